This is an optimization exercise on Yosys and OpenROAD, whose aim is small area, not a production implementation.
At most, simulation tests tie the RTL to the original design; equivalence was not proved.
Order is by start time. A run may have started before the one above it ended, and the first run may already hold edits.
Not every run is shown, and edits may drop behaviour that the tests do not exercise.
For runs 3, 4 and 12, only the layout was checked, not whether the RTL still works.
The clock port is modelled as an ideal driver; clocking choices that lean on that would not hold on a real chip.

===== design.v =====
module simpletimer (
    input         clk,
    input         reset_n,
    output reg [7:0] data_out,
    input   [7:0] data_in,
    input         cs_n,
    input         rd_n,
    input         wr_n,
    input   [3:0] addr
);
    localparam TIMER_DEL0   = 0;
    localparam TIMER_DEL1   = 1;
    localparam TIMER_DEL2   = 2;
    localparam TIMER_DEL3   = 3;
    localparam TIMER_CFG    = 4;
    localparam TIMER_BUSY   = 5;
    localparam TIMER_NOW0   = 6;
    localparam TIMER_NOW1   = 7;
    localparam TIMER_NOW2   = 8;
    localparam TIMER_NOW3   = 9;
    reg         timer_busy;
    reg   [7:0] timer_cfg;
    reg  [31:0] timer_cnt;
    reg  [31:0] timer_now;
    reg  [31:0] timer_del;
    reg  [31:0] done_time;
    reg         start_pulse;
    reg         now_pulse;
    reg         load_pulse;
    wire read_sel  = !cs_n & !rd_n &  wr_n;
    wire write_sel = !cs_n &  rd_n & !wr_n;
    always @(posedge clk or negedge reset_n) begin
        if (~reset_n) begin
            timer_cfg <= 8'h0;
            timer_del <= 32'h0;
            start_pulse <= 1'b0;
            now_pulse <= 1'b0;
            load_pulse <= 1'b0;
        end else begin
            if (write_sel) begin
                case (addr)
                   TIMER_DEL0 : timer_del[0*8 +: 8] <= data_in;
                   TIMER_DEL1 : timer_del[1*8 +: 8] <= data_in;
                   TIMER_DEL2 : timer_del[2*8 +: 8] <= data_in;
                   TIMER_DEL3 : timer_del[3*8 +: 8] <= data_in;
                   TIMER_CFG  : timer_cfg <= data_in;
                endcase
            end
            start_pulse <= write_sel && addr==TIMER_CFG && data_in[1];
            now_pulse   <= write_sel && addr==TIMER_CFG && data_in[2];
            load_pulse  <= write_sel && addr==TIMER_CFG && data_in[3];
        end
    end
    wire timer_on = timer_cfg[0];
    always@(*) begin
        if (~read_sel)
            data_out <= 8'b0;
        else begin
            case (addr)
                TIMER_DEL0 : data_out <= timer_del[0*8 +: 8];
                TIMER_DEL1 : data_out <= timer_del[1*8 +: 8];
                TIMER_DEL2 : data_out <= timer_del[2*8 +: 8];
                TIMER_DEL3 : data_out <= timer_del[3*8 +: 8];
                TIMER_CFG  : data_out <= timer_cfg;
                TIMER_BUSY : data_out <= {7'b0, timer_busy};
                TIMER_NOW0 : data_out <= timer_now[0*8 +: 8];
                TIMER_NOW1 : data_out <= timer_now[1*8 +: 8];
                TIMER_NOW2 : data_out <= timer_now[2*8 +: 8];
                TIMER_NOW3 : data_out <= timer_now[3*8 +: 8];
                default : data_out <= 8'b0;
            endcase
        end
    end
    always @(posedge clk or negedge reset_n) begin
        if (~reset_n) begin
            timer_cnt  <= 32'h0;
            timer_now  <= 32'h0;
            done_time   <= 32'h0;
            timer_busy <= 1'b0;
        end else begin
            if (~timer_on)
                timer_cnt <= 32'h0;
            else if (load_pulse)
                timer_cnt <= timer_now;
            else
                timer_cnt <= timer_cnt + 1;
            if (now_pulse) timer_now <= timer_cnt;
            else if (write_sel) begin
                case (addr)
                   TIMER_NOW0 : timer_now[0*8 +: 8] <= data_in;
                   TIMER_NOW1 : timer_now[1*8 +: 8] <= data_in;
                   TIMER_NOW2 : timer_now[2*8 +: 8] <= data_in;
                   TIMER_NOW3 : timer_now[3*8 +: 8] <= data_in;
                endcase
            end
            if (~timer_on) begin
                timer_busy <= 1'b0;
                done_time <= 'h0;
            end else if (start_pulse) begin
                timer_busy <= 1'b1;
                done_time <= done_time + timer_del;
            end else if (timer_busy && (timer_cnt == done_time) ) begin
                timer_busy <= 1'b0;
            end
        end  
    end  
endmodule

===== run.sh =====
#!/bin/bash
# synth_recipe.tcl (not shown) runs the flow's synth.tcl, then flattens the netlist and writes it again
# the make line also repeats each setting of config.mk as NAME=value (left out here)
make -C /OpenROAD-flow-scripts/flow DESIGN_CONFIG=/design/flow/config.mk WORK_HOME=/design/flow/orfs CLKGATE_MAP_FILE= SYNTH_SCRIPT=/design/flow/synth_recipe.tcl finish

===== config.mk =====
export PLATFORM = sky130hd
export DESIGN_NAME = simpletimer
export DESIGN_NICKNAME = simpletimer
export VERILOG_FILES = /design/flow/design.v
export SDC_FILE = /design/flow/constraint.sdc
export NUM_CORES = 4
export LEC_CHECK = 0
export CAP_MARGIN = 20
export CORE_MARGIN = 2
export CORE_UTILIZATION = 40
export SLEW_MARGIN = 20

===== constraint.sdc =====
create_clock -name core_clock -period 4.0 [get_ports {clk}]
set_input_delay 0.8000 -clock core_clock [delete_from_list [all_inputs] [get_ports {clk}]]
set_output_delay 0.8000 -clock core_clock [all_outputs]
set_load 0.01 [all_outputs]

==> results.py, run 1 <==
metrics = {
    "global_routing": {
        "track_usage": 0.233,
        "antenna_found_initial": 0,
        "grt_pass1_wl_um": 41900,
        "grt_overflow_total": 0,
        "grt_start_max_net_pins": 92,
        "grt_pass1_vias": 7024,
    },
    "synth": {
        "ys_ff_latch": 140,
        "synth_seq_area_share": 0.395,
        "synth.avg_cell_area_um2": 9.39,
        "yosysMostFrequentCell": "dfrtp_1",
        "syn_inst": 946,
        "yosys.area.top_type": "dfrtp_1",
        "yosys-top-cells-count": "140 x dfrtp_1, 115 x nor2_1, 81 x nand2_1",
        "yosys.area.top_type_share": 0.395,
        "ys_warn_count": 1,
        "ys_async_sr_fraction": 1.00,
        "synth_edf_count": 0,
        "ys_types": 74,
        "syn_nets": 996,
        "ys.flop_type": "dfrtp_1",
        "synth_area_leaders": "dfrtp_1 39%, mux2i_1 5.9%, xor2_1 5.5%, nor2_1 4.9%, mux2_2 4.8%",
        "syn-cell-area_mm2": 0.00888,
    },
    "status": {
        "status": "finished clean",
    },
    "timing": {
        "clock.fmax_mhz": 264,
        "finalCritPeriodShare": 0.946,
        "fin_skew_ns": 0.00740,
        "slew_viol_final": 0,
        "hold_viol_final": 0,
        "max_slew_margin": 0.324,
        "worst_slew_pin_slew_ns": 1.01,
        "fin_tns_setup_ns": 0,
        "min_period_ns": 3.78,
        "grt_setup_unrepaired": "false",
        "final-setup-viol-count": 0,
    },
    "detailed_routing": {
        "via_count": 7222,
        "via_per_inst": 5.78,
        "ant_nets": 0,
        "wl_per_cell_um": 21.6,
        "drt-total-wl_um": 26900,
        "drt_iter0_markers": 656,
        "first_pass_iters": 5,
        "drc": 0,
    },
    "floorplan": {
        "dieHeight_um": 153,
        "die_x_um": 153,
        "die_area_mm2": 0.0234,
        "pin_count": 25,
        "core_area_mm2": 0.0218,
        "initial_core_util": 0.407,
        "num_rows": 54,
    },
    "cts": {
        "numClockSinks": 140,
        "clock_latency_ns": 0.42,
        "cts_buffers": 17,
        "cts_tree": "yes",
        "htreeDepth": 4,
        "clockRootBuffer": "clkbuf_16",
        "clk_pin_slew_ns": 0.06,
        "cts.repair.resized": 0,
        "post_cts_buffers": 0,
        "hold_buffers": 0,
        "cts_buffer_depth": 2,
    },
    "critical_path": {
        "crit_fanout": 35,
        "path_class": "input port to output pin",
        "required_ns": 3.20,
        "arrival_ns": 2.98,
        "worstSetupStartpointType": "input port",
        "critPathCaptureType": "output pin",
    },
    "min_path": {
        "hp-class": "input port to async pin",
    },
    "layout": {
        "nets": 1006,
        "diodes": 0,
        "regArea_mm2": 0.00351,
        "drive_gt1_frac": 0.112,
        "area_growth_pct": 13.6,
        "multi_input_area_mm2": 0.00512,
        "n_fill_cell": 2075,
    },
    "flow_run": {
        "max-cap-violations": 0,
    },
    "placement": {
        "gp_congestion": 0.939,
        "numPortBuffers": 24,
        "hpwl_um": 19700,
    },
}
==> layout by cell type (no fill, tap or decap), drive strengths merged, types with 15 or more instances in the layout <==
| master | netlist | routed |
|---|---|---|
| clkdlybuf4s50 | 0 | 23 |
| nor2 | 115 | 115 |
| dfrtp | 140 | 140 |
| nor3 | 18 | 18 |
| xor2 | 56 | 56 |
| inv | 13 | 15 |
| a21oi | 66 | 66 |
| clkbuf | 34 | 20 |
| o21ai | 57 | 57 |
| and3 | 15 | 15 |
| mux2 | 38 | 38 |
| nor2b | 15 | 15 |
| buf | 14 | 16 |
| mux2i | 52 | 52 |
| xnor2 | 22 | 22 |
| ha | 32 | 32 |
| nand3 | 23 | 23 |
| a21o | 23 | 23 |
| nand2 | 83 | 83 |
==> layout make-up <==
type,instances,area share
clock buffers,20,0.0443
clock inverters,12,0.0208
inverters,13,0.00484
multi-input cells,745,0.508
flip-flops and latches,140,0.348
well taps,280,0.0347
repair buffers,39,0.0401
==> path summary, 6_finish.rpt <==
check | end | slack [ns] | cells after the start | start
worst max-delay path | data_out[6] | 0.22 | 8 | addr[0]
worst min-delay path | timer_del[9]$_DFFE_PN0P_ | 0.47 | 1 | reset_n
worst max register to register | done_time[30]$_DFFE_PN0P_ | 0.99 | 11 | timer_del[0]$_DFFE_PN0P_
worst min register to register | timer_cfg[2]$_DFFE_PN0P_ | 0.47 | 1 | timer_cfg[2]$_DFFE_PN0P_
max in group asynchronous | done_time[21]$_DFFE_PN0P_ | 2.77 | 2 | reset_n
min in group core_clock | timer_cfg[2]$_DFFE_PN0P_ | 0.47 | 1 | timer_cfg[2]$_DFFE_PN0P_
==> flip-flops by register name (all words and copies together), names as in the netlist <==
name / cells
start_pulse: 1
load_pulse: 1
now_pulse: 1
timer_busy: 1
done_time: 32
timer_now: 32
timer_del: 32
timer_cfg: 8
timer_cnt: 32
==> stage by stage <==
step                      instances  worst slack, ns  instance area [um2]  utilization  hold slack (ns)
after floorplan                 946             1.04                 8880            -            0.449
after global placement         1217            0.223                 9430        0.432            0.460
after detailed placement       1217            0.234                 9430        0.432            0.465
after CTS                      1249            0.216                10100        0.462            0.478
after global routing           1249            0.101                10100        0.462            0.494
final                          1249            0.218                10100        0.462            0.466
==> metal layers <==
| metal | global-route usage | part of all wire | vias to the layer above |
|---|---|---|---|
| met2 | 0.381 | 0.47 | 197 |
| met5 | 0 | 0 | - |
| met3 | 0.0388 | 0.041 | 42 |
| met4 | 0.0683 | 0.025 | 0 |
| met1 | 0.319 | 0.46 | 3556 |
| li1 | - | - | 3427 |
==> worst max-delay path, cell delays in order <==
cell	delay [ns]
clkdlybuf4s50_1	0.52
buf_12	0.21
mux4_2	0.51
a32oi_1	0.16
nor2_1	0.05
a21oi_1	0.12
nor2_1	0.08
clkdlybuf4s50_1	0.52
==> logic make-up after synthesis <==
family | after synthesis | synth area share
flops | 140 | 0.395
xor+xnor | 78 | 0.0769
fa+ha+maj | 33 | 0.0473
simple gates | 320 | 0.171
buf+inv | 61 | 0.0289
mux | 97 | 0.125
compound gates | 217 | 0.156
Power of run 1 is not shown: the default activity estimate is doubtful for this run.
==> run 2: changes to the inputs <==
==> design.v (replaced) <==
module simpletimer (
    input         clk,
    input         reset_n,
    output  [7:0] data_out,
    input   [7:0] data_in,
    input         cs_n,
    input         rd_n,
    input         wr_n,
    input   [3:0] addr
);
    reg         timer_busy;
    reg   [7:0] timer_cfg;
    reg  [31:0] timer_cnt;
    reg  [31:0] timer_now;
    reg  [31:0] timer_del;
    reg  [31:0] done_time;
    reg         done_c;
    reg         cfg_wr;
    reg         st2_q;
    genvar i, k;
    wire [7:0] din_n;
    wire [3:0] a_n;
    wire cs_i, rd_i, wr_i, wsel_n, rsel_n, wsel, rsel;
    generate for (i = 0; i < 8; i = i + 1) begin : g_dinn
        p_inv u (.a(data_in[i]), .y(din_n[i]));
    end endgenerate
    generate for (i = 0; i < 4; i = i + 1) begin : g_an
        p_inv u (.a(addr[i]), .y(a_n[i]));
    end endgenerate
    p_inv   u_csi (.a(cs_n), .y(cs_i));
    p_inv   u_rdi (.a(rd_n), .y(rd_i));
    p_inv   u_wri (.a(wr_n), .y(wr_i));
    p_nand3 u_wsn (.a(cs_i), .b(rd_n), .c(wr_i), .y(wsel_n));
    p_nand3 u_rsn (.a(cs_i), .b(rd_i), .c(wr_n), .y(rsel_n));
    p_inv   u_ws  (.a(wsel_n), .y(wsel));
    p_inv   u_rs  (.a(rsel_n), .y(rsel));
    wire [3:0] lo_n;
    p_nand2 u_lo0 (.a(a_n[1]),  .b(a_n[0]),  .y(lo_n[0]));
    p_nand2 u_lo1 (.a(a_n[1]),  .b(addr[0]), .y(lo_n[1]));
    p_nand2 u_lo2 (.a(addr[1]), .b(a_n[0]),  .y(lo_n[2]));
    p_nand2 u_lo3 (.a(addr[1]), .b(addr[0]), .y(lo_n[3]));
    wire [2:0] wh_n, rh_n;
    p_nand3 u_wh0 (.a(wsel), .b(a_n[3]),  .c(a_n[2]),  .y(wh_n[0]));
    p_nand3 u_wh1 (.a(wsel), .b(a_n[3]),  .c(addr[2]), .y(wh_n[1]));
    p_nand3 u_wh2 (.a(wsel), .b(addr[3]), .c(a_n[2]),  .y(wh_n[2]));
    p_nand3 u_rh0 (.a(rsel), .b(a_n[3]),  .c(a_n[2]),  .y(rh_n[0]));
    p_nand3 u_rh1 (.a(rsel), .b(a_n[3]),  .c(addr[2]), .y(rh_n[1]));
    p_nand3 u_rh2 (.a(rsel), .b(addr[3]), .c(a_n[2]),  .y(rh_n[2]));
    wire [9:0] we, rs;
    generate for (k = 0; k < 10; k = k + 1) begin : g_sel
        p_nor2 uw (.a(lo_n[k % 4]), .b(wh_n[k / 4]), .y(we[k]));
        p_nor2 ur (.a(lo_n[k % 4]), .b(rh_n[k / 4]), .y(rs[k]));
    end endgenerate
    wire [9:0] we_n;
    generate for (k = 0; k < 10; k = k + 1) begin : g_wen
        if (k != 5) begin : g
            p_inv u (.a(we[k]), .y(we_n[k]));
        end else begin : g5
            assign we_n[k] = 1'b1;
        end
    end endgenerate
    wire on = timer_cfg[0];
    wire on_n, start, cap, ld_n, ld_on, inc_on, cin_hi;
    p_inv   u_onn  (.a(on), .y(on_n));
    p_and2  u_st   (.a(cfg_wr), .b(timer_cfg[1]), .y(start));
    p_and2  u_cap  (.a(cfg_wr), .b(timer_cfg[2]), .y(cap));
    p_nand2 u_ldn  (.a(cfg_wr), .b(timer_cfg[3]), .y(ld_n));
    p_nor2  u_ldon (.a(ld_n), .b(on_n), .y(ld_on));
    p_and2  u_inon (.a(ld_n), .b(on), .y(inc_on));
    p_and2  u_cih  (.a(done_c), .b(st2_q), .y(cin_hi));
    wire clr, clr_n, lo_add, lo_hold, strq;
    p_nor2  u_clr  (.a(we_n[4]), .b(data_in[0]), .y(clr));
    p_inv   u_clrn (.a(clr), .y(clr_n));
    p_and3  u_ladd (.a(we[4]), .b(data_in[1]), .c(data_in[0]), .y(lo_add));
    p_or2   u_strq (.a(data_in[1]), .b(din_n[0]), .y(strq));
    p_nand2 u_lhld (.a(we[4]), .b(strq), .y(lo_hold));
    wire [7:0]  cfg_d;
    wire [31:0] del_d;
    generate for (i = 0; i < 8; i = i + 1) begin : g_cfg
        p_a22o ud (.a1(we[4]), .a2(data_in[i]), .b1(we_n[4]), .b2(timer_cfg[i]), .y(cfg_d[i]));
    end endgenerate
    generate for (i = 0; i < 32; i = i + 1) begin : g_del
        p_a22o ud (.a1(we[i / 8]), .a2(data_in[i % 8]), .b1(we_n[i / 8]), .b2(timer_del[i]), .y(del_d[i]));
    end endgenerate
    wire [3:0] nw, nh;
    generate for (k = 0; k < 4; k = k + 1) begin : g_nsel
        p_nor2 uw (.a(we_n[6 + k]), .b(cap), .y(nw[k]));
        p_nor2 uh (.a(we[6 + k]),   .b(cap), .y(nh[k]));
    end endgenerate
    wire [31:0] now_dn, now_d;
    generate for (i = 0; i < 32; i = i + 1) begin : g_now
        p_a222oi ua (.a1(cap), .a2(timer_cnt[i]), .b1(nw[i / 8]), .b2(data_in[i % 8]),
                     .c1(nh[i / 8]), .c2(timer_now[i]), .y(now_dn[i]));
        p_inv    ui (.a(now_dn[i]), .y(now_d[i]));
    end endgenerate
    wire [31:0] inc;
    wire [32:0] t;
    wire [5:0]  nib_n;
    generate for (k = 0; k < 6; k = k + 1) begin : g_nib
        p_nand4 u (.a(timer_cnt[4*k]), .b(timer_cnt[4*k+1]), .c(timer_cnt[4*k+2]),
                   .d(timer_cnt[4*k+3]), .y(nib_n[k]));
    end endgenerate
    wire z23, z45;
    p_nor2 u_t8  (.a(nib_n[0]), .b(nib_n[1]), .y(t[8]));
    p_nor2 u_z23 (.a(nib_n[2]), .b(nib_n[3]), .y(z23));
    p_and2 u_t16 (.a(t[8]), .b(z23), .y(t[16]));
    p_nor2 u_z45 (.a(nib_n[4]), .b(nib_n[5]), .y(z45));
    p_and2 u_t24 (.a(t[16]), .b(z45), .y(t[24]));
    p_inv  u_i0  (.a(timer_cnt[0]), .y(inc[0]));
    assign t[1] = timer_cnt[0];
    generate for (i = 1; i < 32; i = i + 1) begin : g_inc
        if ((i % 8) == 7) begin : gx
            p_xor2 u (.a(timer_cnt[i]), .b(t[i]), .y(inc[i]));
        end else begin : gh
            p_ha u (.a(timer_cnt[i]), .b(t[i]), .s(inc[i]), .co(t[i+1]));
        end
    end endgenerate
    assign t[0] = 1'b1;
    assign t[32] = 1'b0;
    wire [31:0] cnt_d;
    generate for (i = 0; i < 32; i = i + 1) begin : g_cnt
        p_a22o ud (.a1(ld_on), .a2(timer_now[i]), .b1(inc_on), .b2(inc[i]), .y(cnt_d[i]));
    end endgenerate
    wire [15:0] s_lo;
    wire        c16;
    add16_lo u_addlo (.a(done_time[15:0]), .b(timer_del[15:0]), .s(s_lo), .co(c16));
    wire [15:0] lo_d;
    generate for (i = 0; i < 16; i = i + 1) begin : g_lo
        p_a22o ud (.a1(lo_add), .a2(s_lo[i]), .b1(lo_hold), .b2(done_time[i]), .y(lo_d[i]));
    end endgenerate
    wire [15:0] gdel;
    generate for (i = 0; i < 16; i = i + 1) begin : g_gd
        p_and2 u (.a(timer_del[16 + i]), .b(st2_q), .y(gdel[i]));
    end endgenerate
    wire [3:0]  s_hi_a;
    wire [11:0] s_hi_bn;
    add16_hi u_addhi (.a(done_time[31:16]), .b(gdel), .ci(cin_hi), .s_a(s_hi_a), .s_bn(s_hi_bn));
    wire [15:0] hi_d;
    generate for (i = 0; i < 4; i = i + 1) begin : g_hia
        p_and2 u (.a(s_hi_a[i]), .b(clr_n), .y(hi_d[i]));
    end endgenerate
    generate for (i = 0; i < 12; i = i + 1) begin : g_hib
        p_nor2 u (.a(s_hi_bn[i]), .b(clr), .y(hi_d[4 + i]));
    end endgenerate
    wire [31:0] e;
    wire [7:0]  ne4;
    wire [3:0]  eq8;
    wire [1:0]  ne16;
    wire        neq, bz_n, busy_d;
    generate for (i = 0; i < 32; i = i + 1) begin : g_eq
        p_xnor2 u (.a(timer_cnt[i]), .b(done_time[i]), .y(e[i]));
    end endgenerate
    generate for (k = 0; k < 8; k = k + 1) begin : g_eq4
        p_nand4 u (.a(e[4*k]), .b(e[4*k+1]), .c(e[4*k+2]), .d(e[4*k+3]), .y(ne4[k]));
    end endgenerate
    generate for (k = 0; k < 4; k = k + 1) begin : g_eq8
        p_nor2 u (.a(ne4[2*k]), .b(ne4[2*k+1]), .y(eq8[k]));
    end endgenerate
    p_nand2 u_ne16a (.a(eq8[0]), .b(eq8[1]), .y(ne16[0]));
    p_nand2 u_ne16b (.a(eq8[2]), .b(eq8[3]), .y(ne16[1]));
    p_or2   u_neq   (.a(ne16[0]), .b(ne16[1]), .y(neq));
    p_a21oi u_bz    (.a1(timer_busy), .a2(neq), .b1(start), .y(bz_n));
    p_nor2  u_bd    (.a(bz_n), .b(on_n), .y(busy_d));
    wire [7:0] ra, rb, rc;
    wire       rbusy_n;
    generate for (i = 0; i < 8; i = i + 1) begin : g_rd
        p_a222oi ua (.a1(rs[0]), .a2(timer_del[i]),      .b1(rs[1]), .b2(timer_del[8 + i]),
                     .c1(rs[2]), .c2(timer_del[16 + i]), .y(ra[i]));
        p_a222oi ub (.a1(rs[3]), .a2(timer_del[24 + i]), .b1(rs[4]), .b2(timer_cfg[i]),
                     .c1(rs[6]), .c2(timer_now[i]),      .y(rb[i]));
        p_a222oi uc (.a1(rs[7]), .a2(timer_now[8 + i]),  .b1(rs[8]), .b2(timer_now[16 + i]),
                     .c1(rs[9]), .c2(timer_now[24 + i]), .y(rc[i]));
        if (i == 0) begin : g0
            p_nand2 ubz (.a(rs[5]), .b(timer_busy), .y(rbusy_n));
            p_nand4 uo  (.a(ra[i]), .b(rb[i]), .c(rc[i]), .d(rbusy_n), .y(data_out[i]));
        end else begin : gn
            p_nand3 uo  (.a(ra[i]), .b(rb[i]), .c(rc[i]), .y(data_out[i]));
        end
    end endgenerate
    always @(posedge clk or negedge reset_n) begin
        if (~reset_n) begin
            timer_cfg  <= 8'h0;
            timer_del  <= 32'h0;
            timer_now  <= 32'h0;
            done_time  <= 32'h0;
            timer_busy <= 1'b0;
            cfg_wr     <= 1'b0;
            st2_q      <= 1'b0;
        end else begin
            timer_cfg  <= cfg_d;
            timer_del  <= del_d;
            timer_now  <= now_d;
            done_time  <= {hi_d, lo_d};
            timer_busy <= busy_d;
            cfg_wr     <= we[4];
            st2_q      <= lo_add;
        end
    end
    always @(posedge clk) begin
        timer_cnt <= cnt_d;
        done_c    <= c16;
    end
endmodule
module add16_lo (
    input  [15:0] a,
    input  [15:0] b,
    output [15:0] s,
    output        co
);
    wire [3:0] c;
    wire [11:0] x;
    wire [2:0]  xc;
    rca4 u_a (.a(a[3:0]), .b(b[3:0]), .s(s[3:0]), .co(c[0]));
    genvar j;
    generate for (j = 1; j < 4; j = j + 1) begin : g
        rca4 u_r (.a(a[4*j +: 4]), .b(b[4*j +: 4]), .s(x[4*j-4 +: 4]), .co(xc[j-1]));
        fix4 u_f (.x(x[4*j-4 +: 4]), .c(c[j-1]), .xc(xc[j-1]), .s(s[4*j +: 4]), .co(c[j]));
    end endgenerate
    assign co = c[3];
endmodule
module add16_hi (
    input  [15:0] a,
    input  [15:0] b,
    input         ci,
    output  [3:0] s_a,
    output [11:0] s_bn
);
    wire [3:0] c;
    wire [11:0] x;
    wire [2:0]  xc;
    rca4c u_a (.a(a[3:0]), .b(b[3:0]), .ci(ci), .s(s_a), .co(c[0]));
    genvar j;
    generate for (j = 1; j < 4; j = j + 1) begin : g
        rca4 u_r (.a(a[4*j +: 4]), .b(b[4*j +: 4]), .s(x[4*j-4 +: 4]), .co(xc[j-1]));
        fix4n u_f (.x(x[4*j-4 +: 4]), .c(c[j-1]), .xc(xc[j-1]), .sn(s_bn[4*j-4 +: 4]), .co(c[j]));
    end endgenerate
endmodule
module rca4 (
    input  [3:0] a,
    input  [3:0] b,
    output [3:0] s,
    output       co
);
    wire [4:1] c;
    p_ha u0 (.a(a[0]), .b(b[0]), .s(s[0]), .co(c[1]));
    p_fa u1 (.a(a[1]), .b(b[1]), .ci(c[1]), .s(s[1]), .co(c[2]));
    p_fa u2 (.a(a[2]), .b(b[2]), .ci(c[2]), .s(s[2]), .co(c[3]));
    p_fa u3 (.a(a[3]), .b(b[3]), .ci(c[3]), .s(s[3]), .co(c[4]));
    assign co = c[4];
endmodule
module rca4c (
    input  [3:0] a,
    input  [3:0] b,
    input        ci,
    output [3:0] s,
    output       co
);
    wire [4:1] c;
    p_fa u0 (.a(a[0]), .b(b[0]), .ci(ci),   .s(s[0]), .co(c[1]));
    p_fa u1 (.a(a[1]), .b(b[1]), .ci(c[1]), .s(s[1]), .co(c[2]));
    p_fa u2 (.a(a[2]), .b(b[2]), .ci(c[2]), .s(s[2]), .co(c[3]));
    p_fa u3 (.a(a[3]), .b(b[3]), .ci(c[3]), .s(s[3]), .co(c[4]));
    assign co = c[4];
endmodule
module fix4 (
    input  [3:0] x,
    input        c,
    input        xc,
    output [3:0] s,
    output       co
);
    wire q1, q2, q3, p;
    p_xor2  u0 (.a(x[0]), .b(c), .y(s[0]));
    p_nand2 n1 (.a(c), .b(x[0]), .y(q1));
    p_xnor2 u1 (.a(x[1]), .b(q1), .y(s[1]));
    p_nand3 n2 (.a(c), .b(x[0]), .c(x[1]), .y(q2));
    p_xnor2 u2 (.a(x[2]), .b(q2), .y(s[2]));
    p_nand4 n3 (.a(c), .b(x[0]), .c(x[1]), .d(x[2]), .y(q3));
    p_xnor2 u3 (.a(x[3]), .b(q3), .y(s[3]));
    p_and4  up (.a(x[0]), .b(x[1]), .c(x[2]), .d(x[3]), .y(p));
    p_a21o  uc (.a1(c), .a2(p), .b1(xc), .y(co));
endmodule
module fix4n (
    input  [3:0] x,
    input        c,
    input        xc,
    output [3:0] sn,
    output       co
);
    wire q1, q2, q3, p;
    p_xnor2 u0 (.a(x[0]), .b(c), .y(sn[0]));
    p_nand2 n1 (.a(c), .b(x[0]), .y(q1));
    p_xor2  u1 (.a(x[1]), .b(q1), .y(sn[1]));
    p_nand3 n2 (.a(c), .b(x[0]), .c(x[1]), .y(q2));
    p_xor2  u2 (.a(x[2]), .b(q2), .y(sn[2]));
    p_nand4 n3 (.a(c), .b(x[0]), .c(x[1]), .d(x[2]), .y(q3));
    p_xor2  u3 (.a(x[3]), .b(q3), .y(sn[3]));
    p_and4  up (.a(x[0]), .b(x[1]), .c(x[2]), .d(x[3]), .y(p));
    p_a21o  uc (.a1(c), .a2(p), .b1(xc), .y(co));
endmodule
module p_inv   (input a, output y); assign y = ~a; endmodule
module p_nand2 (input a, input b, output y); assign y = ~(a & b); endmodule
module p_nor2  (input a, input b, output y); assign y = ~(a | b); endmodule
module p_and2  (input a, input b, output y); assign y = a & b; endmodule
module p_or2   (input a, input b, output y); assign y = a | b; endmodule
module p_and3  (input a, input b, input c, output y); assign y = a & b & c; endmodule
module p_and4  (input a, input b, input c, input d, output y); assign y = a & b & c & d; endmodule
module p_a21o  (input a1, input a2, input b1, output y); assign y = (a1 & a2) | b1; endmodule
module p_a22o  (input a1, input a2, input b1, input b2, output y); assign y = (a1 & a2) | (b1 & b2); endmodule
module p_nand3 (input a, input b, input c, output y); assign y = ~(a & b & c); endmodule
module p_nand4 (input a, input b, input c, input d, output y); assign y = ~(a & b & c & d); endmodule
module p_a21oi (input a1, input a2, input b1, output y); assign y = ~((a1 & a2) | b1); endmodule
module p_a222oi (input a1, input a2, input b1, input b2, input c1, input c2, output y);
    assign y = ~((a1 & a2) | (b1 & b2) | (c1 & c2));
endmodule
module p_xor2  (input a, input b, output y); assign y = a ^ b; endmodule
module p_xnor2 (input a, input b, output y); assign y = ~(a ^ b); endmodule
module p_ha    (input a, input b, output s, output co); assign s = a ^ b; assign co = a & b; endmodule
module p_fa    (input a, input b, input ci, output s, output co);
    assign s  = a ^ b ^ ci;
    assign co = (a & b) | (ci & (a ^ b));
endmodule
--- a/config.mk
+++ b/config.mk
@@ -9,3 +9,5 @@
 export CORE_MARGIN = 2
 export CORE_UTILIZATION = 40
+export CTS_BUF_LIST = sky130_fd_sc_hd__clkbuf_8
 export SLEW_MARGIN = 20
+export SYNTH_HIERARCHICAL = 1
==> run 2 against run 1 <==
Against the previous run:
- critical path depth rose by 1
- fmax fell by 3.7%
- global-route usage down 0.16 points
- via count fell by 25%
- hold slack improved by 0.029 ns
- setup slack got worse by 0.15 ns
- final area fell by 20%
- clock skew increased by 0.0037 ns
- area after synthesis shrank 20%
- largest cell class unchanged
==> results.py, run 2 <==
metrics = {
    "detailed_routing": {
        "wl_met2_um": 9120,
        "drc": 0,
        "drt_iter0_markers": 756,
        "drt-total-wl_um": 20200,
        "first_pass_iters": 7,
        "via_per_inst": 6.08,
        "wl_per_cell_um": 22.7,
        "wl_met1_um": 8790,
        "met3_length_um": 1740,
        "via_count": 5418,
        "ant_nets": 0,
        "dr.max_layer_used": "met4",
    },
    "critical_path": {
        "path_class": "input port to output pin",
        "crit_fanout": 8,
        "worstSetupStartpointType": "input port",
        "endpoint": "data_out[1]",
        "regToRegStartpoint": "st2_q$_DFF_PN0_",
        "reg2reg_to": "done_time[31]$_DFF_PN0_",
        "reg2reg_slack_ns": 0.49,
        "arrival_ns": 3.13,
        "rr_worst_depth": 10,
        "critPathCaptureType": "output pin",
        "required_ns": 3.20,
        "critPathLaunch": "cs_n",
    },
    "timing": {
        "clock.fmax_mhz": 255,
        "grt_setup_unrepaired": "true",
        "hold_viol_final": 0,
        "finalCritPeriodShare": 0.982,
        "min_period_ns": 3.93,
        "worst_slew_pin_slew_ns": 0.982,
        "fin_skew_ns": 0.0111,
        "final-setup-viol-count": 0,
        "max_slew_margin": 0.346,
        "slew_viol_final": 0,
    },
    "layout": {
        "n_fill_cell": 1585,
        "diodes": 0,
        "nets": 729,
        "layout.cells.non_filler": 891,
        "layout_commonest_cell": "dfrtp_1",
        "mostFrequentLayoutCells": "107 x dfrtp_1, 88 x a22o_1, 56 x inv_1, 56 x a222oi_1, 45 x nor2_1",
        "drive_gt1_frac": 0.0646,
        "area_growth_pct": 13.8,
    },
    "floorplan": {
        "core_area_mm2": 0.0173,
        "pin_count": 25,
        "initial_core_util": 0.409,
        "die_area_mm2": 0.0188,
        "die_x_um": 137,
        "dieHeight_um": 137,
        "num_rows": 48,
    },
    "cts": {
        "cts_buffers": 17,
        "cts_buffer_depth": 2,
        "clock_latency_ns": 0.45,
        "htreeDepth": 4,
        "hold_buffers": 0,
        "cts.repair.resized": 0,
        "clk_pin_slew_ns": 0.08,
        "post_cts_buffers": 0,
        "cts_tree": "yes",
        "numClockSinks": 140,
        "clockRootBuffer": "clkbuf_8",
    },
    "placement": {
        "numPortBuffers": 24,
        "gp_congestion": 0.980,
        "place_inst": 859,
        "hpwl_um": 14800,
    },
    "synth": {
        "syn_nets": 679,
        "syn_inst": 603,
        "ys_warn_count": 7,
        "synth.avg_cell_area_um2": 11.7,
        "syn-cell-area_mm2": 0.00707,
    },
    "min_path": {
        "hp-class": "input port to async pin",
    },
    "global_routing": {
        "grt_overflow_total": 0,
        "antenna_found_initial": 0,
        "grt_pass1_vias": 5403,
        "grt_pass1_wl_um": 31700,
        "track_usage": 0.231,
        "grt_start_max_net_pins": 74,
    },
    "status": {
        "status": "finished clean",
    },
    "flow_run": {
        "max-cap-violations": 0,
    },
}
[run 2: final cells by class]
type,instances,area (um2),area share
sequential,140,3340,0.415
inverter,54,203,0.0252
clock inverter,12,120,0.0149
timing repair buffer,31,290,0.0361
clock buffer,20,275,0.0342
tap,225,282,0.0350
multi-input combinational,409,3540,0.440
[run 2: critical path: stages]
cell,delay [ns]
clkdlybuf4s50_1,0.46
inv_1,0.05
nand3_1,0.12
inv_1,0.10
nand3_1,0.23
nor2_2,0.14
a222oi_1,0.49
nand3_1,0.21
clkdlybuf4s50_1,0.53
[run 2: worst min-delay path by stage]
| stage | to | depth (start not counted) |
|---|---|---|
| floorplan | timer_cfg[4]$_DFF_PN0_ | 1 |
| global placement | timer_cfg[7]$_DFF_PN0_ | 1 |
| detailed placement | timer_cnt[8]$_DFF_P_ | 1 |
| CTS | timer_now[3]$_DFF_PN0_ | 1 |
| global route | timer_cfg[7]$_DFF_PN0_ | 1 |
| finish | timer_now[3]$_DFF_PN0_ | 1 |
[run 2: per-layer routing]
| metal | global-route usage | vias up |
|---|---|---|
| met5 | 0 | - |
| met4 | 0.0819 | 0 |
| met3 | 0.0489 | 42 |
| met2 | 0.344 | 267 |
| met1 | 0.332 | 2705 |
| li1 | - | 2404 |
[run 2: metrics by stage]
stage          setup slack (ns)  cell area [um2]  setup TNS (ns)  hold WS (ns)  utilization
2_1_floorplan             0.887             7070               0         0.463            -
3_3_place_gp              0.231             7650               0         0.516        0.442
3_5_place_dp              0.158             7650               0         0.521        0.442
4_1_cts                   0.163             8040               0         0.514        0.465
5_1_grt                 -0.0252             8050         -0.0660         0.559        0.465
6_report                 0.0715             8050               0         0.495        0.465
Power of run 2 is not shown: the default activity estimate is doubtful for this run.
==> run 3: changes to the inputs <==
--- a/design.v
+++ b/design.v
@@ -17,5 +17,4 @@
     reg         done_c;
     reg         cfg_wr;
-    reg         st2_q;
     genvar i, k;
     wire [7:0] din_n;
@@ -61,5 +60,5 @@
     end endgenerate
     wire on = timer_cfg[0];
-    wire on_n, start, cap, ld_n, ld_on, inc_on, cin_hi;
+    wire on_n, start, cap, ld_n, ld_on, inc_on;
     p_inv   u_onn  (.a(on), .y(on_n));
     p_and2  u_st   (.a(cfg_wr), .b(timer_cfg[1]), .y(start));
@@ -68,5 +67,4 @@
     p_nor2  u_ldon (.a(ld_n), .b(on_n), .y(ld_on));
     p_and2  u_inon (.a(ld_n), .b(on), .y(inc_on));
-    p_and2  u_cih  (.a(done_c), .b(st2_q), .y(cin_hi));
     wire clr, clr_n, lo_add, lo_hold, strq;
     p_nor2  u_clr  (.a(we_n[4]), .b(data_in[0]), .y(clr));
@@ -129,17 +127,13 @@
         p_a22o ud (.a1(lo_add), .a2(s_lo[i]), .b1(lo_hold), .b2(done_time[i]), .y(lo_d[i]));
     end endgenerate
-    wire [15:0] gdel;
-    generate for (i = 0; i < 16; i = i + 1) begin : g_gd
-        p_and2 u (.a(timer_del[16 + i]), .b(st2_q), .y(gdel[i]));
-    end endgenerate
-    wire [3:0]  s_hi_a;
-    wire [11:0] s_hi_bn;
-    add16_hi u_addhi (.a(done_time[31:16]), .b(gdel), .ci(cin_hi), .s_a(s_hi_a), .s_bn(s_hi_bn));
+    wire st2_n, hi_add, hi_hold;
+    p_nand3 u_st2n (.a(cfg_wr), .b(timer_cfg[1]), .c(on), .y(st2_n));
+    p_nor2  u_hadd (.a(st2_n), .b(clr), .y(hi_add));
+    p_and2  u_hhld (.a(st2_n), .b(clr_n), .y(hi_hold));
+    wire [15:0] s_hi;
+    add16_hi u_addhi (.a(done_time[31:16]), .b(timer_del[31:16]), .ci(done_c), .s(s_hi));
     wire [15:0] hi_d;
-    generate for (i = 0; i < 4; i = i + 1) begin : g_hia
-        p_and2 u (.a(s_hi_a[i]), .b(clr_n), .y(hi_d[i]));
-    end endgenerate
-    generate for (i = 0; i < 12; i = i + 1) begin : g_hib
-        p_nor2 u (.a(s_hi_bn[i]), .b(clr), .y(hi_d[4 + i]));
+    generate for (i = 0; i < 16; i = i + 1) begin : g_hi
+        p_a22o ud (.a1(hi_add), .a2(s_hi[i]), .b1(hi_hold), .b2(done_time[16 + i]), .y(hi_d[i]));
     end endgenerate
     wire [31:0] e;
@@ -186,5 +180,4 @@
             timer_busy <= 1'b0;
             cfg_wr     <= 1'b0;
-            st2_q      <= 1'b0;
         end else begin
             timer_cfg  <= cfg_d;
@@ -194,5 +187,4 @@
             timer_busy <= busy_d;
             cfg_wr     <= we[4];
-            st2_q      <= lo_add;
         end
     end
@@ -223,15 +215,14 @@
     input  [15:0] b,
     input         ci,
-    output  [3:0] s_a,
-    output [11:0] s_bn
+    output [15:0] s
 );
     wire [3:0] c;
     wire [11:0] x;
     wire [2:0]  xc;
-    rca4c u_a (.a(a[3:0]), .b(b[3:0]), .ci(ci), .s(s_a), .co(c[0]));
+    rca4c u_a (.a(a[3:0]), .b(b[3:0]), .ci(ci), .s(s[3:0]), .co(c[0]));
     genvar j;
     generate for (j = 1; j < 4; j = j + 1) begin : g
         rca4 u_r (.a(a[4*j +: 4]), .b(b[4*j +: 4]), .s(x[4*j-4 +: 4]), .co(xc[j-1]));
-        fix4n u_f (.x(x[4*j-4 +: 4]), .c(c[j-1]), .xc(xc[j-1]), .sn(s_bn[4*j-4 +: 4]), .co(c[j]));
+        fix4 u_f (.x(x[4*j-4 +: 4]), .c(c[j-1]), .xc(xc[j-1]), .s(s[4*j +: 4]), .co(c[j]));
     end endgenerate
 endmodule
@@ -280,22 +271,4 @@
     p_and4  up (.a(x[0]), .b(x[1]), .c(x[2]), .d(x[3]), .y(p));
     p_a21o  uc (.a1(c), .a2(p), .b1(xc), .y(co));
-endmodule
-module fix4n (
-    input  [3:0] x,
-    input        c,
-    input        xc,
-    output [3:0] sn,
-    output       co
-);
-    wire q1, q2, q3, p;
-    p_xnor2 u0 (.a(x[0]), .b(c), .y(sn[0]));
-    p_nand2 n1 (.a(c), .b(x[0]), .y(q1));
-    p_xor2  u1 (.a(x[1]), .b(q1), .y(sn[1]));
-    p_nand3 n2 (.a(c), .b(x[0]), .c(x[1]), .y(q2));
-    p_xor2  u2 (.a(x[2]), .b(q2), .y(sn[2]));
-    p_nand4 n3 (.a(c), .b(x[0]), .c(x[1]), .d(x[2]), .y(q3));
-    p_xor2  u3 (.a(x[3]), .b(q3), .y(sn[3]));
-    p_and4  up (.a(x[0]), .b(x[1]), .c(x[2]), .d(x[3]), .y(p));
-    p_a21o  uc (.a1(c), .a2(p), .b1(xc), .y(co));
 endmodule
 module p_inv   (input a, output y); assign y = ~a; endmodule
==> flow/run.sh (new file) <==
#!/bin/bash
# Layout: the standard ORFS flow, with two changes:
#  * ports are buffered with buf_1 cells (the standard flow's buffer_ports picks
#    a larger delay buffer);
#  * clock tree synthesis does not insert dummy loads.
# The make output goes to flow.log here; ORFS keeps each step's log under orfs/logs.
set -euo pipefail
bash standard.sh \
  "BUFFER_PORTS_ARGS=-buffer_cell sky130_fd_sc_hd__buf_1" \
  "CTS_ARGS=-sink_clustering_enable -repair_clock_nets -buf_list sky130_fd_sc_hd__clkbuf_8 -dont_use_dummy_load" \
  finish > flow.log 2>&1
==> standard.sh (new file) <==
#!/bin/bash
# synth_recipe.tcl (not shown) runs the flow's synth.tcl, then flattens the netlist and writes it again
# the make line also repeats each setting of config.mk as NAME=value (left out here)
make -C /OpenROAD-flow-scripts/flow DESIGN_CONFIG=/design/flow/config.mk WORK_HOME=/design/flow/orfs CLKGATE_MAP_FILE= SYNTH_SCRIPT=/design/flow/synth_recipe.tcl "${@:-finish}"
removed: run.sh
==> run 3 against run 2 <==
Against the previous run:
- cell count is 3.4% lower
- setup slack better by 0.68 ns
- sequential share of layout area rose by 1.6 points
- critical path depth rose by 1
- register-to-register slack improved by 0.27 ns
- synthesized cell count is 2.5% lower
- global-route usage about the same
- via count down 0.81%
- wire length is essentially flat
- critical endpoint is now done_time[31]$_DFF_PN0_
==> results.py, run 3 <==
metrics = {
    "cts": {
        "clock_latency_ns": 0.45,
        "cts_tree": "yes",
        "numClockSinks": 139,
        "hold_buffers": 0,
        "cts.repair.resized": 0,
        "cts_buffers": 17,
        "post_cts_buffers": 0,
        "clk_pin_slew_ns": 0.08,
        "clockRootBuffer": "clkbuf_8",
        "htreeDepth": 4,
        "cts_buffer_depth": 2,
    },
    "critical_path": {
        "arrival_ns": 3.58,
        "worstSetupStartpointType": "register",
        "critPathCaptureType": "register",
        "cp_num_buf_inv": 0,
        "crit_chain": "ha_1 -> fa_1 -> fa_1 -> fa_1 -> and4_1 -> a21o_1 -> a21o_1 -> nand4_1 -> xnor2_1 -> a22o_1",
        "path_class": "register to register",
        "crit_fanout": 5,
        "cp_slowest_cell": "fa_1",
        "slowest_delay_ns": 0.55,
        "critPathTopFamily": "adder cells",
        "required_ns": 4.34,
        "cpMostUsedCell": "fa_1",
    },
    "layout": {
        "layout_commonest_cell": "dfrtp_1",
        "drive_gt1_frac": 0.0440,
        "area_growth_pct": 9.47,
        "layout.cells.non_filler": 861,
        "mostFrequentLayoutCells": "106 x dfrtp_1, 104 x a22o_1, 56 x a222oi_1",
        "diodes": 0,
        "nets": 714,
    },
    "synth": {
        "ys_warn_count": 7,
        "syn_nets": 664,
        "synth.avg_cell_area_um2": 11.9,
        "syn-cell-area_mm2": 0.00703,
        "syn_inst": 588,
    },
    "detailed_routing": {
        "drt_iter0_markers": 675,
        "dr.max_layer_used": "met4",
        "drc": 0,
        "via_count": 5374,
        "via_per_inst": 6.24,
        "wl_met1_um": 8610,
        "ant_nets": 0,
        "wl_per_cell_um": 23.4,
        "wl_met2_um": 9670,
        "met3_length_um": 1580,
        "first_pass_iters": 6,
        "drt-total-wl_um": 20200,
    },
    "global_routing": {
        "grt_pass1_wl_um": 31800,
        "grt_overflow_total": 0,
        "antenna_found_initial": 0,
        "grt_pass1_vias": 5404,
        "track_usage": 0.231,
        "grt_start_max_net_pins": 37,
    },
    "floorplan": {
        "core_area_mm2": 0.0172,
        "initial_core_util": 0.408,
        "dieHeight_um": 137,
        "num_rows": 48,
        "pin_count": 25,
        "die_area_mm2": 0.0186,
        "die_x_um": 137,
    },
    "placement": {
        "hpwl_um": 14700,
        "numPortBuffers": 24,
        "place_inst": 844,
        "gp_congestion": 0.943,
    },
    "timing": {
        "fin_skew_ns": 0.0228,
        "grt_setup_unrepaired": "false",
        "clock.fmax_mhz": 308,
        "min_period_ns": 3.24,
        "finalCritPeriodShare": 0.811,
        "final-setup-viol-count": 0,
        "max_slew_margin": 0.359,
        "hold_viol_final": 0,
        "slew_viol_final": 0,
        "worst_slew_pin_slew_ns": 0.961,
        "fin_tns_setup_ns": 0,
    },
    "status": {
        "status": "finished clean",
    },
    "flow_run": {
        "max-cap-violations": 0,
    },
    "min_path": {
        "hp-class": "input port to async pin",
    },
}
==> run 3: cell types whose count changed in the layout (fill, tap and decap cells not counted), moves of 8 or more <==
| cell | delta |
|---|---|
| buf_1 | +23 |
| and2_1 | -21 |
| a22o_1 | +16 |
| nor2_1 | -8 |
| clkdlybuf4s50_1 | -23 |
==> run 3: area by class of cell <==
type	instances	area, um2
inverter	54	203
sequential	139	3310
tap	225	282
timing repair buffer	31	146
fill	1607	9550
multi-input combinational	395	3510
clock buffer	17	234
==> run 3: metrics by stage <==
stage | hold WS [ns] | util | instance area (um2) | worst slack (ns)
after CTS | 0.351 | 0.446 | 7690 | 0.771
after global placement | 0.495 | 0.433 | 7460 | 0.847
after detailed placement | 0.490 | 0.433 | 7460 | 0.790
final | 0.335 | 0.446 | 7690 | 0.756
after global routing | 0.360 | 0.446 | 7690 | 0.618
after floorplan | 0.463 | - | 7030 | 1.02
==> run 3: worst paths after layout <==
check | startpoint | slack (ns) | endpoint | depth (start not counted)
setup / recovery | timer_del[20]$_DFF_PN0_ | 0.76 | done_time[31]$_DFF_PN0_ | 10
hold / removal | reset_n | 0.33 | timer_now[29]$_DFF_PN0_ | 1
setup reg to reg | timer_del[20]$_DFF_PN0_ | 0.76 | done_time[31]$_DFF_PN0_ | 10
hold reg to reg | timer_cfg[7]$_DFF_PN0_ | 0.52 | timer_cfg[7]$_DFF_PN0_ | 1
max in group asynchronous | reset_n | 2.74 | done_time[12]$_DFF_PN0_ | 2
min in group core_clock | timer_cfg[7]$_DFF_PN0_ | 0.52 | timer_cfg[7]$_DFF_PN0_ | 1
==> run 3: worst register-to-register path: cells and delay by family (launching register included) <==
kind | cells | cell delay, ns
AND/OR/NAND/NOR | 2 | 0.33
adder cells (fa/ha/maj) | 4 | 1.57
flip-flops | 1 | 0.44
AO/OA/AOI/OAI | 3 | 0.66
XOR/XNOR | 1 | 0.15
==> run 3: metal layers <==
| layer | vias to the layer above | global-route usage |
|---|---|---|
| met4 | 0 | 0.0648 |
| met1 | 2731 | 0.321 |
| met5 | - | 0 |
| met3 | 24 | 0.0500 |
| met2 | 238 | 0.367 |
| li1 | 2381 | - |
Power of run 3 is not shown: the default activity estimate is doubtful for this run.
==> run 4: changes to the inputs <==
==> run.sh (new file) <==
#!/bin/bash
# synth_recipe.tcl (not shown) runs the flow's synth.tcl, then flattens the netlist and writes it again
# the make line also repeats each setting of config.mk as NAME=value (left out here)
make -C /OpenROAD-flow-scripts/flow DESIGN_CONFIG=/design/flow/config.mk WORK_HOME=/design/flow/orfs CLKGATE_MAP_FILE= SYNTH_SCRIPT=/design/flow/synth_recipe.tcl finish
removed: flow/run.sh
removed: standard.sh
==> run 4 against run 3 <==
Against the previous run:
- still clean
- hold slack better by 0.069 ns
- cell count up 1.6%
- setup slack lost 0.67 ns
- via count increased by 1.1%
- clock skew shrank 0.0094 ns
- utilization grew 1.6 points
- first-iteration DRC count grew 40%
- fmax shrank 17%
- area after synthesis did not move
- count of clock-buffer cells in the layout increased by 1
- global-route usage rose by 0.33 points
- synthesized cell count did not move
- critical path type is now input port to output pin
==> results.py, run 4 <==
metrics = {
    "floorplan": {
        "dieHeight_um": 137,
        "initial_core_util": 0.408,
        "pin_count": 25,
        "core_area_mm2": 0.0172,
        "die_area_mm2": 0.0186,
        "die_x_um": 137,
        "num_rows": 48,
    },
    "timing": {
        "max_slew_margin": 0.289,
        "grt_setup_unrepaired": "false",
        "fin_skew_ns": 0.0134,
        "worst_slew_pin_slew_ns": 1.07,
        "final-setup-viol-count": 0,
        "clock.fmax_mhz": 255,
        "slew_viol_final": 0,
        "hold_viol_final": 0,
        "min_period_ns": 3.92,
        "finalCritPeriodShare": 0.979,
        "fin_tns_setup_ns": 0,
    },
    "critical_path": {
        "crit_fanout": 8,
        "required_ns": 3.20,
        "cpMostUsedCell": "nand3_1",
        "arrival_ns": 3.12,
        "reg2reg_to": "done_time[31]$_DFF_PN0_",
        "cp_num_buf_inv": 4,
        "slowest_delay_ns": 0.55,
        "regToRegStartpoint": "done_time[16]$_DFF_PN0_",
        "worstSetupStartpointType": "input port",
        "critPathCaptureType": "output pin",
        "crit_chain": "clkdlybuf4s50_1 -> inv_1 -> nand3_1 -> inv_1 -> nand3_1 -> nor2_2 -> a222oi_1 -> nand3_1 -> clkdlybuf4s50_1",
        "rr_worst_depth": 9,
        "reg2reg_slack_ns": 0.71,
        "path_class": "input port to output pin",
        "critPathTopFamily": "buffers and inverters",
        "cp_slowest_cell": "clkdlybuf4s50_1",
    },
    "global_routing": {
        "grt_pass1_wl_um": 32200,
        "antenna_found_initial": 0,
        "grt_overflow_total": 0,
        "grt_start_max_net_pins": 82,
        "grt_pass1_vias": 5437,
        "track_usage": 0.235,
    },
    "detailed_routing": {
        "drt_iter0_markers": 943,
        "drt-total-wl_um": 20200,
        "ant_nets": 0,
        "via_count": 5433,
        "via_per_inst": 6.21,
        "wl_per_cell_um": 23.1,
        "drc": 0,
        "first_pass_iters": 7,
    },
    "cts": {
        "cts_buffer_depth": 2,
        "cts_tree": "yes",
        "post_cts_buffers": 0,
        "clock_latency_ns": 0.45,
        "hold_buffers": 0,
        "cts_buffers": 17,
        "clk_pin_slew_ns": 0.07,
        "htreeDepth": 4,
        "cts.repair.resized": 0,
        "numClockSinks": 139,
        "clockRootBuffer": "clkbuf_8",
    },
    "synth": {
        "syn_nets": 664,
        "synth.avg_cell_area_um2": 11.9,
        "ys_warn_count": 7,
        "syn_inst": 588,
        "syn-cell-area_mm2": 0.00703,
    },
    "status": {
        "status": "finished clean",
    },
    "min_path": {
        "hp-class": "input port to async pin",
    },
    "layout": {
        "area_growth_pct": 13.5,
        "nets": 713,
        "diodes": 0,
        "drive_gt1_frac": 0.0600,
        "layout_commonest_cell": "dfrtp_1",
        "n_fill_cell": 1568,
        "mostFrequentLayoutCells": "106 x dfrtp_1, 104 x a22o_1, 61 x inv_1",
    },
    "placement": {
        "numPortBuffers": 24,
        "gp_congestion": 0.947,
        "hpwl_um": 14700,
    },
    "flow_run": {
        "max-cap-violations": 0,
    },
}
## run 4: layout make-up
cell class | instances | area (um2) | area share
clock inverter | 14 | 118 | 0.0147
sequential | 139 | 3310 | 0.416
inverter | 54 | 203 | 0.0254
multi-input combinational | 395 | 3520 | 0.442
timing repair buffer | 30 | 287 | 0.0359
clock buffer | 18 | 248 | 0.0311
tap | 225 | 282 | 0.0353
## run 4: worst max-delay path by stage
stage	from	slack (ns)	depth (start not counted)	end
final	rd_n	0.08	9	data_out[1]
after global routing	wr_n	0.001	8	data_out[0]
after CTS	wr_n	0.12	8	data_out[0]
after detailed placement	wr_n	0.13	8	data_out[0]
after global placement	wr_n	0.22	8	data_out[0]
after floorplan	done_time[16]$_DFF_PN0_	1.02	9	done_time[31]$_DFF_PN0_
## run 4: through the flow
step                      utilization  std cells  setup slack (ns)  hold slack [ns]  instance area [um2]
after floorplan                     -        588              1.02            0.463                 7030
after global placement          0.440        843             0.216            0.509                 7590
after detailed placement        0.440        843             0.131            0.488                 7590
after CTS                       0.462        875             0.125            0.508                 7960
after global routing            0.463        875           0.00103            0.448                 7970
final                           0.463        875            0.0822            0.404                 7970
## run 4: worst register-to-register path, stage by stage, from the launching register on
cell     delay [ns]
dfrtp_1        0.42
fa_1           0.46
fa_1           0.41
fa_1           0.40
fa_1           0.50
a21o_1         0.33
a21o_1         0.26
nand4_1        0.12
xnor2_1        0.08
a22o_1         0.21
## run 4: layer usage
metal  share of wire  GRT usage  vias up
met4           0.014     0.0654        0
met5               0          0        -
met1            0.44      0.327     2821
met3           0.069     0.0493       24
met2            0.48      0.371      203
li1                -          -     2385
Power of run 4 is not shown: the default activity estimate is doubtful for this run.
==> run 5: changes to the inputs <==
--- a/design.v
+++ b/design.v
@@ -14,5 +14,7 @@
     reg  [31:0] timer_now;
     reg  [31:0] timer_del;
-    reg  [31:0] done_time;
+    reg  [15:0] done_lo;
+    reg  [15:0] done_hi;
+    wire [31:0] done_time = {done_hi, done_lo};
     reg         done_c;
     reg         cfg_wr;
@@ -67,7 +69,5 @@
     p_nor2  u_ldon (.a(ld_n), .b(on_n), .y(ld_on));
     p_and2  u_inon (.a(ld_n), .b(on), .y(inc_on));
-    wire clr, clr_n, lo_add, lo_hold, strq;
-    p_nor2  u_clr  (.a(we_n[4]), .b(data_in[0]), .y(clr));
-    p_inv   u_clrn (.a(clr), .y(clr_n));
+    wire lo_add, lo_hold, strq;
     p_and3  u_ladd (.a(we[4]), .b(data_in[1]), .c(data_in[0]), .y(lo_add));
     p_or2   u_strq (.a(data_in[1]), .b(din_n[0]), .y(strq));
@@ -129,6 +129,6 @@
     wire st2_n, hi_add, hi_hold;
     p_nand3 u_st2n (.a(cfg_wr), .b(timer_cfg[1]), .c(on), .y(st2_n));
-    p_nor2  u_hadd (.a(st2_n), .b(clr), .y(hi_add));
-    p_and2  u_hhld (.a(st2_n), .b(clr_n), .y(hi_hold));
+    p_inv   u_hadd (.a(st2_n), .y(hi_add));
+    p_and2  u_hhld (.a(st2_n), .b(on), .y(hi_hold));
     wire [15:0] s_hi;
     add16_hi u_addhi (.a(done_time[31:16]), .b(timer_del[31:16]), .ci(done_c), .s(s_hi));
@@ -177,5 +177,5 @@
             timer_del  <= 32'h0;
             timer_now  <= 32'h0;
-            done_time  <= 32'h0;
+            done_lo    <= 16'h0;
             timer_busy <= 1'b0;
             cfg_wr     <= 1'b0;
@@ -184,5 +184,5 @@
             timer_del  <= del_d;
             timer_now  <= now_d;
-            done_time  <= {hi_d, lo_d};
+            done_lo    <= lo_d;
             timer_busy <= busy_d;
             cfg_wr     <= we[4];
@@ -192,4 +192,5 @@
         timer_cnt <= cnt_d;
         done_c    <= c16;
+        done_hi   <= hi_d;
     end
 endmodule
==> flow/run.sh (new file) <==
#!/bin/bash
# Layout: the standard ORFS flow, with two changes:
#  * ports are buffered with buf_1 cells (the standard flow's buffer_ports picks
#    a larger delay buffer);
#  * clock tree synthesis does not insert dummy loads.
# The make output goes to flow.log here; ORFS keeps each step's log under orfs/logs.
set -euo pipefail
bash standard.sh \
  "BUFFER_PORTS_ARGS=-buffer_cell sky130_fd_sc_hd__buf_1" \
  "CTS_ARGS=-sink_clustering_enable -repair_clock_nets -buf_list sky130_fd_sc_hd__clkbuf_8 -dont_use_dummy_load" \
  finish > flow.log 2>&1
==> standard.sh (new file) <==
#!/bin/bash
# synth_recipe.tcl (not shown) runs the flow's synth.tcl, then flattens the netlist and writes it again
# the make line also repeats each setting of config.mk as NAME=value (left out here)
make -C /OpenROAD-flow-scripts/flow DESIGN_CONFIG=/design/flow/config.mk WORK_HOME=/design/flow/orfs CLKGATE_MAP_FILE= SYNTH_SCRIPT=/design/flow/synth_recipe.tcl "${@:-finish}"
removed: run.sh
==> run 5 against run 4 <==
Against the previous run:
- utilization down 1.8 points
- via count down 0.99%
- cell count down 1.8%
- setup slack better by 0.70 ns
- global-route usage down 0.31 points
- hold slack better by 0.10 ns
- synthesized cell count down 0.34%
- register-to-register slack better by 0.09 ns
- highest routed layer unchanged
==> results.py, run 5 <==
metrics = {
    "timing": {
        "final-setup-viol-count": 0,
        "hold_slack_ns": 0.506,
        "clock.fmax_mhz": 311,
        "slew_viol_final": 0,
        "worst_slew_pin_slew_ns": 1.05,
        "fin_skew_ns": 0.0287,
        "max_slew_margin": 0.303,
        "fin_tns_setup_ns": 0,
        "finalCritPeriodShare": 0.805,
        "hold_viol_final": 0,
        "min_period_ns": 3.22,
        "grt_setup_unrepaired": "false",
    },
    "layout": {
        "diodes": 0,
        "area_growth_pct": 9.58,
        "nets": 712,
        "reg_top3": "timer_cnt x32, timer_del x32, timer_now x32",
        "layout.cells.non_filler": 859,
        "layout_commonest_cell": "a22o_1",
        "drive_gt1_frac": 0.0426,
        "final_util": 0.444,
        "mostFrequentLayoutCells": "104 x a22o_1, 90 x dfrtp_1, 56 x a222oi_1",
        "n_fill_cell": 1576,
    },
    "critical_path": {
        "cp_slowest_cell": "nor2_1",
        "required_ns": 3.20,
        "crit_fanout": 8,
        "path_class": "input port to output pin",
        "worstSetupStartpointType": "input port",
        "crit_chain": "buf_1 -> inv_1 -> nand3_1 -> inv_1 -> nand3_1 -> nor2_1 -> a222oi_1 -> nand4_1 -> buf_1",
        "arrival_ns": 2.42,
        "critPathCaptureType": "output pin",
        "reg2reg_to": "done_hi[14]$_DFF_P_",
        "regToRegStartpoint": "timer_del[16]$_DFF_PN0_",
        "reg2reg_slack_ns": 0.80,
        "slowest_delay_ns": 0.49,
        "rr_worst_depth": 9,
    },
    "floorplan": {
        "num_rows": 48,
        "initial_core_util": 0.405,
        "die_area_mm2": 0.0184,
        "die_x_um": 136,
        "pin_count": 25,
        "core_area_mm2": 0.0171,
        "dieHeight_um": 136,
    },
    "placement": {
        "hpwl_um": 14400,
        "numPortBuffers": 24,
        "gp_congestion": 0.906,
        "place_inst": 842,
    },
    "cts": {
        "cts_buffers": 17,
        "cts.repair.resized": 0,
        "clk_pin_slew_ns": 0.07,
        "numClockSinks": 139,
        "post_cts_buffers": 0,
        "cts_buffer_depth": 2,
        "clock_latency_ns": 0.46,
        "cts_tree": "yes",
        "clockRootBuffer": "clkbuf_8",
        "hold_buffers": 0,
        "htreeDepth": 4,
    },
    "global_routing": {
        "grt_start_max_net_pins": 64,
        "grt_overflow_total": 0,
        "grt_pass1_wl_um": 31600,
        "grt_pass1_vias": 5477,
        "antenna_found_initial": 0,
        "track_usage": 0.232,
    },
    "detailed_routing": {
        "via_per_inst": 6.26,
        "drc": 0,
        "first_pass_iters": 6,
        "drt-total-wl_um": 20100,
        "ant_nets": 0,
        "drt_iter0_markers": 749,
        "wl_per_cell_um": 23.4,
        "via_count": 5379,
    },
    "synth": {
        "ys_warn_count": 7,
        "syn_nets": 662,
        "syn_inst": 586,
        "synth.avg_cell_area_um2": 11.8,
        "syn-cell-area_mm2": 0.00694,
    },
    "status": {
        "status": "finished clean",
    },
    "min_path": {
        "hp-class": "input port to async pin",
    },
    "flow_run": {
        "max-cap-violations": 0,
    },
}
run 5: through the flow:
stage	cell area [um2]	setup slack, ns
6_report	7600	0.781
5_1_grt	7600	0.606
4_1_cts	7600	0.837
3_5_place_dp	7370	0.850
3_3_place_gp	7370	0.853
2_1_floorplan	6940	1.04
run 5: critical path: cells and delay by family:
kind | cells | cell delay [ns]
AO/OA/AOI/OAI | 1 | 0.22
AND/OR/NAND/NOR | 4 | 0.95
buffers and inverters | 4 | 0.45
run 5: final cells by class:
| class | count | area, um2 | share of cell area |
|---|---|---|---|
| timing repair buffer | 31 | 146 | 0.0193 |
| sequential | 139 | 3230 | 0.425 |
| clock buffer | 17 | 234 | 0.0308 |
| multi-input combinational | 393 | 3500 | 0.461 |
| inverter | 54 | 203 | 0.0267 |
| tap | 225 | 282 | 0.0370 |
run 5: how the worst max path moves through the flow:
| stage | depth (start not counted) | end | slack [ns] | start |
|---|---|---|---|---|
| finish | 9 | data_out[0] | 0.78 | cs_n |
| global route | 9 | data_out[0] | 0.61 | cs_n |
| CTS | 10 | done_lo[15]$_DFF_PN0_ | 0.84 | timer_del[4]$_DFF_PN0_ |
| floorplan | 10 | done_lo[15]$_DFF_PN0_ | 1.04 | done_lo[4]$_DFF_PN0_ |
| global placement | 9 | data_out[0] | 0.85 | cs_n |
| detailed placement | 10 | done_lo[15]$_DFF_PN0_ | 0.85 | timer_del[4]$_DFF_PN0_ |
run 5: layer usage:
metal | wire length [um] | vias to the layer above | global-route usage
met2 | 9390 | 268 | 0.365
met1 | 8580 | 2710 | 0.310
met5 | 0 | - | 0
li1 | - | 2363 | -
met3 | 1610 | 38 | 0.0580
met4 | 514 | 0 | 0.0828
Power of run 5 is not shown: the default activity estimate is doubtful for this run.
==> run 6: changes to the inputs <==
==> flow/run.sh (replaced) <==
#!/bin/bash
# Layout: the standard ORFS flow, with these changes:
#  * ports are buffered with buf_1 cells (the standard flow's buffer_ports picks
#    a larger delay buffer);
#  * clock tree synthesis uses clkbuf_4 and inserts no dummy loads; clock
#    buffers with a large fanout are then upsized to clkbuf_8 (post_cts.tcl).
# The make output goes to flow.log here; ORFS keeps each step's log under orfs/logs.
set -euo pipefail
bash standard.sh \
  "BUFFER_PORTS_ARGS=-buffer_cell sky130_fd_sc_hd__buf_1" \
  "CTS_ARGS=-sink_clustering_enable -repair_clock_nets -buf_list sky130_fd_sc_hd__clkbuf_4 -dont_use_dummy_load" \
  "POST_CTS_TCL=$PWD/flow/post_cts.tcl" \
  finish > flow.log 2>&1
==> flow/post_cts.tcl (new file) <==
# After clock tree synthesis (built with clkbuf_4), upsize the clock buffers
# that drive more than 10 pins to clkbuf_8, to keep the flip-flop clock slew
# low, then legalize the placement again.
foreach inst [get_cells clkbuf_*] {
  set out [get_pins -of_objects $inst -filter "direction == output"]
  set net [get_nets -of_objects $out]
  set fo [llength [get_pins -of_objects $net -filter "direction == input"]]
  if { $fo > 10 } {
    replace_cell $inst sky130_fd_sc_hd__clkbuf_8
    puts "post_cts: upsized [get_property $inst name] (fanout $fo)"
  }
}
detailed_placement
check_placement -verbose
estimate_parasitics -placement
==> run 6 against run 5 <==
Against the previous run:
- via count up 0.35%
- register-to-register slack better by 0.02 ns
- setup slack better by 0.029 ns
- first-iteration DRC count up 5.6%
- hold slack better by 0.012 ns
- utilization down 0.55 points
- highest routed layer unchanged
- final area down 1.2%
- clock skew up 0.0057 ns
- fmax up 0.91%
- largest cell class unchanged
- still clean
- wire length down 0.50%
- cell count unchanged
- non-clock buffer count unchanged
==> results.py, run 6 <==
metrics = {
    "flow_run": {
        "max-cap-violations": 0,
    },
    "status": {
        "status": "finished clean",
    },
    "detailed_routing": {
        "ant_nets": 0,
        "first_pass_iters": 8,
        "wl_per_cell_um": 23.3,
        "via_per_inst": 6.28,
        "via_count": 5398,
        "drt-total-wl_um": 20000,
        "drt_iter0_markers": 791,
        "drc": 0,
    },
    "global_routing": {
        "grt_pass1_vias": 5484,
        "track_usage": 0.231,
        "grt_overflow_total": 0,
        "grt_start_max_net_pins": 64,
        "grt_pass1_wl_um": 31500,
        "antenna_found_initial": 0,
    },
    "synth": {
        "syn_nets": 662,
        "syn-cell-area_mm2": 0.00694,
        "synth.avg_cell_area_um2": 11.8,
        "syn_inst": 586,
        "ys_warn_count": 7,
    },
    "critical_path": {
        "arrival_ns": 2.39,
        "worstSetupStartpointType": "input port",
        "critPathCaptureType": "output pin",
        "path_class": "input port to output pin",
        "reg2reg_slack_ns": 0.82,
        "required_ns": 3.20,
        "crit_fanout": 8,
    },
    "placement": {
        "hpwl_um": 14400,
        "numPortBuffers": 24,
        "gp_congestion": 0.906,
        "postPlaceCellArea_mm2": 0.00737,
        "preCtsSetupSlack_ns": 0.850,
    },
    "timing": {
        "fin_skew_ns": 0.0344,
        "max_slew_margin": 0.303,
        "grt_setup_unrepaired": "false",
        "worst_slew_pin_slew_ns": 1.05,
        "min_period_ns": 3.19,
        "slew_viol_final": 0,
        "fin_ws_ns": 0.810,
        "hold_slack_ns": 0.519,
        "final-setup-viol-count": 0,
        "clock.fmax_mhz": 313,
        "fin_tns_setup_ns": 0,
        "finalCritPeriodShare": 0.798,
        "hold_viol_final": 0,
    },
    "layout": {
        "area_growth_pct": 8.22,
        "n_fill_cell": 1589,
        "reg_top3": "timer_cnt x32, timer_del x32, timer_now x32",
        "diodes": 0,
        "fin_area_mm2": 0.00751,
        "drive_gt1_frac": 0.0426,
        "layout_commonest_cell": "a22o_1",
        "nets": 712,
        "mostFrequentLayoutCells": "104 x a22o_1, 90 x dfrtp_1, 56 x a222oi_1",
    },
    "floorplan": {
        "core_area_mm2": 0.0171,
        "die_x_um": 136,
        "num_rows": 48,
        "dieHeight_um": 136,
        "die_area_mm2": 0.0184,
        "pin_count": 25,
        "initial_core_util": 0.405,
    },
    "min_path": {
        "hp-class": "input port to async pin",
    },
    "cts": {
        "clk_pin_slew_ns": 0.11,
        "clock_latency_ns": 0.45,
        "numClockSinks": 139,
        "cts_tree": "yes",
    },
}
==> run 6: critical path, stage by stage <==
cell and delay, ns:
buf_1 0.06, inv_1 0.05, nand3_1 0.11, inv_1 0.08, nand3_1 0.18, nor2_1 0.16
a222oi_1 0.53, nand3_1 0.23, buf_1 0.18
==> run 6: final timing paths <==
kind	startpoint	depth (start not counted)	endpoint
min in group core_clock	timer_cfg[4]$_DFF_PN0_	1	timer_cfg[4]$_DFF_PN0_
hold / removal	reset_n	1	timer_del[14]$_DFF_PN0_
setup / recovery	cs_n	9	data_out[6]
max in group asynchronous	reset_n	2	timer_cfg[0]$_DFF_PN0_
hold reg to reg	timer_cfg[4]$_DFF_PN0_	1	timer_cfg[4]$_DFF_PN0_
setup reg to reg	timer_del[16]$_DFF_PN0_	9	done_hi[14]$_DFF_P_
==> run 6: per-layer routing <==
layer,global-route usage,up-vias,share of wire,wire (um)
met3,0.0584,30,0.081,1610
met5,0,-,0,0
met2,0.364,280,0.47,9340
met1,0.309,2713,0.43,8570
li1,-,2375,-,-
met4,0.0851,0,0.023,461
==> run 6: layout make-up <==
type / instances / area, um2 / area share
clock buffer: 17 / 140 / 0.0187
inverter: 54 / 203 / 0.0270
multi-input combinational: 393 / 3500 / 0.467
sequential: 139 / 3230 / 0.431
tap: 225 / 282 / 0.0375
timing repair buffer: 31 / 146 / 0.0195
==> run 6: through the flow <==
stage	instances	util
finish	859	0.439
global route	859	0.439
detailed placement	842	0.430
global placement	842	0.430
floorplan	586	-
Power of run 6 is not shown: the default activity estimate is doubtful for this run.
==> run 7: changes to the inputs <==
==> flow/post_cts.tcl (replaced) <==
# After clock tree synthesis (built with clkbuf_4), upsize the clock buffers
# that drive more than 7 pins to clkbuf_8, to keep the flip-flop clock slew
# low, then legalize the placement again.
foreach inst [get_cells clkbuf_*] {
  set out [get_pins -of_objects $inst -filter "direction == output"]
  set net [get_nets -of_objects $out]
  set fo [llength [get_pins -of_objects $net -filter "direction == input"]]
  if { $fo > 7 } {
    replace_cell $inst sky130_fd_sc_hd__clkbuf_8
    puts "post_cts: upsized [get_property $inst name] (fanout $fo)"
  }
}
detailed_placement
check_placement -verbose
estimate_parasitics -placement
==> run 7 against run 6 <==
Against the previous run:
- still clean on timing, DRC and antenna
- non-clock buffer count is the same
- count of clock-buffer cells in the layout is the same
- die area is the same
- synthesized cell count is the same
- via count shrank 0.37%
- clock skew shrank 0.010 ns
- critical path type unchanged
==> results.py, run 7 <==
metrics = {
    "cts": {
        "numClockSinks": 139,
        "cts_tree": "yes",
        "clock_latency_ns": 0.47,
        "clk_pin_slew_ns": 0.08,
    },
    "timing": {
        "clock.fmax_mhz": 311,
        "fin_tns_setup_ns": 0,
        "hold_viol_final": 0,
        "slew_viol_final": 0,
        "min_period_ns": 3.21,
        "fin_skew_ns": 0.0241,
        "max_slew_margin": 0.306,
        "finalCritPeriodShare": 0.804,
        "worst_slew_pin_slew_ns": 1.04,
        "grt_setup_unrepaired": "false",
        "final-setup-viol-count": 0,
    },
    "critical_path": {
        "required_ns": 3.20,
        "worstSetupStartpointType": "input port",
        "reg2reg_to": "done_hi[14]$_DFF_P_",
        "endpoint": "data_out[2]",
        "arrival_ns": 2.41,
        "critPathLaunch": "cs_n",
        "regToRegStartpoint": "timer_del[16]$_DFF_PN0_",
        "path_class": "input port to output pin",
        "rr_worst_depth": 9,
        "critPathCaptureType": "output pin",
        "reg2reg_slack_ns": 0.82,
        "crit_fanout": 8,
    },
    "detailed_routing": {
        "wl_per_cell_um": 23.3,
        "via_per_inst": 6.26,
        "first_pass_iters": 9,
        "drc": 0,
        "drt_iter0_markers": 760,
        "via_count": 5378,
        "ant_nets": 0,
        "drt-total-wl_um": 20100,
    },
    "min_path": {
        "hp-class": "input port to async pin",
    },
    "layout": {
        "diodes": 0,
        "layout.cells.non_filler": 859,
        "nets": 712,
        "multi_input_area_mm2": 0.00350,
        "n_fill_cell": 1583,
        "final_util": 0.443,
        "area_growth_pct": 9.31,
        "layout_commonest_cell": "a22o_1",
        "drive_gt1_frac": 0.0426,
        "mostFrequentLayoutCells": "104 x a22o_1, 90 x dfrtp_1, 56 x a222oi_1",
        "regArea_mm2": 0.00323,
        "reg_top3": "timer_cnt x32, timer_del x32, timer_now x32",
    },
    "global_routing": {
        "track_usage": 0.232,
        "grt_start_max_net_pins": 64,
        "grt_overflow_total": 0,
        "grt_pass1_vias": 5527,
        "grt_pass1_wl_um": 31700,
        "antenna_found_initial": 0,
    },
    "placement": {
        "hpwl_um": 14400,
        "place_inst": 842,
        "numPortBuffers": 24,
        "gp_congestion": 0.906,
    },
    "synth": {
        "syn_nets": 662,
        "syn-cell-area_mm2": 0.00694,
        "synth.avg_cell_area_um2": 11.8,
        "ys_warn_count": 7,
        "syn_inst": 586,
    },
    "floorplan": {
        "die_area_mm2": 0.0184,
        "initial_core_util": 0.405,
        "dieHeight_um": 136,
        "die_x_um": 136,
        "core_area_mm2": 0.0171,
        "num_rows": 48,
        "pin_count": 25,
    },
    "status": {
        "status": "finished clean",
    },
    "flow_run": {
        "max-cap-violations": 0,
    },
}
[run 7: changes by cell type in the layout (fill, tap and decap cells not counted)]
cell	before	now
clkbuf_4	16	4
clkbuf_8	2	14
[run 7: metrics by stage]
stage               hold WS (ns)  cell area [um2]  worst slack, ns
floorplan                  0.463             6940             1.04
global placement           0.499             7370            0.853
detailed placement         0.492             7370            0.850
global route               0.536             7580            0.606
finish                     0.490             7580            0.785
[run 7: area by class of cell]
cell class	count	area share
Inverter	54	0.0267
Multi-Input combinational cell	393	0.462
Sequential cell	139	0.426
Clock buffer	17	0.0284
Tap cell	225	0.0371
Timing Repair Buffer	31	0.0193
[run 7: layer usage]
layer | up-vias | global-route usage | routed length, um
li1 | 2372 | - | -
met1 | 2696 | 0.309 | 8480
met2 | 277 | 0.367 | 9430
met3 | 33 | 0.0595 | 1650
met4 | 0 | 0.0851 | 488
met5 | - | 0 | 0
[run 7: worst min path at each step]
stage,from,to,slack (ns)
finish,reset_n,done_lo[13]$_DFF_PN0_,0.49
global route,reset_n,done_lo[13]$_DFF_PN0_,0.54
detailed placement,timer_cfg[4]$_DFF_PN0_,timer_cfg[4]$_DFF_PN0_,0.49
floorplan,timer_cfg[4]$_DFF_PN0_,timer_cfg[4]$_DFF_PN0_,0.46
global placement,timer_cfg[5]$_DFF_PN0_,timer_cfg[5]$_DFF_PN0_,0.50
[run 7: worst max-delay path: stages]
cell and delay [ns]:
buf_1 0.07, inv_1 0.06, nand3_1 0.12, inv_1 0.11
nand3_1 0.17, nor2_1 0.50, a222oi_1 0.21, nand3_1 0.18
buf_1 0.19
Power of run 7 is not shown: the default activity estimate is doubtful for this run.
==> run 8: changes to the inputs <==
--- a/config.mk
+++ b/config.mk
@@ -8,6 +8,5 @@
 export CAP_MARGIN = 20
 export CORE_MARGIN = 2
-export CORE_UTILIZATION = 40
-export CTS_BUF_LIST = sky130_fd_sc_hd__clkbuf_8
+export CORE_UTILIZATION = 55
 export SLEW_MARGIN = 20
 export SYNTH_HIERARCHICAL = 1
==> run 8 against run 7 <==
Against the previous run:
- sequential share of layout area grew 0.34 points
- clock skew grew 0.0040 ns
- hold slack gained 0.0014 ns
- largest cell class unchanged
==> results.py, run 8 <==
metrics = {
    "global_routing": {
        "grt_overflow_total": 0,
        "grt_pass1_vias": 5247,
        "grt_start_max_net_pins": 58,
        "antenna_found_initial": 0,
        "track_usage": 0.310,
        "grt_pass1_wl_um": 30500,
    },
    "timing": {
        "clock.fmax_mhz": 312,
        "finalCritPeriodShare": 0.801,
        "min_period_ns": 3.20,
        "fin_ws_ns": 0.796,
        "hold_viol_final": 0,
        "final-setup-viol-count": 0,
        "worst_slew_pin_slew_ns": 0.860,
        "slew_viol_final": 0,
        "max_slew_margin": 0.426,
        "grt_setup_unrepaired": "false",
        "fin_tns_setup_ns": 0,
        "fin_skew_ns": 0.0281,
    },
    "layout": {
        "reg_top3": "timer_cnt x32, timer_del x32, timer_now x32",
        "nets": 712,
        "layout_commonest_cell": "a22o_1",
        "diodes": 0,
        "area_growth_pct": 8.44,
        "mostFrequentLayoutCells": "104 x a22o_1, 90 x dfrtp_1, 56 x a222oi_1",
        "drive_gt1_frac": 0.0426,
    },
    "synth": {
        "ys_warn_count": 7,
        "syn-cell-area_mm2": 0.00694,
        "syn_inst": 586,
        "syn_nets": 662,
        "synth.avg_cell_area_um2": 11.8,
    },
    "status": {
        "status": "finished clean",
    },
    "detailed_routing": {
        "ant_nets": 0,
        "first_pass_iters": 13,
        "drc": 0,
        "via_per_inst": 6.66,
        "drt-total-wl_um": 19500,
        "wl_per_cell_um": 24.2,
        "drt_iter0_markers": 703,
        "via_count": 5370,
    },
    "min_path": {
        "hp-class": "input port to async pin",
    },
    "floorplan": {
        "pin_count": 25,
        "die_x_um": 116,
        "dieHeight_um": 116,
        "initial_core_util": 0.557,
        "die_area_mm2": 0.0135,
        "core_area_mm2": 0.0125,
        "num_rows": 41,
    },
    "critical_path": {
        "crit_fanout": 5,
        "worstSetupStartpointType": "register",
        "arrival_ns": 3.53,
        "crit_chain": "ha_1 -> fa_1 -> fa_1 -> fa_1 -> and4_1 -> a21o_1 -> a21o_1 -> nand4_1 -> xnor2_1 -> a22o_1",
        "cpMostUsedCell": "fa_1",
        "critPathTopFamily": "adder cells",
        "slowest_delay_ns": 0.52,
        "cp_num_buf_inv": 0,
        "path_class": "register to register",
        "required_ns": 4.33,
        "critPathCaptureType": "register",
        "cp_slowest_cell": "fa_1",
    },
    "placement": {
        "preCtsSetupSlack_ns": 0.830,
        "numPortBuffers": 24,
        "hpwl_um": 14300,
        "gp_congestion": 0.920,
    },
    "cts": {
        "numClockSinks": 139,
        "clk_pin_slew_ns": 0.08,
        "clock_latency_ns": 0.46,
        "cts_tree": "yes",
    },
    "flow_run": {
        "max-cap-violations": 0,
    },
}
-- run 8: worst register-to-register path: stages (launching register included) --
cell and delay, ns:
dfrtp_1 0.44, ha_1 0.22, fa_1 0.38, fa_1 0.39, fa_1 0.52, and4_1 0.20
a21o_1 0.24, a21o_1 0.22, nand4_1 0.13, xnor2_1 0.15, a22o_1 0.20
-- run 8: final timing paths --
kind	start	to	slack, ns	cells past startpoint
worst min register to register	timer_cfg[5]$_DFF_PN0_	timer_cfg[5]$_DFF_PN0_	0.53	1
worst min-delay path	reset_n	timer_now[20]$_DFF_PN0_	0.49	1
min in group core_clock	timer_cfg[5]$_DFF_PN0_	timer_cfg[5]$_DFF_PN0_	0.53	1
worst max register to register	timer_del[20]$_DFF_PN0_	done_hi[15]$_DFF_P_	0.80	10
worst max-delay path	timer_del[20]$_DFF_PN0_	done_hi[15]$_DFF_P_	0.80	10
max in group asynchronous	reset_n	timer_del[12]$_DFF_PN0_	2.70	2
-- run 8: final cells by class --
type	count	area, um2
inverters	54	203
repair buffers	31	146
fillers	1087	4940
well taps	172	215
clock buffers	17	221
multi-input cells	393	3500
flip-flops and latches	139	3230
-- run 8: stage by stage --
step                       util  hold WS, ns  std cells  cell area (um2)
after floorplan               -        0.463        586             6940
after global placement    0.586        0.495        789             7300
after detailed placement  0.586        0.498        789             7300
after global routing      0.604        0.531        806             7520
final                     0.604        0.491        806             7520
-- run 8: layer usage --
metal  GRT usage  routed length, um
met5           0                  0
met4       0.125                544
met3      0.0804               1590
met2       0.459               9050
met1       0.436               8300
Power of run 8 is not shown: the default activity estimate is doubtful for this run.
==> run 9: changes to the inputs <==
--- a/flow/run.sh
+++ b/flow/run.sh
@@ -4,5 +4,6 @@
 #    a larger delay buffer);
 #  * clock tree synthesis uses clkbuf_4 and inserts no dummy loads; clock
-#    buffers with a large fanout are then upsized to clkbuf_8 (post_cts.tcl).
+#    buffers with a large fanout or load slew are then upsized to clkbuf_8
+#    (post_cts.tcl).
 # The make output goes to flow.log here; ORFS keeps each step's log under orfs/logs.
 set -euo pipefail
==> flow/post_cts.tcl (replaced) <==
# After clock tree synthesis (built with clkbuf_4), upsize to clkbuf_8 each
# clock buffer that drives more than 12 pins or whose loads see a slew over
# 95 ps (placement estimate), to keep the flip-flop clock slew low; then
# legalize the placement again.
estimate_parasitics -placement
foreach inst [get_cells clkbuf_*] {
  set out [get_pins -of_objects $inst -filter "direction == output"]
  set net [get_nets -of_objects $out]
  set loads [get_pins -of_objects $net -filter "direction == input"]
  set worst 0.0
  foreach p $loads {
    set s [get_property $p slew_max]
    if { $s > $worst } { set worst $s }
  }
  set fo [llength $loads]
  if { $fo > 12 || $worst > 0.095 } {
    replace_cell $inst sky130_fd_sc_hd__clkbuf_8
    puts "post_cts: upsized [get_property $inst name] (fanout $fo, slew $worst)"
  }
}
detailed_placement
check_placement -verbose
estimate_parasitics -placement
--- a/config.mk
+++ b/config.mk
@@ -8,5 +8,6 @@
 export CAP_MARGIN = 20
 export CORE_MARGIN = 2
-export CORE_UTILIZATION = 55
+export CORE_UTILIZATION = 40
+export CTS_BUF_LIST = sky130_fd_sc_hd__clkbuf_8
 export SLEW_MARGIN = 20
 export SYNTH_HIERARCHICAL = 1
==> run 9 against run 8 <==
Against the previous run:
- die area up 36%
- wire length up 3.0%
- count of clock-buffer cells in the layout unchanged
- still clean on timing, DRC and antenna
- critical path depth down 1
- global-route usage down 7.7 points
- sequential share of layout area down 0.13 points
- area after synthesis unchanged
- via count up 0.22%
==> results.py, run 9 <==
metrics = {
    "layout": {
        "mostFrequentLayoutCells": "104 x a22o_1, 90 x dfrtp_1, 56 x a222oi_1",
        "drive_gt1_frac": 0.0426,
        "area_growth_pct": 8.76,
        "nets": 712,
        "diodes": 0,
        "n_fill_cell": 1589,
        "reg_top3": "timer_cnt x32, timer_del x32, timer_now x32",
        "layout_commonest_cell": "a22o_1",
    },
    "synth": {
        "synth.avg_cell_area_um2": 11.8,
        "syn-cell-area_mm2": 0.00694,
        "ys_warn_count": 7,
        "syn_nets": 662,
        "syn_inst": 586,
    },
    "flow_run": {
        "max-cap-violations": 0,
    },
    "global_routing": {
        "grt_start_max_net_pins": 64,
        "grt_overflow_total": 0,
        "grt_pass1_vias": 5504,
        "grt_pass1_wl_um": 31600,
        "track_usage": 0.232,
        "antenna_found_initial": 0,
    },
    "cts": {
        "numClockSinks": 139,
        "clock_latency_ns": 0.46,
        "cts_tree": "yes",
        "clk_pin_slew_ns": 0.10,
    },
    "floorplan": {
        "core_area_mm2": 0.0171,
        "dieHeight_um": 136,
        "die_area_mm2": 0.0184,
        "pin_count": 25,
        "die_x_um": 136,
        "initial_core_util": 0.405,
        "num_rows": 48,
    },
    "critical_path": {
        "required_ns": 3.20,
        "cpMostUsedCell": "nand3_1",
        "cp_slowest_cell": "a222oi_1",
        "worstSetupStartpointType": "input port",
        "slowest_delay_ns": 0.58,
        "critPathTopFamily": "simple AND/OR/NAND/NOR gates",
        "crit_chain": "buf_1 -> inv_1 -> nand3_1 -> inv_1 -> nand3_1 -> nor2_1 -> a222oi_1 -> nand3_1 -> buf_1",
        "path_class": "input port to output pin",
        "crit_fanout": 8,
        "arrival_ns": 2.43,
        "critPathCaptureType": "output pin",
        "cp_num_buf_inv": 4,
    },
    "timing": {
        "max_slew_margin": 0.303,
        "min_period_ns": 3.23,
        "worst_slew_pin_slew_ns": 1.05,
        "grt_setup_unrepaired": "false",
        "fin_skew_ns": 0.0305,
        "final-setup-viol-count": 0,
        "fin_tns_setup_ns": 0,
        "finalCritPeriodShare": 0.808,
        "clock.fmax_mhz": 310,
        "fin_ws_ns": 0.770,
        "slew_viol_final": 0,
        "hold_viol_final": 0,
    },
    "detailed_routing": {
        "drt-total-wl_um": 20100,
        "via_per_inst": 6.27,
        "via_count": 5382,
        "drt_iter0_markers": 765,
        "wl_per_cell_um": 23.4,
        "first_pass_iters": 8,
        "ant_nets": 0,
        "drc": 0,
    },
    "min_path": {
        "hp-class": "input port to async pin",
    },
    "placement": {
        "preCtsSetupSlack_ns": 0.850,
        "numPortBuffers": 24,
        "gp_congestion": 0.906,
        "hpwl_um": 14400,
    },
    "status": {
        "status": "finished clean",
    },
}
[run 9: metrics by stage]
stage / cells / cell area, um2 / utilization / hold WS, ns
5_1_grt: 859 / 7550 / 0.441 / 0.540
3_5_place_dp: 842 / 7370 / 0.430 / 0.492
2_1_floorplan: 586 / 6940 / - / 0.463
3_3_place_gp: 842 / 7370 / 0.430 / 0.499
6_report: 859 / 7550 / 0.441 / 0.491
[run 9: area by class of cell]
type                       count  area (um2)  area share
multi-input combinational    393        3500       0.464
sequential                   139        3230       0.428
tap                          225         282      0.0373
timing repair buffer          31         146      0.0194
inverter                      54         203      0.0269
clock buffer                  17         178      0.0235
[run 9: worst reg2reg max path, delay by kind of cell (launching register included)]
kind | cells | cell delay, ns
flops | 1 | 0.44
fa+ha+maj | 4 | 1.70
xor+xnor | 1 | 0.08
compound gates | 3 | 0.76
simple gates | 1 | 0.11
[run 9: worst paths after layout]
check,startpoint,endpoint,slack [ns],cells past startpoint
max,rd_n,data_out[4],0.77,9
min,reset_n,done_lo[6]$_DFF_PN0_,0.49,1
max reg2reg,timer_del[16]$_DFF_PN0_,done_hi[14]$_DFF_P_,0.81,9
min reg2reg,timer_cfg[4]$_DFF_PN0_,timer_cfg[4]$_DFF_PN0_,0.52,1
max in group asynchronous,reset_n,timer_cfg[5]$_DFF_PN0_,2.72,2
min in group core_clock,timer_cfg[4]$_DFF_PN0_,timer_cfg[4]$_DFF_PN0_,0.52,1
[run 9: per-layer routing]
| metal | vias to the layer above | track usage | share of wire |
|---|---|---|---|
| li1 | 2371 | - | - |
| met1 | 2704 | 0.310 | 0.42 |
| met2 | 275 | 0.366 | 0.47 |
| met3 | 32 | 0.0595 | 0.088 |
| met4 | 0 | 0.0851 | 0.022 |
| met5 | - | 0 | 0 |
Power of run 9 is not shown: the default activity estimate is doubtful for this run.
==> run 10: changes to the inputs <==
==> flow/post_cts.tcl (replaced) <==
# After clock tree synthesis (built with clkbuf_4), upsize clock buffers to
# clkbuf_8 to keep the flip-flop clock slew low: first each buffer that
# drives more than 12 pins (the root), then each buffer whose loads see a
# slew over 105 ps (placement estimate); then legalize the placement again.
proc clk_loads { inst } {
  set out [get_pins -of_objects $inst -filter "direction == output"]
  set net [get_nets -of_objects $out]
  return [get_pins -of_objects $net -filter "direction == input"]
}
foreach inst [get_cells clkbuf_*] {
  set fo [llength [clk_loads $inst]]
  if { $fo > 12 } {
    replace_cell $inst sky130_fd_sc_hd__clkbuf_8
    puts "post_cts: upsized [get_property $inst name] (fanout $fo)"
  }
}
estimate_parasitics -placement
foreach inst [get_cells clkbuf_*] {
  if { [get_property [get_lib_cells -of_objects $inst] name] eq "sky130_fd_sc_hd__clkbuf_8" } {
    continue
  }
  set worst 0.0
  foreach p [clk_loads $inst] {
    set s [get_property $p slew_max]
    if { $s > $worst } { set worst $s }
  }
  if { $worst > 0.105 } {
    replace_cell $inst sky130_fd_sc_hd__clkbuf_8
    puts "post_cts: upsized [get_property $inst name] (slew $worst)"
  }
}
detailed_placement
check_placement -verbose
estimate_parasitics -placement
==> run 10 against run 9 <==
Against the previous run:
- still clean on timing, DRC and antenna
- global-route usage decreased by 0.056 points
- utilization decreased by 0.073 points
- final area decreased by 0.17%
- via count increased by 0.24%
- flip-flop and latch count unchanged
- sequential share of layout area increased by 0.071 points
- critical path depth increased by 1
- area after synthesis unchanged
- cell count unchanged
- register-to-register slack about the same
- count of clock-buffer cells in the layout unchanged
==> results.py, run 10 <==
metrics = {
    "placement": {
        "place_inst": 842,
        "hpwl_um": 14400,
        "gp_congestion": 0.906,
        "numPortBuffers": 24,
        "preCtsSetupSlack_ns": 0.850,
    },
    "synth": {
        "ys_warn_count": 7,
        "syn_inst": 586,
        "syn_nets": 662,
        "syn-cell-area_mm2": 0.00694,
        "synth.avg_cell_area_um2": 11.8,
    },
    "critical_path": {
        "endpoint": "done_lo[14]$_DFF_PN0_",
        "required_ns": 4.31,
        "reg2reg_slack_ns": 0.81,
        "critPathLaunch": "timer_del[4]$_DFF_PN0_",
        "path_class": "register to register",
        "worstSetupStartpointType": "register",
        "reg2reg_to": "done_lo[14]$_DFF_PN0_",
        "arrival_ns": 3.50,
        "crit_fanout": 5,
        "rr_worst_depth": 10,
        "critPathCaptureType": "register",
        "regToRegStartpoint": "timer_del[4]$_DFF_PN0_",
    },
    "global_routing": {
        "track_usage": 0.232,
        "grt_start_max_net_pins": 64,
        "grt_pass1_wl_um": 31600,
        "grt_pass1_vias": 5501,
        "antenna_found_initial": 0,
        "grt_overflow_total": 0,
    },
    "floorplan": {
        "num_rows": 48,
        "die_x_um": 136,
        "core_area_mm2": 0.0171,
        "initial_core_util": 0.405,
        "pin_count": 25,
        "dieHeight_um": 136,
        "die_area_mm2": 0.0184,
    },
    "timing": {
        "worst_slew_pin_slew_ns": 1.08,
        "hold_viol_final": 0,
        "max_slew_margin": 0.282,
        "finalCritPeriodShare": 0.798,
        "slew_viol_final": 0,
        "final-setup-viol-count": 0,
        "grt_setup_unrepaired": "false",
        "fin_skew_ns": 0.0297,
        "clock.fmax_mhz": 313,
        "fin_ws_ns": 0.810,
        "min_period_ns": 3.19,
        "fin_tns_setup_ns": 0,
    },
    "detailed_routing": {
        "via_count": 5395,
        "ant_nets": 0,
        "via_per_inst": 6.28,
        "drc": 0,
        "drt-total-wl_um": 20000,
        "first_pass_iters": 9,
        "wl_per_cell_um": 23.3,
        "drt_iter0_markers": 756,
    },
    "flow_run": {
        "max-cap-violations": 0,
    },
    "cts": {
        "cts_tree": "yes",
        "clk_pin_slew_ns": 0.09,
        "numClockSinks": 139,
        "clock_latency_ns": 0.45,
    },
    "layout": {
        "drive_gt1_frac": 0.0426,
        "layout.cells.non_filler": 859,
        "diodes": 0,
        "mostFrequentLayoutCells": "104 x a22o_1, 90 x dfrtp_1, 56 x a222oi_1",
        "reg_top3": "timer_cnt x32, timer_del x32, timer_now x32",
        "nets": 712,
        "layout_commonest_cell": "a22o_1",
        "area_growth_pct": 8.58,
    },
    "status": {
        "status": "finished clean",
    },
    "min_path": {
        "hp-class": "input port to async pin",
    },
}
## run 10: final cells by class
class                   count  area [um2]
fillers                  1590        9580
multi-input cells         393        3500
flip-flops and latches    139        3230
well taps                 225         282
inverters                  54         203
clock buffers              17         165
repair buffers             31         146
## run 10: worst min path at each step
stage	endpoint	cells past startpoint	from
2_1_floorplan	timer_cfg[4]$_DFF_PN0_	1	timer_cfg[4]$_DFF_PN0_
3_3_place_gp	timer_cfg[5]$_DFF_PN0_	1	timer_cfg[5]$_DFF_PN0_
3_5_place_dp	timer_cfg[4]$_DFF_PN0_	1	timer_cfg[4]$_DFF_PN0_
5_1_grt	timer_cfg[5]$_DFF_PN0_	1	timer_cfg[5]$_DFF_PN0_
6_report	done_lo[11]$_DFF_PN0_	1	reset_n
## run 10: stage by stage
| step | instance area (um2) | utilization | hold WS [ns] |
|---|---|---|---|
| floorplan | 6940 | - | 0.463 |
| global placement | 7370 | 0.430 | 0.499 |
| detailed placement | 7370 | 0.430 | 0.492 |
| global route | 7530 | 0.440 | 0.540 |
| finish | 7530 | 0.440 | 0.509 |
## run 10: layer usage
layer  vias to the layer above  track usage  wire (um)
li1                       2368            -          -
met2                       280        0.365       9420
met1                      2718        0.310       8400
met5                         -            0          0
met4                         0       0.0851        463
met3                        29       0.0584       1730
## run 10: worst max-delay path, cell delays in order, from the launching register on
cell and delay [ns]:
dfrtp_1 0.45, ha_1 0.21, fa_1 0.37, fa_1 0.38, fa_1 0.52, and4_1 0.20
a21o_1 0.20, a21o_1 0.24, nand3_1 0.12, xnor2_1 0.15, a22o_1 0.21
Power of run 10 is not shown: the default activity estimate is doubtful for this run.
==> run 11: changes to the inputs <==
--- a/design.v
+++ b/design.v
@@ -19,4 +19,6 @@
     reg         done_c;
     reg         cfg_wr;
+    reg         run;
+    wire        run_n;
     genvar i, k;
     wire [7:0] din_n;
@@ -33,5 +35,5 @@
     p_inv   u_wri (.a(wr_n), .y(wr_i));
     p_nand3 u_wsn (.a(cs_i), .b(rd_n), .c(wr_i), .y(wsel_n));
-    p_nand3 u_rsn (.a(cs_i), .b(rd_i), .c(wr_n), .y(rsel_n));
+    p_nand4 u_rsn (.a(cs_i), .b(rd_i), .c(wr_n), .d(run), .y(rsel_n));
     p_inv   u_ws  (.a(wsel_n), .y(wsel));
     p_inv   u_rs  (.a(rsel_n), .y(rsel));
@@ -53,36 +55,40 @@
         p_nor2 ur (.a(lo_n[k % 4]), .b(rh_n[k / 4]), .y(rs[k]));
     end endgenerate
-    wire [9:0] we_n;
-    generate for (k = 0; k < 10; k = k + 1) begin : g_wen
-        if (k != 5) begin : g
-            p_inv u (.a(we[k]), .y(we_n[k]));
-        end else begin : g5
-            assign we_n[k] = 1'b1;
-        end
-    end endgenerate
-    wire on = timer_cfg[0];
+    wire [4:0] hd;
+    generate for (k = 0; k < 5; k = k + 1) begin : g_hd
+        p_nor2 u (.a(we[k]), .b(run_n), .y(hd[k]));
+    end endgenerate
+    wire [9:6] we_n;
+    generate for (k = 6; k < 10; k = k + 1) begin : g_wen
+        p_inv u (.a(we[k]), .y(we_n[k]));
+    end endgenerate
+    p_inv u_runn (.a(run), .y(run_n));
+    wire on;
+    p_and2  u_on   (.a(timer_cfg[0]), .b(run), .y(on));
     wire on_n, start, cap, ld_n, ld_on, inc_on;
     p_inv   u_onn  (.a(on), .y(on_n));
     p_and2  u_st   (.a(cfg_wr), .b(timer_cfg[1]), .y(start));
-    p_and2  u_cap  (.a(cfg_wr), .b(timer_cfg[2]), .y(cap));
+    p_and3  u_cap  (.a(cfg_wr), .b(timer_cfg[2]), .c(run), .y(cap));
     p_nand2 u_ldn  (.a(cfg_wr), .b(timer_cfg[3]), .y(ld_n));
     p_nor2  u_ldon (.a(ld_n), .b(on_n), .y(ld_on));
     p_and2  u_inon (.a(ld_n), .b(on), .y(inc_on));
     wire lo_add, lo_hold, strq;
-    p_and3  u_ladd (.a(we[4]), .b(data_in[1]), .c(data_in[0]), .y(lo_add));
+    p_and4  u_ladd (.a(we[4]), .b(data_in[1]), .c(data_in[0]), .d(run), .y(lo_add));
     p_or2   u_strq (.a(data_in[1]), .b(din_n[0]), .y(strq));
-    p_nand2 u_lhld (.a(we[4]), .b(strq), .y(lo_hold));
+    p_a21oi u_lhld (.a1(we[4]), .a2(strq), .b1(run_n), .y(lo_hold));
     wire [7:0]  cfg_d;
     wire [31:0] del_d;
     generate for (i = 0; i < 8; i = i + 1) begin : g_cfg
-        p_a22o ud (.a1(we[4]), .a2(data_in[i]), .b1(we_n[4]), .b2(timer_cfg[i]), .y(cfg_d[i]));
+        p_a22o ud (.a1(we[4]), .a2(data_in[i]), .b1(hd[4]), .b2(timer_cfg[i]), .y(cfg_d[i]));
     end endgenerate
     generate for (i = 0; i < 32; i = i + 1) begin : g_del
-        p_a22o ud (.a1(we[i / 8]), .a2(data_in[i % 8]), .b1(we_n[i / 8]), .b2(timer_del[i]), .y(del_d[i]));
+        p_a22o ud (.a1(we[i / 8]), .a2(data_in[i % 8]), .b1(hd[i / 8]), .b2(timer_del[i]), .y(del_d[i]));
     end endgenerate
     wire [3:0] nw, nh;
+    wire cap_h;
+    p_or2 u_caph (.a(cap), .b(run_n), .y(cap_h));
     generate for (k = 0; k < 4; k = k + 1) begin : g_nsel
-        p_nor2 uw (.a(we_n[6 + k]), .b(cap), .y(nw[k]));
-        p_nor2 uh (.a(we[6 + k]),   .b(cap), .y(nh[k]));
+        p_nor2 uw (.a(we_n[6 + k]), .b(cap),   .y(nw[k]));
+        p_nor2 uh (.a(we[6 + k]),   .b(cap_h), .y(nh[k]));
     end endgenerate
     wire [31:0] now_dn, now_d;
@@ -121,5 +127,6 @@
     end endgenerate
     wire [15:0] s_lo;
-    wire        c16;
+    wire        c16, c16_r;
+    p_and2 u_c16r (.a(c16), .b(run), .y(c16_r));
     add16_lo u_addlo (.a(done_time[15:0]), .b(timer_del[15:0]), .s(s_lo), .co(c16));
     wire [15:0] lo_d;
@@ -173,24 +180,19 @@
     end endgenerate
     always @(posedge clk or negedge reset_n) begin
-        if (~reset_n) begin
-            timer_cfg  <= 8'h0;
-            timer_del  <= 32'h0;
-            timer_now  <= 32'h0;
-            done_lo    <= 16'h0;
-            timer_busy <= 1'b0;
-            cfg_wr     <= 1'b0;
-        end else begin
-            timer_cfg  <= cfg_d;
-            timer_del  <= del_d;
-            timer_now  <= now_d;
-            done_lo    <= lo_d;
-            timer_busy <= busy_d;
-            cfg_wr     <= we[4];
-        end
+        if (~reset_n)
+            run <= 1'b0;
+        else
+            run <= 1'b1;
     end
     always @(posedge clk) begin
-        timer_cnt <= cnt_d;
-        done_c    <= c16;
-        done_hi   <= hi_d;
+        timer_cfg  <= cfg_d;
+        timer_del  <= del_d;
+        timer_now  <= now_d;
+        done_lo    <= lo_d;
+        done_hi    <= hi_d;
+        timer_busy <= busy_d;
+        cfg_wr     <= we[4];
+        timer_cnt  <= cnt_d;
+        done_c     <= c16_r;
     end
 endmodule
==> run 11 against run 10 <==
Against the previous run:
- still clean
- area after synthesis decreased by 5.6%
- via count is 2.7% lower
- first-iteration DRC count fell by 16%
- wire length down 4.9%
- global-route usage decreased by 1.0 points
- count of clock-buffer cells in the layout is the same
- fmax down 2.8%
==> results.py, run 11 <==
metrics = {
    "status": {
        "status": "finished clean",
    },
    "detailed_routing": {
        "via_count": 5251,
        "wl_met2_um": 8540,
        "dr.max_layer_used": "met4",
        "wl_met1_um": 8620,
        "met3_length_um": 1350,
        "drc": 0,
        "wl_per_cell_um": 22.3,
        "ant_nets": 0,
        "drt_iter0_markers": 633,
        "via_per_inst": 6.15,
        "first_pass_iters": 6,
        "drt-total-wl_um": 19000,
    },
    "timing": {
        "min_period_ns": 3.28,
        "finalCritPeriodShare": 0.821,
        "hold_viol_final": 0,
        "final-setup-viol-count": 0,
        "grt_setup_unrepaired": "false",
        "slew_viol_final": 0,
        "fin_skew_ns": 0.0299,
        "max_slew_margin": 0.373,
        "fin_tns_setup_ns": 0,
        "worst_slew_pin_slew_ns": 0.940,
        "clock.fmax_mhz": 305,
    },
    "synth": {
        "syn-cell-area_mm2": 0.00655,
        "syn_inst": 592,
        "ys_warn_count": 7,
        "syn_nets": 668,
        "synth.avg_cell_area_um2": 11.1,
    },
    "layout": {
        "regArea_mm2": 0.00281,
        "drive_gt1_frac": 0.0376,
        "multi_input_area_mm2": 0.00355,
        "nets": 716,
        "n_fill_cell": 1572,
        "mostFrequentLayoutCells": "139 x dfxtp_1, 104 x a22o_1, 56 x a222oi_1",
        "reg_top3": "timer_cnt x32, timer_del x32, timer_now x32",
        "area_growth_pct": 8.58,
        "layout_commonest_cell": "dfxtp_1",
        "diodes": 0,
    },
    "min_path": {
        "hp-class": "register to register",
    },
    "global_routing": {
        "grt_pass1_wl_um": 29500,
        "grt_pass1_vias": 5046,
        "grt_overflow_total": 0,
        "antenna_found_initial": 0,
        "track_usage": 0.221,
        "grt_start_max_net_pins": 38,
    },
    "floorplan": {
        "die_area_mm2": 0.0174,
        "num_rows": 46,
        "dieHeight_um": 132,
        "pin_count": 25,
        "initial_core_util": 0.411,
        "core_area_mm2": 0.0159,
        "die_x_um": 132,
    },
    "critical_path": {
        "crit_fanout": 8,
        "critPathLaunch": "run$_DFF_PN0_",
        "worstSetupStartpointType": "register",
        "reg2reg_slack_ns": 0.83,
        "path_class": "register to output pin",
        "reg2reg_to": "done_hi[15]$_DFF_P_",
        "endpoint": "data_out[0]",
        "required_ns": 3.20,
        "rr_worst_depth": 10,
        "critPathCaptureType": "output pin",
        "arrival_ns": 2.48,
        "regToRegStartpoint": "timer_del[20]$_DFF_P_",
    },
    "placement": {
        "hpwl_um": 14100,
        "numPortBuffers": 24,
        "gp_congestion": 1.01,
    },
    "cts": {
        "cts_tree": "yes",
        "clk_pin_slew_ns": 0.10,
        "clock_latency_ns": 0.42,
        "numClockSinks": 140,
    },
    "flow_run": {
        "max-cap-violations": 0,
    },
}
## run 11: area by class of cell
type,count,share of cell area
inverter,50,0.0264
sequential,140,0.395
clock buffer,17,0.0224
timing repair buffer,29,0.0183
multi-input combinational,402,0.500
tap,216,0.0380
## run 11: worst min-delay path by stage
stage                          from              endpoint  slack (ns)  depth (start not counted)
3_3_place_gp   timer_cfg[4]$_DFF_P_  timer_cfg[4]$_DFF_P_        0.47                          1
2_1_floorplan  timer_cfg[4]$_DFF_P_  timer_cfg[4]$_DFF_P_        0.44                          1
3_5_place_dp   timer_cfg[4]$_DFF_P_  timer_cfg[4]$_DFF_P_        0.46                          1
6_report       timer_cfg[7]$_DFF_P_  timer_cfg[7]$_DFF_P_        0.49                          1
5_1_grt        timer_cfg[7]$_DFF_P_  timer_cfg[7]$_DFF_P_        0.52                          1
## run 11: through the flow
stage | cell area (um2) | instances | hold slack (ns) | utilization | setup WS (ns)
2_1_floorplan | 6550 | 592 | 0.440 | - | 1.10
3_3_place_gp | 6940 | 836 | 0.467 | 0.435 | 0.891
3_5_place_dp | 6940 | 836 | 0.463 | 0.435 | 0.843
5_1_grt | 7110 | 854 | 0.517 | 0.446 | 0.524
6_report | 7110 | 854 | 0.492 | 0.446 | 0.717
## run 11: critical path, cell delays in order (launching register included)
cell	delay [ns]
dfrtp_1	0.53
nand4_1	0.14
inv_1	0.11
nand3_1	0.18
nor2_1	0.47
a222oi_1	0.26
nand4_1	0.18
buf_1	0.18
## run 11: layer usage
layer | global-route usage | up-vias
li1 | - | 2389
met1 | 0.310 | 2605
met2 | 0.333 | 224
met3 | 0.0488 | 33
met4 | 0.0851 | 0
met5 | 0 | -
Power of run 11 is not shown: the default activity estimate is doubtful for this run.
==> run 12: changes to the inputs <==
--- a/design.v
+++ b/design.v
@@ -14,6 +14,6 @@
     reg  [31:0] timer_now;
     reg  [31:0] timer_del;
-    reg  [15:0] done_lo;
-    reg  [15:0] done_hi;
+    reg  [14:0] done_lo;
+    reg  [16:0] done_hi;
     wire [31:0] done_time = {done_hi, done_lo};
     reg         done_c;
@@ -126,10 +126,10 @@
         p_a22o ud (.a1(ld_on), .a2(timer_now[i]), .b1(inc_on), .b2(inc[i]), .y(cnt_d[i]));
     end endgenerate
-    wire [15:0] s_lo;
+    wire [14:0] s_lo;
     wire        c16, c16_r;
     p_and2 u_c16r (.a(c16), .b(run), .y(c16_r));
-    add16_lo u_addlo (.a(done_time[15:0]), .b(timer_del[15:0]), .s(s_lo), .co(c16));
-    wire [15:0] lo_d;
-    generate for (i = 0; i < 16; i = i + 1) begin : g_lo
+    add15_lo u_addlo (.a(done_time[14:0]), .b(timer_del[14:0]), .s(s_lo), .co(c16));
+    wire [14:0] lo_d;
+    generate for (i = 0; i < 15; i = i + 1) begin : g_lo
         p_a22o ud (.a1(lo_add), .a2(s_lo[i]), .b1(lo_hold), .b2(done_time[i]), .y(lo_d[i]));
     end endgenerate
@@ -138,9 +138,9 @@
     p_inv   u_hadd (.a(st2_n), .y(hi_add));
     p_and2  u_hhld (.a(st2_n), .b(on), .y(hi_hold));
-    wire [15:0] s_hi;
-    add16_hi u_addhi (.a(done_time[31:16]), .b(timer_del[31:16]), .ci(done_c), .s(s_hi));
-    wire [15:0] hi_d;
-    generate for (i = 0; i < 16; i = i + 1) begin : g_hi
-        p_a22o ud (.a1(hi_add), .a2(s_hi[i]), .b1(hi_hold), .b2(done_time[16 + i]), .y(hi_d[i]));
+    wire [16:0] s_hi;
+    add17_hi u_addhi (.a(done_time[31:15]), .b(timer_del[31:15]), .ci(done_c), .s(s_hi));
+    wire [16:0] hi_d;
+    generate for (i = 0; i < 17; i = i + 1) begin : g_hi
+        p_a22o ud (.a1(hi_add), .a2(s_hi[i]), .b1(hi_hold), .b2(done_time[15 + i]), .y(hi_d[i]));
     end endgenerate
     wire [31:0] e;
@@ -197,37 +197,87 @@
     end
 endmodule
-module add16_lo (
-    input  [15:0] a,
-    input  [15:0] b,
-    output [15:0] s,
+module add15_lo (
+    input  [14:0] a,
+    input  [14:0] b,
+    output [14:0] s,
     output        co
 );
-    wire [3:0] c;
-    wire [11:0] x;
-    wire [2:0]  xc;
-    rca4 u_a (.a(a[3:0]), .b(b[3:0]), .s(s[3:0]), .co(c[0]));
+    wire [2:0] c;
+    wire [9:0] x;
+    wire [1:0] xc;
+    rca5 u_a (.a(a[4:0]), .b(b[4:0]), .s(s[4:0]), .co(c[0]));
     genvar j;
-    generate for (j = 1; j < 4; j = j + 1) begin : g
-        rca4 u_r (.a(a[4*j +: 4]), .b(b[4*j +: 4]), .s(x[4*j-4 +: 4]), .co(xc[j-1]));
-        fix4 u_f (.x(x[4*j-4 +: 4]), .c(c[j-1]), .xc(xc[j-1]), .s(s[4*j +: 4]), .co(c[j]));
+    generate for (j = 1; j < 3; j = j + 1) begin : g
+        rca5 u_r (.a(a[5*j +: 5]), .b(b[5*j +: 5]), .s(x[5*j-5 +: 5]), .co(xc[j-1]));
+        fix5 u_f (.x(x[5*j-5 +: 5]), .c(c[j-1]), .xc(xc[j-1]), .s(s[5*j +: 5]), .co(c[j]));
     end endgenerate
-    assign co = c[3];
+    assign co = c[2];
 endmodule
-module add16_hi (
-    input  [15:0] a,
-    input  [15:0] b,
+module add17_hi (
+    input  [16:0] a,
+    input  [16:0] b,
     input         ci,
-    output [15:0] s
+    output [16:0] s
 );
     wire [3:0] c;
     wire [11:0] x;
     wire [2:0]  xc;
-    rca4c u_a (.a(a[3:0]), .b(b[3:0]), .ci(ci), .s(s[3:0]), .co(c[0]));
+    rca5c u_a (.a(a[4:0]), .b(b[4:0]), .ci(ci), .s(s[4:0]), .co(c[0]));
     genvar j;
-    generate for (j = 1; j < 4; j = j + 1) begin : g
-        rca4 u_r (.a(a[4*j +: 4]), .b(b[4*j +: 4]), .s(x[4*j-4 +: 4]), .co(xc[j-1]));
-        fix4 u_f (.x(x[4*j-4 +: 4]), .c(c[j-1]), .xc(xc[j-1]), .s(s[4*j +: 4]), .co(c[j]));
+    generate for (j = 0; j < 3; j = j + 1) begin : g
+        rca4 u_r (.a(a[5+4*j +: 4]), .b(b[5+4*j +: 4]), .s(x[4*j +: 4]), .co(xc[j]));
+        fix4 u_f (.x(x[4*j +: 4]), .c(c[j]), .xc(xc[j]), .s(s[5+4*j +: 4]), .co(c[j+1]));
     end endgenerate
 endmodule
+module rca5 (
+    input  [4:0] a,
+    input  [4:0] b,
+    output [4:0] s,
+    output       co
+);
+    wire [5:1] c;
+    p_ha u0 (.a(a[0]), .b(b[0]), .s(s[0]), .co(c[1]));
+    p_fa u1 (.a(a[1]), .b(b[1]), .ci(c[1]), .s(s[1]), .co(c[2]));
+    p_fa u2 (.a(a[2]), .b(b[2]), .ci(c[2]), .s(s[2]), .co(c[3]));
+    p_fa u3 (.a(a[3]), .b(b[3]), .ci(c[3]), .s(s[3]), .co(c[4]));
+    p_fa u4 (.a(a[4]), .b(b[4]), .ci(c[4]), .s(s[4]), .co(c[5]));
+    assign co = c[5];
+endmodule
+module rca5c (
+    input  [4:0] a,
+    input  [4:0] b,
+    input        ci,
+    output [4:0] s,
+    output       co
+);
+    wire [5:1] c;
+    p_fa u0 (.a(a[0]), .b(b[0]), .ci(ci),   .s(s[0]), .co(c[1]));
+    p_fa u1 (.a(a[1]), .b(b[1]), .ci(c[1]), .s(s[1]), .co(c[2]));
+    p_fa u2 (.a(a[2]), .b(b[2]), .ci(c[2]), .s(s[2]), .co(c[3]));
+    p_fa u3 (.a(a[3]), .b(b[3]), .ci(c[3]), .s(s[3]), .co(c[4]));
+    p_fa u4 (.a(a[4]), .b(b[4]), .ci(c[4]), .s(s[4]), .co(c[5]));
+    assign co = c[5];
+endmodule
+module fix5 (
+    input  [4:0] x,
+    input        c,
+    input        xc,
+    output [4:0] s,
+    output       co
+);
+    wire q1, q2, q3, q4, q5, xc_n;
+    p_xor2   u0 (.a(x[0]), .b(c), .y(s[0]));
+    p_nand2  n1 (.a(c), .b(x[0]), .y(q1));
+    p_xnor2  u1 (.a(x[1]), .b(q1), .y(s[1]));
+    p_nand3  n2 (.a(c), .b(x[0]), .c(x[1]), .y(q2));
+    p_xnor2  u2 (.a(x[2]), .b(q2), .y(s[2]));
+    p_nand4  n3 (.a(c), .b(x[0]), .c(x[1]), .d(x[2]), .y(q3));
+    p_xnor2  u3 (.a(x[3]), .b(q3), .y(s[3]));
+    p_nand2b n4 (.a_n(q3), .b(x[3]), .y(q4));
+    p_xnor2  u4 (.a(x[4]), .b(q4), .y(s[4]));
+    p_nand2b n5 (.a_n(q4), .b(x[4]), .y(q5));
+    p_inv    ux (.a(xc), .y(xc_n));
+    p_nand2  uc (.a(xc_n), .b(q5), .y(co));
+endmodule
 module rca4 (
     input  [3:0] a,
@@ -284,4 +334,5 @@
 module p_a21o  (input a1, input a2, input b1, output y); assign y = (a1 & a2) | b1; endmodule
 module p_a22o  (input a1, input a2, input b1, input b2, output y); assign y = (a1 & a2) | (b1 & b2); endmodule
+module p_nand2b (input a_n, input b, output y); assign y = ~(~a_n & b); endmodule
 module p_nand3 (input a, input b, input c, output y); assign y = ~(a & b & c); endmodule
 module p_nand4 (input a, input b, input c, input d, output y); assign y = ~(a & b & c & d); endmodule
==> run 12 against run 11 <==
Against the previous run:
- synthesized cell count is 0.51% lower
- register-to-register slack worse by 0.41 ns
- critical path depth is 3 higher
- highest routed layer unchanged
==> results.py, run 12 <==
metrics = {
    "floorplan": {
        "pin_count": 25,
        "dieHeight_um": 132,
        "core_area_mm2": 0.0159,
        "die_x_um": 132,
        "initial_core_util": 0.410,
        "die_area_mm2": 0.0173,
        "num_rows": 46,
    },
    "critical_path": {
        "critPathCaptureType": "register",
        "path_class": "register to register",
        "arrival_ns": 3.91,
        "worstSetupStartpointType": "register",
        "required_ns": 4.33,
        "crit_fanout": 5,
    },
    "cts": {
        "numClockSinks": 140,
        "clock_latency_ns": 0.43,
        "cts_tree": "yes",
        "clk_pin_slew_ns": 0.09,
    },
    "global_routing": {
        "grt_pass1_vias": 5021,
        "grt_start_max_net_pins": 25,
        "grt_overflow_total": 0,
        "grt_pass1_wl_um": 29200,
        "antenna_found_initial": 0,
        "track_usage": 0.222,
    },
    "timing": {
        "grt_setup_unrepaired": "false",
        "worst_slew_pin_slew_ns": 0.950,
        "max_slew_margin": 0.367,
        "final-setup-viol-count": 0,
        "fin_skew_ns": 0.0315,
        "fin_tns_setup_ns": 0,
        "slew_viol_final": 0,
        "finalCritPeriodShare": 0.895,
        "hold_viol_final": 0,
        "clock.fmax_mhz": 279,
        "min_period_ns": 3.58,
    },
    "layout": {
        "layout_commonest_cell": "dfxtp_1",
        "n_fill_cell": 1546,
        "nets": 714,
        "diodes": 0,
        "mostFrequentLayoutCells": "139 x dfxtp_1, 104 x a22o_1, 56 x a222oi_1",
        "drive_gt1_frac": 0.0393,
        "reg_top3": "timer_cnt x32, timer_del x32, timer_now x32",
        "area_growth_pct": 8.74,
    },
    "detailed_routing": {
        "via_count": 5245,
        "first_pass_iters": 8,
        "drc": 0,
        "drt-total-wl_um": 19000,
        "via_per_inst": 6.16,
        "wl_per_cell_um": 22.3,
        "drt_iter0_markers": 680,
        "ant_nets": 0,
    },
    "placement": {
        "hpwl_um": 13800,
        "numPortBuffers": 24,
        "gp_congestion": 0.862,
    },
    "synth": {
        "syn-cell-area_mm2": 0.00651,
        "ys_warn_count": 7,
        "synth.avg_cell_area_um2": 11.1,
        "syn_nets": 665,
        "syn_inst": 589,
    },
    "status": {
        "status": "finished clean",
    },
    "flow_run": {
        "max-cap-violations": 0,
    },
    "min_path": {
        "hp-class": "register to register",
    },
}
run 12: final timing paths:
path | startpoint | endpoint | slack [ns] | cells after the start
max in group asynchronous | reset_n | run$_DFF_PN0_ | 3.23 | 2
min in group asynchronous | reset_n | run$_DFF_PN0_ | 0.68 | 2
setup reg to reg | done_hi[0]$_DFF_P_ | done_hi[16]$_DFF_P_ | 0.42 | 10
hold reg to reg | timer_cfg[7]$_DFF_P_ | timer_cfg[7]$_DFF_P_ | 0.48 | 1
hold / removal | timer_cfg[7]$_DFF_P_ | timer_cfg[7]$_DFF_P_ | 0.48 | 1
setup / recovery | done_hi[0]$_DFF_P_ | done_hi[16]$_DFF_P_ | 0.42 | 10
run 12: cell type report:
class	count	area [um2]	share of cell area
well taps	216	270	0.0382
clock buffers	17	159	0.0224
flip-flops and latches	140	2810	0.396
multi-input cells	397	3510	0.496
inverters	52	195	0.0276
repair buffers	30	138	0.0194
run 12: metal layers:
metal	vias to the layer above	global-route usage	wire, um
met5	-	0	0
met4	0	0.108	568
met3	37	0.0517	1430
met2	234	0.345	8840
met1	2603	0.291	8170
li1	2371	-	-
run 12: critical path, cell delays in order (launching register included):
cell and delay [ns]:
dfxtp_1 0.35, fa_1 0.45, fa_1 0.40, fa_1 0.43, fa_1 0.43, fa_1 0.50, a21o_1 0.29, a21o_1 0.25
nand4_1 0.11, xnor2_1 0.08, a22o_1 0.20
run 12: through the flow:
step | std cells | area [um2] | hold slack (ns) | setup slack, ns | util
after global placement | 834 | 6910 | 0.453 | 0.543 | 0.435
after detailed placement | 834 | 6910 | 0.458 | 0.457 | 0.435
after floorplan | 589 | 6510 | 0.440 | 0.722 | -
after global routing | 852 | 7080 | 0.507 | 0.320 | 0.446
final | 852 | 7080 | 0.481 | 0.422 | 0.446
Power of run 12 is not shown: the default activity estimate is doubtful for this run.
==> run 13: changes to the inputs <==
--- a/design.v
+++ b/design.v
@@ -220,13 +220,16 @@
     output [16:0] s
 );
-    wire [3:0] c;
+    wire [2:0] c;
     wire [11:0] x;
-    wire [2:0]  xc;
+    wire [1:0]  xc;
     rca5c u_a (.a(a[4:0]), .b(b[4:0]), .ci(ci), .s(s[4:0]), .co(c[0]));
     genvar j;
-    generate for (j = 0; j < 3; j = j + 1) begin : g
+    generate for (j = 0; j < 2; j = j + 1) begin : g
         rca4 u_r (.a(a[5+4*j +: 4]), .b(b[5+4*j +: 4]), .s(x[4*j +: 4]), .co(xc[j]));
         fix4 u_f (.x(x[4*j +: 4]), .c(c[j]), .xc(xc[j]), .s(s[5+4*j +: 4]), .co(c[j+1]));
     end endgenerate
+    wire [3:0] xt;
+    rca4s  u_rt (.a(a[16:13]), .b(b[16:13]), .s(xt));
+    fix4s  u_ft (.x(xt), .c(c[2]), .s(s[16:13]));
 endmodule
 module rca5 (
@@ -259,4 +262,18 @@
     assign co = c[5];
 endmodule
+module fix4s (
+    input  [3:0] x,
+    input        c,
+    output [3:0] s
+);
+    wire q1, q2, q3;
+    p_xor2  u0 (.a(x[0]), .b(c), .y(s[0]));
+    p_nand2 n1 (.a(c), .b(x[0]), .y(q1));
+    p_xnor2 u1 (.a(x[1]), .b(q1), .y(s[1]));
+    p_nand3 n2 (.a(c), .b(x[0]), .c(x[1]), .y(q2));
+    p_xnor2 u2 (.a(x[2]), .b(q2), .y(s[2]));
+    p_nand4 n3 (.a(c), .b(x[0]), .c(x[1]), .d(x[2]), .y(q3));
+    p_xnor2 u3 (.a(x[3]), .b(q3), .y(s[3]));
+endmodule
 module fix5 (
     input  [4:0] x,
@@ -293,4 +310,15 @@
     assign co = c[4];
 endmodule
+module rca4s (
+    input  [3:0] a,
+    input  [3:0] b,
+    output [3:0] s
+);
+    wire [3:1] c;
+    p_ha u0 (.a(a[0]), .b(b[0]), .s(s[0]), .co(c[1]));
+    p_fa u1 (.a(a[1]), .b(b[1]), .ci(c[1]), .s(s[1]), .co(c[2]));
+    p_fa u2 (.a(a[2]), .b(b[2]), .ci(c[2]), .s(s[2]), .co(c[3]));
+    p_fa u3 (.a(a[3]), .b(b[3]), .ci(c[3]), .s(s[3]), .co());
+endmodule
 module rca4c (
     input  [3:0] a,
==> run 13 against run 12 <==
Against the previous run:
- still clean on timing, DRC and antenna
- non-clock buffer count unchanged
- fmax up 2.7%
- global-route usage down 0.37 points
- utilization about the same
- area after synthesis unchanged
- via count down 1.9%
==> results.py, run 13 <==
metrics = {
    "status": {
        "status": "finished clean",
    },
    "critical_path": {
        "cp_slowest_cell": "fa_1",
        "required_ns": 4.32,
        "slowest_delay_ns": 0.48,
        "reg2reg_to": "done_hi[15]$_DFF_P_",
        "crit_fanout": 5,
        "critPathCaptureType": "register",
        "worstSetupStartpointType": "register",
        "crit_chain": "fa_1 -> fa_1 -> fa_1 -> fa_1 -> fa_1 -> a21o_1 -> a21o_1 -> nand3_1 -> xnor2_1 -> a22o_1",
        "cpMostUsedCell": "fa_1",
        "regToRegStartpoint": "done_hi[0]$_DFF_P_",
        "rr_worst_depth": 10,
        "reg2reg_slack_ns": 0.51,
        "arrival_ns": 3.80,
        "critPathLaunch": "done_hi[0]$_DFF_P_",
        "path_class": "register to register",
    },
    "detailed_routing": {
        "via_count": 5144,
        "via_per_inst": 6.04,
        "drt_iter0_markers": 776,
        "drt-total-wl_um": 18600,
        "drc": 0,
        "wl_per_cell_um": 21.8,
        "ant_nets": 0,
        "first_pass_iters": 7,
    },
    "synth": {
        "syn-cell-area_mm2": 0.00651,
        "ys_ff_latch": 140,
        "ys_types": 21,
        "syn_nets": 665,
        "synth_edf_count": 0,
        "syn_inst": 589,
        "yosys.area.top_type_share": 0.427,
        "synth.avg_cell_area_um2": 11.1,
        "yosys.area.top_type": "dfxtp_1",
        "yosys-top-cells-count": "139 x dfxtp_1, 104 x a22o_1, 56 x a222oi_1",
        "ys_warn_count": 7,
        "ys_async_sr_fraction": 0.00714,
        "yosysMostFrequentCell": "dfxtp_1",
        "synth_area_leaders": "dfxtp_1 43%, a22o_1 14%, a222oi_1 8.6%, fa_1 8.0%, xnor2_1 6.6%",
        "ys.flop_type": "dfxtp_1",
        "synth_seq_area_share": 0.431,
    },
    "global_routing": {
        "grt_pass1_wl_um": 29000,
        "grt_pass1_vias": 5044,
        "grt_start_max_net_pins": 37,
        "grt_overflow_total": 0,
        "track_usage": 0.218,
        "antenna_found_initial": 0,
    },
    "min_path": {
        "hold_start": "timer_cfg[5]$_DFF_P_",
        "hold_depth": 1,
        "hp-class": "register to register",
        "hold_end": "timer_cfg[5]$_DFF_P_",
    },
    "floorplan": {
        "dieHeight_um": 132,
        "die_area_mm2": 0.0173,
        "core_area_mm2": 0.0159,
        "die_x_um": 132,
        "num_rows": 46,
        "pin_count": 25,
        "initial_core_util": 0.410,
    },
    "placement": {
        "hpwl_um": 13700,
        "numPortBuffers": 24,
        "gp_congestion": 0.867,
    },
    "timing": {
        "min_period_ns": 3.49,
        "slew_viol_final": 0,
        "grt_setup_unrepaired": "false",
        "fin_tns_setup_ns": 0,
        "max_slew_margin": 0.389,
        "hold_viol_final": 0,
        "worst_slew_pin_slew_ns": 0.917,
        "fin_skew_ns": 0.0337,
        "clock.fmax_mhz": 287,
        "final-setup-viol-count": 0,
        "finalCritPeriodShare": 0.871,
    },
    "layout": {
        "layout_commonest_cell": "dfxtp_1",
        "reg_top3": "timer_cnt x32, timer_del x32, timer_now x32",
        "area_growth_pct": 8.66,
        "nets": 714,
        "mostFrequentLayoutCells": "139 x dfxtp_1, 104 x a22o_1, 56 x a222oi_1",
        "diodes": 0,
        "drive_gt1_frac": 0.0409,
    },
    "cts": {
        "clk_pin_slew_ns": 0.09,
        "cts_tree": "yes",
        "numClockSinks": 140,
        "clock_latency_ns": 0.43,
    },
    "flow_run": {
        "max-cap-violations": 0,
    },
}
==> run 13: worst max-delay path: cells and delay by family (launching register included) <==
family	cells	cell delay [ns]
fa+ha+maj	5	2.11
compound gates	3	0.73
flops	1	0.35
simple gates	1	0.11
xor+xnor	1	0.08
==> run 13: cells by family (layout without fill, tap and decap cells) <==
| logic type | Yosys count | count (layout) | synth area share |
|---|---|---|---|
| flip-flops | 140 | 140 | 0.431 |
| XOR/XNOR | 58 | 58 | 0.0780 |
| AND/OR/NAND/NOR | 115 | 115 | 0.0862 |
| buffers and inverters | 52 | 99 | 0.0300 |
| AO/OA/AOI/OAI | 164 | 164 | 0.231 |
| other | 1 | 1 | 0.000576 |
| adder cells (fa/ha/maj) | 59 | 59 | 0.143 |
==> run 13: metrics by stage <==
stage | worst slack [ns] | hold WS [ns] | utilization | instance area, um2 | std cells
after floorplan | 0.722 | 0.440 | - | 6510 | 589
after global placement | 0.583 | 0.456 | 0.435 | 6910 | 834
after detailed placement | 0.569 | 0.459 | 0.435 | 6910 | 834
after global routing | 0.368 | 0.501 | 0.446 | 7080 | 852
final | 0.515 | 0.483 | 0.446 | 7080 | 852
==> run 13: area by class of cell <==
| cell class | count | area [um2] |
|---|---|---|
| Multi-Input combinational cell | 397 | 3510 |
| Sequential cell | 140 | 2810 |
| Clock buffer | 17 | 153 |
| Fill cell | 1537 | 8810 |
| Timing Repair Buffer | 30 | 138 |
| Inverter | 52 | 195 |
| Tap cell | 216 | 270 |
==> run 13: layer usage <==
metal	vias to the layer above	GRT usage	wire, um
met5	-	0	0
met4	0	0.0737	402
met3	28	0.0517	1270
met2	203	0.350	8750
met1	2550	0.289	8150
li1	2363	-	-
==> run 13: how the worst max path moves through the flow <==
| stage | to | slack (ns) |
|---|---|---|
| floorplan | done_hi[16]$_DFF_P_ | 0.72 |
| global placement | done_hi[16]$_DFF_P_ | 0.58 |
| detailed placement | done_hi[15]$_DFF_P_ | 0.57 |
| global route | done_c$_DFF_P_ | 0.37 |
| finish | done_hi[15]$_DFF_P_ | 0.51 |
==> run 13: per-module statistics from Yosys (local to each module, per instance), a selection <==
module / flops+latches / cells / times used
p_inv: 0 / 1 / 52
p_and4: 0 / 1 / 3
p_ha: 0 / 1 / 33
p_or2: 0 / 1 / 3
p_xor2: 0 / 1 / 9
p_a22o: 0 / 1 / 104
p_fa: 0 / 1 / 26
p_nand3: 0 / 1 / 20
p_a21oi: 0 / 1 / 2
p_nand2b: 0 / 1 / 4
simpletimer: 140 / 141 / 1
p_xnor2: 0 / 1 / 49
p_and2: 0 / 1 / 7
Power of run 13 is not shown: the default activity estimate is doubtful for this run.
==> run 14: changes to the inputs <==
--- a/config.mk
+++ b/config.mk
@@ -10,4 +10,5 @@
 export CORE_UTILIZATION = 40
 export CTS_BUF_LIST = sky130_fd_sc_hd__clkbuf_8
+export GPL_TIMING_DRIVEN = 0
 export SLEW_MARGIN = 20
 export SYNTH_HIERARCHICAL = 1
==> run 14 against run 13 <==
Against the previous run:
- flip-flop and latch count unchanged
- count of clock-buffer cells in the layout unchanged
- non-clock buffer count decreased by 4
- fmax down 0.88%
- largest cell class unchanged
- highest routed layer unchanged
==> results.py, run 14 <==
metrics = {
    "critical_path": {
        "path_class": "register to register",
        "crit_fanout": 5,
        "rr_worst_depth": 10,
        "critPathCaptureType": "register",
        "reg2reg_slack_ns": 0.48,
        "critPathLaunch": "done_hi[0]$_DFF_P_",
        "arrival_ns": 3.85,
        "slowest_delay_ns": 0.48,
        "endpoint": "done_hi[16]$_DFF_P_",
        "cpMostUsedCell": "fa_1",
        "worstSetupStartpointType": "register",
        "cp_slowest_cell": "fa_1",
        "required_ns": 4.34,
        "regToRegStartpoint": "done_hi[0]$_DFF_P_",
        "crit_chain": "fa_1 -> fa_1 -> fa_1 -> fa_1 -> fa_1 -> a21o_1 -> a21o_1 -> nand4_1 -> xnor2_1 -> a22o_1",
        "reg2reg_to": "done_hi[16]$_DFF_P_",
    },
    "timing": {
        "min_period_ns": 3.52,
        "fin_ws_ns": 0.484,
        "finalCritPeriodShare": 0.879,
        "slew_viol_final": 0,
        "fin_skew_ns": 0.0345,
        "max_slew_margin": 0.382,
        "fin_tns_setup_ns": 0,
        "worst_slew_pin_slew_ns": 0.927,
        "final-setup-viol-count": 0,
        "hold_viol_final": 0,
        "clock.fmax_mhz": 284,
        "grt_setup_unrepaired": "false",
    },
    "floorplan": {
        "initial_core_util": 0.410,
        "die_x_um": 132,
        "core_area_mm2": 0.0159,
        "die_area_mm2": 0.0173,
        "dieHeight_um": 132,
        "num_rows": 46,
        "pin_count": 25,
    },
    "synth": {
        "synth_area_leaders": "dfxtp_1 43%, a22o_1 14%, a222oi_1 8.6%, fa_1 8.0%, xnor2_1 6.6%",
        "ys_warn_count": 7,
        "ys_async_sr_fraction": 0.00714,
        "synth.avg_cell_area_um2": 11.1,
        "syn_nets": 665,
        "syn_inst": 589,
        "ys_ff_latch": 140,
        "syn-cell-area_mm2": 0.00651,
        "yosys.area.top_type": "dfxtp_1",
        "ys_types": 21,
        "synth_edf_count": 0,
        "yosysMostFrequentCell": "dfxtp_1",
        "synth_seq_area_share": 0.431,
        "yosys-top-cells-count": "139 x dfxtp_1, 104 x a22o_1, 56 x a222oi_1",
        "yosys.area.top_type_share": 0.427,
        "ys.flop_type": "dfxtp_1",
    },
    "cts": {
        "numClockSinks": 140,
        "cts_tree": "yes",
        "clk_pin_slew_ns": 0.10,
        "clock_latency_ns": 0.44,
    },
    "layout": {
        "area_growth_pct": 8.49,
        "mostFrequentLayoutCells": "139 x dfxtp_1, 104 x a22o_1, 56 x a222oi_1",
        "nets": 710,
        "drive_gt1_frac": 0.0364,
        "layout_commonest_cell": "dfxtp_1",
        "reg_top3": "timer_cnt x32, timer_del x32, timer_now x32",
        "diodes": 0,
        "fin_area_mm2": 0.00707,
    },
    "placement": {
        "numPortBuffers": 24,
        "gp_congestion": 0.973,
        "postPlaceCellArea_mm2": 0.00690,
        "hpwl_um": 13500,
        "preCtsSetupSlack_ns": 0.476,
    },
    "detailed_routing": {
        "drc": 0,
        "via_count": 5157,
        "wl_per_cell_um": 22.1,
        "wl_met2_um": 8600,
        "dr.max_layer_used": "met4",
        "via_per_inst": 6.08,
        "met3_length_um": 1390,
        "ant_nets": 0,
        "wl_met1_um": 8050,
        "first_pass_iters": 7,
        "drt-total-wl_um": 18700,
        "drt_iter0_markers": 822,
    },
    "flow_run": {
        "max-cap-violations": 0,
    },
    "global_routing": {
        "grt_overflow_total": 0,
        "grt_pass1_vias": 5039,
        "grt_pass1_wl_um": 28900,
        "antenna_found_initial": 0,
        "grt_start_max_net_pins": 38,
        "track_usage": 0.218,
    },
    "status": {
        "status": "finished clean",
    },
    "min_path": {
        "hp-class": "register to register",
    },
}
-- run 14: cell counts after synthesis --
No cell type changed its count.
-- run 14: metal layers --
layer | vias to the layer above | track usage
met2 | 228 | 0.336
met5 | - | 0
li1 | 2368 | -
met3 | 47 | 0.0505
met4 | 0 | 0.0942
met1 | 2514 | 0.292
-- run 14: modules after synthesis (local to each module, per instance), a selection --
module,cells inside,cell area (um2),flip-flops and latches,copies in the design
p_nand4,1,6.26,0,21
p_and2,1,6.26,0,7
p_a22o,1,8.76,0,104
p_nand2,1,3.75,0,15
p_nand2b,1,6.26,0,4
p_a21oi,1,8.76,0,2
p_nor2,1,3.75,0,41
-- run 14: cell families (layout without fill, tap and decap cells) --
logic type / after synthesis / in the layout / synth area share
other: 1 / 1 / 0.000576
XOR/XNOR: 58 / 58 / 0.0780
buffers and inverters: 52 / 95 / 0.0300
flip-flops: 140 / 140 / 0.431
adder cells (fa/ha/maj): 59 / 59 / 0.143
AND/OR/NAND/NOR: 115 / 115 / 0.0862
AO/OA/AOI/OAI: 164 / 164 / 0.231
-- run 14: cell type report --
| class | count | area, um2 |
|---|---|---|
| sequential | 140 | 2810 |
| multi-input combinational | 397 | 3520 |
| tap | 216 | 270 |
| fill | 1537 | 8820 |
| clock buffer | 17 | 153 |
| timing repair buffer | 26 | 120 |
| inverter | 52 | 195 |
-- run 14: worst min-delay path by stage --
stage / start / end / slack (ns) / cells after the start
2_1_floorplan: timer_cfg[4]$_DFF_P_ / timer_cfg[4]$_DFF_P_ / 0.44 / 1
3_3_place_gp: timer_cfg[6]$_DFF_P_ / timer_cfg[6]$_DFF_P_ / 0.46 / 1
3_5_place_dp: timer_cfg[6]$_DFF_P_ / timer_cfg[6]$_DFF_P_ / 0.45 / 1
6_report: timer_cfg[5]$_DFF_P_ / timer_cfg[5]$_DFF_P_ / 0.49 / 1
5_1_grt: timer_cfg[5]$_DFF_P_ / timer_cfg[5]$_DFF_P_ / 0.50 / 1
-- run 14: per-stage QoR --
stage          cells   util  hold slack, ns
3_5_place_dp     830  0.435           0.454
6_report         848  0.445           0.488
2_1_floorplan    589      -           0.440
3_3_place_gp     829  0.433           0.455
5_1_grt          848  0.445           0.502
-- run 14: critical path, delay by kind of cell (launching register included) --
family / cells / cell delay, ns
and+or+nand+nor: 1 / 0.12
DFF: 1 / 0.35
AOI/OAI and AO/OA: 3 / 0.74
xor gates and xnor gates: 1 / 0.08
adders and majority gates: 5 / 2.14
Power of run 14 is not shown: the default activity estimate is doubtful for this run.

[afterwards: timing with drivers on the ports]
The flow's constraints put no driver on any port. The routed layouts listed below were extracted and timed again, unchanged, in two steps. Step 1 assumes that a clkbuf_16 drives the clock port and a buf_2 every other input. Step 2, shift: input delay + t, output delay - t, t = (earliest + latest rising clock arrival at the registers) / 2. This alone moves slack from input paths to output paths. Three values: no drivers, after step 1, after step 2; two values: the first two.
run | t (ns) | setup slack, ns | worst setup path at the end | worst data-port slew with drivers (ns)
run 1 | 0.469 | 0.218 / 0.195 / 0.195 | input to output | 0.05
run 2 | 0.481 | 0.071 / 0.050 / 0.050 | input to output | 0.03
run 3 | 0.478 | 0.756 / 0.739 / 0.739 | input to output | 0.04
run 4 | 0.478 | 0.082 / 0.051 / 0.051 | input to output | 0.04
run 5 | 0.486 | 0.781 / 0.761 / 0.761 | input to output | 0.03
run 6 | 0.471 | 0.810 / 0.785 / 0.785 | input to output | 0.04
run 7 | 0.492 | 0.785 / 0.766 / 0.766 | input to output | 0.04
run 8 | 0.482 | 0.796 / 0.796 / 0.796 | register to register | 0.04
run 9 | 0.479 | 0.770 / 0.743 / 0.743 | input to output | 0.04
run 10 | 0.471 | 0.810 / 0.792 / 0.792 | input to output | 0.04
run 11 | 0.444 | 0.717 / 0.682 / 0.765 | input to output | 0.03
run 12 | 0.457 | 0.422 / 0.422 / 0.422 | register to register | 0.03
run 13 | 0.450 | 0.515 / 0.500 / 0.515 | register to register | 0.04
run 14 | 0.464 | 0.484 / 0.484 / 0.484 | register to register | 0.03
After both steps every run listed still meets setup and hold. The setup slack of run 4, which loses most, moves by -0.031 ns with the drivers and by -0.031 ns with both steps.
